This design comes from an exercise in tuning for small area on the open sky130 flow, not from production work.
RTL that was checked went through simulation tests only; none was proved equivalent to the original.
Runs are listed by start time; runs that overlapped did not see each other's results, and the first one shown may already differ from the original design.
Not every run is shown, and edits may drop behaviour that the tests do not exercise.
No functional check of the RTL was part of runs 1 and 3.
No driver is modelled on the clock port, so clocking that relies on it looks cheaper here than on a real chip.
Power is estimated from default activity; no workload was simulated.

### design/flow/config.mk
export PLATFORM = sky130hd
export DESIGN_NAME = hart
export DESIGN_NICKNAME = hart
export VERILOG_FILES = /design/flow/design.v
export SDC_FILE = /design/flow/constraint.sdc
export NUM_CORES = 4
export LEC_CHECK = 0
export CAP_MARGIN = 20
export CORE_MARGIN = 2
export CORE_UTILIZATION = 40
export SLEW_MARGIN = 20
### design/flow/constraint.sdc
create_clock -name core_clock -period 11.0 [get_ports {i_clk}]
set_input_delay 2.2000 -clock core_clock [delete_from_list [all_inputs] [get_ports {i_clk}]]
set_output_delay 2.2000 -clock core_clock [all_outputs]
set_load 0.01 [all_outputs]
### design/flow/design.v
`default_nettype none
module Control (
    input wire [6:0] i_opcode,
    output wire jal,   
    output wire jalr,   
    output wire branch,   
    output wire MemRead,
    output wire MemWrite,
    output wire ALUsrc2,
    output wire ALUsrc1,
    output wire RegWrite,
    output wire [1:0] Data_sel,
    output wire [2:0] ALUOp
);
  localparam R_type = 7'b0110011;
  localparam I_type = 7'b0010011;
  localparam Load = 7'b0000011;
  localparam S_type = 7'b0100011;
  localparam B_type = 7'b1100011;
  localparam LUI = 7'b0110111;   
  localparam auipc = 7'b0010111;   
  localparam Jump = 7'b1101111;   
  localparam JumpR = 7'b1100111;   
  assign jal = (i_opcode == Jump);   
  assign jalr = (i_opcode == JumpR);   
  assign branch = (i_opcode == B_type);   
  assign MemRead = (i_opcode == Load);   
  assign MemWrite = (i_opcode == S_type);   
  assign ALUsrc1 = (i_opcode == auipc);   
  assign ALUsrc2 = (i_opcode == I_type) || (i_opcode == Load) || (i_opcode == S_type) || (i_opcode==auipc);
  assign RegWrite = (i_opcode == R_type) ||   
      (i_opcode == I_type) ||   
      (i_opcode == Load) ||   
      (i_opcode == Jump) ||   
      (i_opcode == JumpR)  ||   
      (i_opcode == LUI) || (i_opcode == auipc);
  assign ALUOp    =    (i_opcode == R_type) ? 3'b000 : 
                     (i_opcode == I_type) ? 3'b001 : 
                     (i_opcode == Load)   ? 3'b111 :  
      (i_opcode == S_type) ? 3'b010 :
                     (i_opcode == B_type) ? 3'b011 :
                     (i_opcode == LUI)    ? 3'b100 :  
      (i_opcode == auipc) ? 3'b100 :   
      (i_opcode == Jump)   ? 3'b101 : 
                     (i_opcode == JumpR)  ? 3'b001 : 3'b000;   
  assign Data_sel    = (i_opcode == R_type) ? 2'b10 : 
                     (i_opcode == I_type) ? 2'b10 : 
                     (i_opcode == Load)   ? 2'b11 : 
                     (i_opcode == auipc)  ? 2'b10 :
                     (i_opcode == LUI)    ? 2'b01 :
                     (i_opcode == Jump)   ? 2'b00 : 
                     (i_opcode == JumpR)  ? 2'b00 : 2'b10;
endmodule
`default_nettype wire
`default_nettype none
module imm_format(
    input wire [6:0] opcode,
    output wire [5:0] i_format
);
localparam R_type = 7'b0110011;
localparam I_type = 7'b0010011;
localparam Load   = 7'b0000011; 
localparam S_type = 7'b0100011; 
localparam B_type = 7'b1100011; 
localparam LUI    = 7'b0110111;  
localparam auipc  = 7'b0010111;  
localparam Jump   = 7'b1101111;  
localparam JumpR  = 7'b1100111;  
    assign i_format = (opcode == R_type) ? 6'b000001 :  
                      (opcode == Load || opcode == I_type || opcode == JumpR) ? 6'b000010 :  
                      (opcode ==  S_type) ? 6'b000100 :  
                      (opcode ==  B_type) ? 6'b001000 :  
                      (opcode == LUI || opcode == auipc) ? 6'b010000 :  
                      (opcode == Jump) ? 6'b100000 :  
                      6'b000001;  
endmodule
`default_nettype wire
`default_nettype none
module imm (
    input  wire [31:0] i_inst,
    input  wire [ 5:0] i_format,
    output wire [31:0] o_immediate
);
    assign o_immediate = i_format[1] ? {{20{i_inst[31]}}, i_inst[31:20]} :  
                         i_format[2] ? {{20{i_inst[31]}}, i_inst[31:25], i_inst[11:7]} :  
                         i_format[3] ? {{20{i_inst[31]}}, i_inst[7], i_inst[30:25], i_inst[11:8], 1'b0} :  
                         i_format[4] ? {i_inst[31:12], 12'b0} :  
                                       {{12{i_inst[31]}}, i_inst[19:12], i_inst[20], i_inst[30:21], 1'b0};  
endmodule
`default_nettype wire
`default_nettype none
module ID (
    input wire rst,            
    input wire clk,            
    input wire [31:0] i_instruct,  
    input wire [31:0] i_currentPC,  
    input wire [31:0] i_regData1, 
    input wire [31:0] i_regData2, 
    output wire o_jal,
    output wire o_jalr,     
    output wire o_branch,   
    output wire o_MemRead,  
    output wire [1:0] o_Data_sel,  
    output wire o_MemWrite,        
    output wire [31:0] o_op1,        
    output wire [31:0] o_op2,       
    output wire [2:0] o_ALUop,     
    output wire [31:0] o_imm,      
    output wire [31:0] o_Rdata2,  
    output wire o_RegWrite,       
    output wire [3:0] func,
    output wire [2:0] func3
);
    wire ALUmux1; 
    wire ALUmux2;
    wire [5:0] OneHotDecode; 
  Control decoder(
      .i_opcode(i_instruct[6:0]),
      .jal(o_jal),
      .jalr(o_jalr),
      .branch(o_branch),
      .MemRead(o_MemRead),
      .MemWrite(o_MemWrite),
      .ALUsrc1(ALUmux1),
      .ALUsrc2(ALUmux2),
      .RegWrite(o_RegWrite),
      .Data_sel(o_Data_sel),
      .ALUOp(o_ALUop)
  );
 imm_format OneHot(
   .opcode(i_instruct[6:0]),
   .i_format(OneHotDecode)     
);
   imm imm_gen(
      .i_inst(i_instruct),       
      .i_format(OneHotDecode),   
      .o_immediate(o_imm)        
  ); 
  assign func3 = {i_instruct[14:12]}; 
  assign func = {i_instruct[30], i_instruct[14:12] }; 
  assign o_Rdata2 = i_regData2; 
  assign o_op1 = (ALUmux1)? i_currentPC : i_regData1;  
  assign o_op2 = (ALUmux2)? o_imm : i_regData2;
endmodule
`default_nettype wire
`default_nettype none
module IF(
  input wire IF_EN,
  input wire i_clk,            
  input wire i_rst,            
  input wire [31:0] i_NextPC,       
  output reg [31:0] o_PC,           
  output wire [31:0] o_inc_pc   
);
always @(posedge i_clk) begin
    if (i_rst) begin
        o_PC <= 32'h00000000;   
    end else if (IF_EN) begin
        o_PC <= i_NextPC;       
    end else begin
        o_PC <= o_PC;            
    end
end
  assign o_inc_pc = o_PC + 32'd4;
endmodule
`default_nettype wire
`default_nettype none
module rf #(
    parameter BYPASS_EN = 1
) (
    input  wire        i_clk,
    input  wire        i_rst,
    input  wire [ 4:0] i_rs1_raddr,
    output wire [31:0] o_rs1_rdata,
    input  wire [ 4:0] i_rs2_raddr,
    output wire [31:0] o_rs2_rdata,
    input  wire        i_rd_wen,
    input  wire [ 4:0] i_rd_waddr,
    input  wire [31:0] i_rd_wdata
);
  reg [31:0] mem[31:0];   
  integer i;   
  always @(posedge i_clk) begin
    if (i_rst) begin   
      for (i = 0; i < 32; i = i + 1) begin
        mem[i] <= 32'd0;
      end
    end else if (i_rd_wen && (i_rd_waddr != 5'd0)) begin   
      mem[i_rd_waddr] <= i_rd_wdata;
    end
  end
  assign o_rs1_rdata = (BYPASS_EN && i_rd_wen && (i_rd_waddr == i_rs1_raddr) && (i_rd_waddr != 5'd0)) ? i_rd_wdata : mem[i_rs1_raddr];  
  assign o_rs2_rdata = (BYPASS_EN && i_rd_wen && (i_rd_waddr == i_rs2_raddr) && (i_rd_waddr != 5'd0)) ? i_rd_wdata : mem[i_rs2_raddr];  
endmodule
`default_nettype wire
module hazard (
    input wire [4:0] IF_ID_RS1,
    input wire [4:0] IF_ID_RS2,
    input wire valid_inst, 
    input wire [4:0] ID_EX_WriteReg,
    input wire ID_EX_RegWrite,
    input wire [4:0] EX_MEM_WriteReg,
    input wire EX_MEM_RegWrite,
    output wire PC_En,
    output wire IF_ID_En,
    output wire Mux_sel
);
 wire hazard;
assign hazard = valid_inst && (
                   (ID_EX_RegWrite && (ID_EX_WriteReg != 5'd0) &&
                        ((ID_EX_WriteReg == IF_ID_RS1) || (ID_EX_WriteReg == IF_ID_RS2))) ||
                   (EX_MEM_RegWrite && (EX_MEM_WriteReg != 5'd0) &&
                        ((EX_MEM_WriteReg == IF_ID_RS1) || (EX_MEM_WriteReg == IF_ID_RS2)))
                 );
  assign PC_En = (~hazard);
  assign IF_ID_En = (~hazard);
  assign Mux_sel = (hazard);
endmodule
`default_nettype none
module alu_control (
    input wire [3:0] instruction_bits,
    input wire [2:0] alu_op,
    output wire o_unsigned,
    output wire o_sub,
    output wire o_arith,
    output wire [2:0] o_opsel
);
  wire [2:0] sbuj_type;   
  wire [2:0] func3;
  assign func3 = instruction_bits[2:0];   
  assign o_arith = instruction_bits[3] && (alu_op == 3'b000 || alu_op == 3'b001);
  assign o_unsigned = (alu_op == 3'b000 && func3 == 3'b011) || 
                      (alu_op == 3'b001 && func3 == 3'b011) ||
                      (alu_op == 3'b011 && func3 == 3'b110) ||
                      (alu_op == 3'b011 && func3 == 3'b111);
  assign o_sub = instruction_bits[3] && (alu_op == 3'b000);
  assign sbuj_type = 3'b000;
  assign o_opsel =(alu_op==3'b111)?3'b000:((alu_op == 3'b000 || alu_op == 3'b001) ? func3 : sbuj_type);
endmodule
`default_nettype wire
`default_nettype none
module alu (
    input  wire [ 2:0] i_opsel,
    input  wire        i_sub,
    input  wire        i_unsigned,
    input  wire        i_arith,
    input  wire [31:0] i_op1,
    input  wire [31:0] i_op2,
    output wire [31:0] o_result,
    output wire        o_eq,
    output wire        o_slt
);
  assign o_eq = (i_op1 == i_op2);
  wire signed [31:0] signed_op1 = i_op1;
  wire signed [31:0] signed_op2 = i_op2;
  wire slt_signed = (signed_op1 < signed_op2);
  wire slt_unsigned = (i_op1 < i_op2);
  assign o_slt = i_unsigned ? slt_unsigned : slt_signed;
  wire [31:0] op2_mux = i_sub ? ~i_op2 + 1 : i_op2;
  wire [31:0] add_sub_result = i_op1 + op2_mux;
  wire [31:0] and_result = i_op1 & i_op2;
  wire [31:0] or_result = i_op1 | i_op2;
  wire [31:0] xor_result = i_op1 ^ i_op2;
  wire [31:0] shift_result;
  wire shift_left;
  assign shift_left = (i_opsel == 3'b001) ? 1'b1 : 1'b0;
  barrel_shifter shifter (
      .i_value(i_op1),
      .i_shift_amt(i_op2[4:0]),
      .i_left(shift_left),
      .i_arith(i_arith),
      .o_result(shift_result)
  );
  wire is_shift;
  assign is_shift = (i_opsel == 3'b001) | (i_opsel == 3'b101);
  assign o_result = (i_opsel == 3'b000) ? add_sub_result :   
      (i_opsel == 3'b111) ? and_result :   
      (i_opsel == 3'b110) ? or_result :   
      (i_opsel == 3'b100) ? xor_result :   
      (is_shift) ? shift_result :   
      {{31'b0}, o_slt};   
endmodule
module barrel_shifter (
    input wire [31:0] i_value,
    input wire [4:0] i_shift_amt,
    input wire i_left,
    input wire i_arith,
    output wire [31:0] o_result
);
  wire [31:0] stage[4:0];
  assign stage[0] = i_shift_amt[0] ? (i_left ? {i_value[30:0], 1'b0} :   
      (i_arith ? {i_value[31], i_value[31:1]} :   
      {1'b0, i_value[31:1]}))   
      : i_value;
  assign stage[1] = i_shift_amt[1] ? (i_left ? {stage[0][29:0], 2'b0} :   
      (i_arith) ? {{2{stage[0][31]}}, stage[0][31:2]} :   
      {2'b0, stage[0][31:2]}) :   
      stage[0];
  assign stage[2] = i_shift_amt[2] ? (i_left ? {stage[1][27:0], 4'b0} :   
      (i_arith ? {{4{stage[1][31]}}, stage[1][31:4]} :   
      {4'b0, stage[1][31:4]})) :   
      stage[1];
  assign stage[3] = i_shift_amt[3] ? (i_left ? {stage[2][23:0], 8'b0} :   
      (i_arith ? {{8{stage[2][31]}}, stage[2][31:8]} :   
      {8'b0, stage[2][31:8]})) :   
      stage[2];
  assign stage[4] = i_shift_amt[4] ? (i_left ? {stage[3][15:0], 16'b0} :   
      (i_arith ? {{16{stage[3][31]}}, stage[3][31:16]} :   
      {16'b0, stage[3][31:16]})) :   
      stage[3];
  assign o_result = stage[4];
endmodule
`default_nettype wire
`default_nettype none
module branch (
    input wire [2:0] func3,
    input wire jal,
    input wire jalr,
    input wire branch,
    input wire eq,
    input wire slt,
    output wire [1:0] out
);
  assign out=
    (jal)?(2'b11):
    (jalr)?(2'b01):  
    (branch & func3==3'b000)? (eq?  2'b11: 2'b00):
    (branch & func3==3'b001)? (~eq ? 2'b11: 2'b00):
    (branch & func3==3'b100)? (slt ? 2'b11: 2'b00):
    (branch & func3==3'b101)? ((~slt || eq) ? 2'b11:2'b00):
    (branch & func3==3'b110)? (slt ? 2'b11 : 2'b00) :
    (branch & func3==3'b111)? ((~slt||eq) ? 2'b11:2'b00):
    2'b00;
endmodule
`default_nettype wire
`default_nettype none
module EX (
    input wire[31:0] i_pc,     
    input wire [2:0] func3,   
    input wire i_jal,   
    input wire i_jalr,   
    input wire i_branch,   
    input wire [2:0] i_ALUOp,   
    input wire [31:0] i_op1,   
    input wire [31:0] i_op2,   
    input wire[31:0] i_imm, 
    input wire [3:0] func,   
    output wire [31:0] o_result,   
    output wire [1:0] o_PC_Select,   
    output wire [31:0] o_inc_pc   
);
  wire o_sub;
  wire o_unsigned;
  wire o_arith;
  wire [2:0] o_opsel;
  wire o_eq;   
  wire o_slt;   
  alu_control ALU_cntrl (
      .instruction_bits(func),
      .alu_op(i_ALUOp),
      .o_sub(o_sub),
      .o_unsigned(o_unsigned),
      .o_arith(o_arith),
      .o_opsel(o_opsel)
  );
  alu ALU (
      .i_opsel(o_opsel),
      .i_sub(o_sub),
      .i_unsigned(o_unsigned),
      .i_arith(o_arith),
      .i_op1(i_op1),
      .i_op2(i_op2),
      .o_result(o_result),
      .o_eq(o_eq),
      .o_slt(o_slt)
  );
  branch BRANCH (
      .func3(func3),
      .jal(i_jal),
      .jalr(i_jalr),
      .branch(i_branch),
      .eq(o_eq),
      .slt(o_slt),
      .out(o_PC_Select)
  );
  assign o_inc_pc = i_pc + i_imm; 
endmodule
`default_nettype wire
`default_nettype none
module S_extend(
  input wire [3:0] i_mask,         
  input wire i_unsign,
  input wire [3:0] i_old_mask,
  input wire i_old_unsign,
  input wire [31:0] i_Rs2Data,    
  output wire[31:0] o_Memdata,    
  input wire [31:0] i_WB,
  output wire [31:0] o_regData
);
assign o_Memdata = (i_mask == 4'b1111)?  i_Rs2Data :
                   (i_mask == 4'b1100)? { i_Rs2Data[15:0] , 16'h0}:
                   (i_mask == 4'b0011)? { {16{i_Rs2Data[15]}} ,i_Rs2Data[15:0] }:
                   (i_mask == 4'b0001)? { {24{i_Rs2Data[7]}} ,i_Rs2Data[7:0]  }:
                   (i_mask == 4'b0010)? { {16{i_Rs2Data[7]}} ,i_Rs2Data[7:0] , 8'h0 }:
                   (i_mask == 4'b0100)? { {8{i_Rs2Data[7]}} ,i_Rs2Data[7:0] , 16'h0 }:
                   (i_mask == 4'b1000)? { i_Rs2Data[7:0], 24'h0 }:
                   i_Rs2Data; 
assign o_regData = (i_old_mask ==  4'b1111) ? i_WB : 
                   ((i_old_mask == 4'b0011)  &  i_old_unsign)  ? { 16'h0 ,i_WB[15:0] }:
                   ((i_old_mask == 4'b0011)  & ~i_old_unsign)  ? { {16{i_WB[15]}} , i_WB[15:0] } :
                   (i_old_mask  == 4'b1100   & i_old_unsign)   ? {  16'h0,i_WB[31:16] }:
                   (i_old_mask  == 4'b1100   & ~i_old_unsign)  ? {  {16{i_WB[15]}},i_WB[31:16] }:
                   ((i_old_mask == 4'b0001)  & ~i_old_unsign ) ? { {24{i_WB[7]}} ,i_WB[7:0]} : 
                   ((i_old_mask == 4'b0001)  & i_old_unsign)   ? { 24'h0, i_WB[7:0]} :
                   ((i_old_mask == 4'b0010)  & ~i_old_unsign)  ? { {16{i_WB[7]}} ,i_WB[7:0], 8'h0 }: 
                   ((i_old_mask == 4'b0010)  & i_old_unsign)   ? { 16'h0 ,i_WB[7:0], 8'h0 }:
                   ((i_old_mask == 4'b0100)  & ~i_old_unsign)  ? { {8{i_WB[7]}} ,i_WB[7:0], 16'h0 }:
                   ((i_old_mask == 4'b0100)  & i_old_unsign)   ? { 8'h0 ,i_WB[7:0], 16'h0 }:
                   (i_old_mask ==  4'b1000)                ? {i_WB[7:0], 24'h0} 
                    :i_WB; 
endmodule
`default_nettype wire
module mask_gen (
    input wire [31:0] address,
    input wire [2:0] func3,
    input wire [6:0] opcode,
    output wire [31:0] aligned_address,
    output wire o_unsigned,
    output wire [3:0] mask
);
  wire[1:0] lsb;
  assign lsb = address[1:0];
  assign aligned_address = {address[31:2], 2'b0};
  assign mask = (opcode==7'b0000011 || opcode==7'b0100011)?((func3 == 3'b000 || func3 == 3'b100) ?   
      (lsb == 2'b00 ? 4'b0001 :
         lsb == 2'b01 ? 4'b0010 :
         lsb == 2'b10 ? 4'b0100 :
                        4'b1000 ) :
    (func3 == 3'b001 || func3 == 3'b101) ?   
      (lsb[1] == 1'b1 ? 4'b1100 : 4'b0011) : 4'b1111) : 4'b1111;   
  assign o_unsigned = (func3 == 3'b100 || func3 == 3'b101);
endmodule
`default_nettype none
module WB(
  input wire[31:0] i_MemData,   
  input wire[31:0] i_AluRslt,    
  input wire[31:0] i_imm,         
  input wire[31:0] i_PC4,        
  input wire [1:0] i_MUXsel,     
  output wire [31:0] o_dataSel  
  );
  assign o_dataSel = 
   (i_MUXsel == 2'b00) ? i_PC4 
  :(i_MUXsel == 2'b01) ? i_imm
  :(i_MUXsel == 2'b10) ? i_AluRslt : i_MemData;
endmodule
`default_nettype wire
`default_nettype none
module hart #(
    parameter RESET_ADDR = 32'h00000000
) (
    input  wire        i_clk,
    input  wire        i_rst,
    output wire [31:0] o_imem_raddr,
    input  wire [31:0] i_imem_rdata,
    output wire [31:0] o_dmem_addr,
    output wire        o_dmem_ren,
    output wire        o_dmem_wen,
    output wire [31:0] o_dmem_wdata,
    output wire [ 3:0] o_dmem_mask,
    input  wire [31:0] i_dmem_rdata,
    output wire        o_retire_valid,
    output wire [31:0] o_retire_inst,
    output wire        o_retire_trap,
    output wire        o_retire_halt,
    output wire [ 4:0] o_retire_rs1_raddr,
    output wire [ 4:0] o_retire_rs2_raddr,
    output wire [31:0] o_retire_rs1_rdata,
    output wire [31:0] o_retire_rs2_rdata,
    output wire [ 4:0] o_retire_rd_waddr,
    output wire [31:0] o_retire_rd_wdata,
    output wire [31:0] o_retire_dmem_addr,
    output wire [ 3:0] o_retire_dmem_mask,
    output wire        o_retire_dmem_ren,
    output wire        o_retire_dmem_wen,
    output wire [31:0] o_retire_dmem_rdata,
    output wire [31:0] o_retire_dmem_wdata,
    output wire [31:0] o_retire_pc,
    output wire [31:0] o_retire_next_pc
);
  wire [31:0] JB_PC;
  wire [31:0] current_PC;   
  wire [31:0] next_PC;   
  wire [31:0] PC_plus4;   
  wire        jal_C;   
  wire        jalr_C;   
  wire        branch_C;   
  wire        MemRead_C;   
  wire        MemWrite_C;   
  wire [ 1:0] Data_sel_C;   
  wire [ 2:0] ALUop_C;   
  wire [31:0] ALU_operand1;   
  wire [31:0] ALU_operand2;   
  wire [31:0] immediate_val;   
  wire [31:0] Mem_WD;   
  wire [ 2:0] func3_val;   
  wire [ 3:0] func_val;   
  wire [31:0] ALU_result;   
  wire [ 1:0] PC_MUX_SEL;   
  wire [31:0] PC_offset;   
  wire [31:0] MEM_DATA;   
  wire [31:0] WB_DATA;   
  wire IF_ID_En;  
  reg reg2_regWrite;
  reg [31:0] reg3_curr_instruct;
  assign next_PC = (PC_MUX_SEL[0]) ? JB_PC : PC_plus4;
  wire[31:0] current_PC_w;
  IF fetch_inst (
      .IF_EN(IF_ID_En),
      .i_clk   (i_clk),    
      .i_rst   (i_rst),    
      .i_NextPC(next_PC),  
      .o_PC(current_PC_w),             
      .o_inc_pc(PC_plus4)   
  );
  assign current_PC=(IF_ID_En)?(current_PC_w):(current_PC_w-32'd4);
  assign o_imem_raddr = current_PC;   
  reg[31:0] PC_plus4_flop;
  reg rst_reg;
  always@(posedge i_clk)begin
    if(i_rst)
      rst_reg<=1'b1;
    else
      rst_reg<=1'b0;
  end
reg [31:0] flopped_current_PC;
  always @(posedge i_clk) begin
    if (i_rst || rst_reg)begin
      flopped_current_PC      <= 32'd0;
    PC_plus4_flop<=32'd0;
  end
  else if (IF_ID_En)begin
      flopped_current_PC      <= current_PC;
    PC_plus4_flop<=PC_plus4;
  end
  else begin
      flopped_current_PC      <= flopped_current_PC; 
      PC_plus4_flop<=PC_plus4_flop;
    end
  end
  reg [31:0] reg0_PC_plus4;
  reg [31:0] reg0_current_PC;
  reg [31:0] reg0_curr_instruct;
  reg reg0_retire_valid; 
  always @(posedge i_clk) begin
    if (i_rst || rst_reg) begin
      reg0_PC_plus4      <= 32'd0;
      reg0_current_PC    <= 32'd0;
      reg0_curr_instruct <= 32'd0;
      reg0_retire_valid  <= 1'd0; 
    end else if (IF_ID_En) begin
      reg0_PC_plus4      <= PC_plus4_flop;
      reg0_current_PC    <= flopped_current_PC;
      reg0_curr_instruct <= i_imem_rdata;
      reg0_retire_valid  <= 1'd1;
    end else begin 
      reg0_PC_plus4      <= reg0_PC_plus4;
      reg0_current_PC    <= reg0_current_PC;
      reg0_curr_instruct <= reg0_curr_instruct;
      reg0_retire_valid  <= reg0_retire_valid; 
    end
  end
  wire [4:0] IF_ID_RS1;
  wire [4:0] IF_ID_RS2;
  wire [4:0] ID_EX_WriteReg;
  wire ID_EX_RegWrite;
  wire [4:0] EX_MEM_WriteReg;
  wire EX_MEM_RegWrite;
  reg reg0_regWrite;
  reg [31:0] reg1_curr_instruct;
  reg [31:0] reg2_curr_instruct;
  reg reg1_regWrite; 
  wire PC_En;
  wire Mux_sel;
  hazard haz (
      .IF_ID_RS1(reg0_curr_instruct[19:15]),
      .IF_ID_RS2(reg0_curr_instruct[24:20]),
      .ID_EX_RegWrite(reg0_regWrite),
      .EX_MEM_RegWrite(reg1_regWrite), 
      .ID_EX_WriteReg(reg1_curr_instruct[11:7]),
      .EX_MEM_WriteReg(reg2_curr_instruct[11:7]),
      .valid_inst(reg0_retire_valid),
      .PC_En(PC_En),
      .IF_ID_En(IF_ID_En),
      .Mux_sel(Mux_sel)
  );
  wire [31:0] regData1;
  wire [31:0] regData2;
  wire regWrite;
  ID decode_I (
      .rst        (i_rst),                
      .clk        (i_clk),                
      .i_instruct (reg0_curr_instruct),   
      .i_currentPC(reg0_current_PC),      
      .o_RegWrite (regWrite),
      .i_regData1 (regData1),
      .i_regData2 (regData2),
      .o_jal     (jal_C),           
      .o_jalr    (jalr_C),          
      .o_branch  (branch_C),        
      .o_MemRead (MemRead_C),       
      .o_Data_sel(Data_sel_C),      
      .o_MemWrite(MemWrite_C),      
      .o_op1     (ALU_operand1),    
      .o_op2     (ALU_operand2),    
      .o_ALUop   (ALUop_C),         
      .o_imm     (immediate_val),   
      .o_Rdata2  (Mem_WD),          
      .func      (func_val),        
      .func3     (func3_val)        
  );
  wire [4:0] rf_writeAddress;
  assign rf_writeAddress = (reg2_regWrite) ? reg3_curr_instruct[11:7] : 5'b00000;
  wire [31:0] WriteDataReg;
  rf rf (
      .i_clk(i_clk),
      .i_rst(i_rst),
      .i_rs1_raddr(reg0_curr_instruct[19:15]),
      .i_rs2_raddr(reg0_curr_instruct[24:20]),
      .o_rs1_rdata(regData1),
      .o_rs2_rdata(regData2),
      .i_rd_waddr(rf_writeAddress),
      .i_rd_wen  (reg2_regWrite),
      .i_rd_wdata(WriteDataReg)
  );
  reg [31:0] reg1_PC_plus4;
  reg [31:0] reg1_current_PC;
  reg [31:0] reg0_immediate_val;
  reg [2:0] reg0_func3_val;
  reg reg0_jal_C;
  reg reg0_jalr_C;
  reg reg0_branch_C;
  reg reg0_MemRead_C;
  reg [1:0] reg0_Data_sel_C;
  reg reg0_MemWrite_C;
  reg [31:0] reg0_ALU_operand1;
  reg [31:0] reg0_ALU_operand2;
  reg [31:0] reg0_Mem_WD;
  reg [2:0] reg0_ALUop_C;
  reg [3:0] reg0_func_val;
  reg [6:0] reg0_OP;
  reg reg1_retire_valid; 
reg [31:0] reg0_regData1;
reg [31:0] reg0_regData2;
  always @(posedge i_clk) begin
    if (i_rst || Mux_sel) begin
      reg1_current_PC    <= 32'd0;
      reg1_PC_plus4      <= 32'd0;
      reg0_immediate_val <= 32'd0;
      reg0_func3_val     <= 3'd0;
      reg0_jal_C         <= 1'd0;
      reg0_jalr_C        <= 1'd0;
      reg0_branch_C      <= 1'd0;
      reg0_regWrite      <= 1'd0;
      reg0_MemRead_C     <= 1'd0; 
      reg0_Data_sel_C    <= 2'd0; 
      reg0_MemWrite_C    <= 1'd0;
      reg0_ALU_operand1  <= 32'd0;
      reg0_ALU_operand2  <= 32'd0;
      reg0_Mem_WD        <= 32'd0;
      reg0_ALUop_C       <= 3'd0;
      reg0_func_val      <= 4'd0;
      reg0_OP            <= 7'd0;
      reg1_curr_instruct <= 32'd0;
      reg1_retire_valid  <= 1'd0;
      reg0_regData1      <= 32'd0;
      reg0_regData2      <=32'd0;
    end else begin
      reg1_current_PC    <= reg0_current_PC;
      reg1_PC_plus4      <= reg0_PC_plus4;
      reg0_immediate_val <= immediate_val;
      reg0_func3_val     <= func3_val;
      reg0_jal_C         <= jal_C;
      reg0_jalr_C        <= jalr_C;
      reg0_branch_C      <= branch_C;
      reg0_regWrite      <= regWrite;
      reg0_MemRead_C     <= MemRead_C;
      reg0_Data_sel_C    <= Data_sel_C;
      reg0_MemWrite_C    <= MemWrite_C;
      reg0_ALU_operand1  <= ALU_operand1;
      reg0_ALU_operand2  <= ALU_operand2;
      reg0_Mem_WD        <= Mem_WD;
      reg0_ALUop_C       <= ALUop_C;
      reg0_func_val      <= func_val;
      reg0_OP            <= reg0_curr_instruct[6:0];
      reg1_curr_instruct <= reg0_curr_instruct; 
      reg1_retire_valid  <= reg0_retire_valid;
      reg0_regData1      <= regData1;
      reg0_regData2      <= regData2;      
    end 
 end
  EX execute_I (
      .i_pc(reg1_current_PC),       
      .func3(reg0_func3_val),   
      .i_jal(reg0_jal_C),   
      .i_jalr(reg0_jalr_C),   
      .i_branch(reg0_branch_C),   
      .i_ALUOp(reg0_ALUop_C),   
      .i_op1(reg0_ALU_operand1),   
      .i_op2(reg0_ALU_operand2),   
      .i_imm(reg0_immediate_val),         
      .func(reg0_func_val),   
      .o_result(ALU_result),   
      .o_PC_Select(PC_MUX_SEL),      
      .o_inc_pc(PC_offset)           
  );
assign JB_PC = (PC_MUX_SEL[1]) ? PC_offset :  ALU_result;
wire byte_hw_unsigned;
wire [3:0] mask;
wire [31:0] WriteDataMem;
reg [3:0]  reg1_mask;
reg reg1_byte_hw_unsigned;
S_extend dataEXT(
  .i_mask(mask),         
  .i_unsign(byte_hw_unsigned),
  .i_old_mask(reg1_mask),
  .i_old_unsign(reg1_byte_hw_unsigned), 
  .i_Rs2Data(Mem_WD),                  
  .o_Memdata(WriteDataMem),            
  .i_WB(WB_DATA),
  .o_regData(WriteDataReg)
);
wire [31:0] aligned_address;
  mask_gen mask_gen (
      .address(ALU_result),
      .func3(reg0_func3_val),
      .aligned_address(aligned_address),
      .o_unsigned(byte_hw_unsigned),
      .mask(mask),
      .opcode(reg0_OP)
  );
  reg [31:0] reg2_PC_plus4;
  reg [31:0] reg0_alu_result;
  reg [31:0] reg0_aligned_address; 
  reg [3:0] reg0_mask;
  reg reg0_byte_hw_unsigned;
  reg [31:0] reg0_ALU_result;
  reg [31:0] reg1_immediate_val; 
  reg reg1_MemRead_C;
  reg [1:0] reg1_Data_sel_C; 
  reg reg1_MemWrite_C; 
  reg [31:0] reg0_WriteDataMem; 
  reg reg2_retire_valid;
  reg [31:0] reg2_current_PC;
  reg [31:0] reg1_regData1;
  reg [31:0] reg1_regData2;
  always @(posedge i_clk) begin
    if (i_rst) begin
      reg2_PC_plus4 <= 32'b0;
      reg0_aligned_address <= 32'b0;
      reg0_mask <= 4'b0;
      reg0_byte_hw_unsigned <= 1'b0;
      reg0_ALU_result <= 32'b0;
      reg1_immediate_val <= 32'd0;
      reg1_regWrite <= 1'd0;
      reg1_MemRead_C <= 1'd0;
      reg1_Data_sel_C <= 2'd0;
      reg1_MemWrite_C <= 1'd0;
      reg0_WriteDataMem <= 32'd0;
      reg2_curr_instruct <= 32'd0;
      reg2_retire_valid  <= 1'd0;
      reg2_current_PC    <= 32'd0;
      reg1_regData2     <= 32'd0;
      reg1_regData1     <= 32'd0;   
    end else begin
      reg2_PC_plus4 <= reg1_PC_plus4;
      reg0_aligned_address <= aligned_address;
      reg0_mask <= mask;
      reg0_byte_hw_unsigned <= byte_hw_unsigned;
      reg0_ALU_result <= ALU_result;
      reg1_immediate_val <= reg0_immediate_val;
      reg1_regWrite <= reg0_regWrite;
      reg1_MemRead_C <= reg0_MemRead_C;
      reg1_Data_sel_C <= reg0_Data_sel_C;
      reg1_MemWrite_C <= reg0_MemWrite_C;
      reg0_WriteDataMem <= WriteDataMem;
      reg2_curr_instruct <= reg1_curr_instruct;
      reg2_retire_valid  <= reg1_retire_valid;
      reg2_current_PC    <= reg1_current_PC;
      reg1_regData2     <= reg0_regData2;
      reg1_regData1     <= reg0_regData1;       
    end
  end
  assign o_dmem_addr = reg0_aligned_address;   
  assign o_dmem_ren  = reg1_MemRead_C;    
  assign o_dmem_wen  = reg1_MemWrite_C;   
  assign o_dmem_wdata = reg0_WriteDataMem;      
  assign MEM_DATA = i_dmem_rdata;     
reg [1:0]  reg2_Data_sel_C;
reg [31:0] reg0_MEM_DATA;
reg [31:0] reg1_ALU_result;
reg [31:0] reg2_immediate_val;
reg [31:0] reg3_PC_plus4; 
reg reg3_retire_valid;
reg [31:0] reg3_current_PC;
reg [31:0] reg1_aligned_address;
reg reg2_MemRead_C;
reg reg2_MemWrite_C;
reg [31:0] reg1_WriteDataMem;
reg [31:0] reg2_regData1;
reg [31:0] reg2_regData2;
always @(posedge i_clk) begin
    if (i_rst)begin
      reg2_regWrite         <= 1'd0;
      reg2_Data_sel_C       <= 2'd0;
      reg0_MEM_DATA         <= 32'd0; 
      reg1_ALU_result       <= 32'd0;
      reg2_immediate_val    <= 32'd0;
      reg3_PC_plus4         <= 32'd0;
      reg1_mask             <= 4'd0;
      reg1_byte_hw_unsigned <= 1'd0;
      reg3_curr_instruct    <= 32'd0; 
      reg3_retire_valid     <= 1'd0;
      reg3_current_PC       <= 32'd0;  
      reg1_aligned_address  <= 32'd0;
      reg2_MemRead_C        <= 1'd0; 
      reg2_MemWrite_C       <= 1'd0;
      reg1_WriteDataMem     <= 32'd0;
      reg2_regData1         <= 32'd0;
      reg2_regData2         <= 32'd0;   
    end else begin
      reg2_regWrite         <= reg1_regWrite;
      reg2_Data_sel_C       <= reg1_Data_sel_C; 
      reg0_MEM_DATA         <= MEM_DATA;
      reg1_ALU_result       <= reg0_ALU_result;
      reg2_immediate_val    <= reg1_immediate_val; 
      reg3_PC_plus4         <= reg2_PC_plus4;
      reg1_mask             <= reg0_mask;
      reg1_byte_hw_unsigned <= reg0_byte_hw_unsigned;
      reg3_curr_instruct    <= reg2_curr_instruct; 
      reg3_retire_valid     <= reg2_retire_valid;
      reg3_current_PC       <= reg2_current_PC;
      reg1_aligned_address  <= reg0_aligned_address;
      reg2_MemRead_C        <= reg1_MemRead_C;
      reg2_MemWrite_C       <= reg1_MemWrite_C;
      reg1_WriteDataMem     <= reg0_WriteDataMem; 
      reg2_regData1         <= reg1_regData1;
      reg2_regData2         <= reg1_regData2;
    end 
 end
  WB writeback (
      .i_MemData(MEM_DATA),   
      .i_AluRslt(reg1_ALU_result),   
      .i_imm(reg2_immediate_val),   
      .i_PC4(reg3_PC_plus4),   
      .i_MUXsel(reg2_Data_sel_C),   
      .o_dataSel(WB_DATA)         
  );
  assign o_dmem_mask = reg0_mask;  
  assign o_retire_valid = reg3_retire_valid &  ~i_rst;  
  assign o_retire_inst = reg3_curr_instruct;
  assign o_retire_trap = 1'b0;   
  assign o_retire_halt = (reg3_curr_instruct == 32'h00100073);   
  assign o_retire_rs1_raddr = reg3_curr_instruct[19:15];
  assign o_retire_rs2_raddr = reg3_curr_instruct[24:20];
  assign o_retire_rd_waddr = rf_writeAddress;
  assign o_retire_rs1_rdata = reg2_regData1;
  assign o_retire_rs2_rdata = reg2_regData2;
  assign o_retire_rd_wdata = WriteDataReg;
  assign o_retire_pc = reg3_current_PC;
  assign o_retire_next_pc = next_PC;
  assign o_retire_dmem_addr = reg1_aligned_address; 
  assign o_retire_dmem_ren = reg2_MemRead_C;
  assign o_retire_dmem_wen = reg2_MemWrite_C;
  assign o_retire_dmem_mask = reg1_mask; 
  assign o_retire_dmem_wdata = reg1_WriteDataMem; 
  assign o_retire_dmem_rdata = MEM_DATA; 
endmodule
`default_nettype wire
### design/flow/run.sh
#!/bin/bash
# synth_recipe.tcl (not shown) runs the flow's synth.tcl, then flattens the netlist and writes it again
# the make line also repeats each setting of config.mk as NAME=value (left out here)
make -C /OpenROAD-flow-scripts/flow DESIGN_CONFIG=/design/flow/config.mk WORK_HOME=/design/flow/orfs CLKGATE_MAP_FILE= SYNTH_SCRIPT=/design/flow/synth_recipe.tcl finish
==> impl_metrics.json, run 1 <==
{
  "combined_area_of_the_multi_input_logic_cells_um2": 43340,
  "power_leakage_nw": 40.08,
  "synth-main-ff-cell": "sky130_fd_sc_hd__edfxtp_1",
  "finalHoldViolCount": 0,
  "crit_type": "reg -> out",
  "grt_antenna_before_repair": 42,
  "timing.slew.headroom_pct": 12.28,
  "fin_crit_ns": 10.10,
  "nets_finish": 8925,
  "detailed_route_via_count": 76170,
  "die_h_um": 498.0,
  "largest_register": "rf.mem",
  "timing.setup.tns_ns": 0,
  "design.core.area_um2": 243000,
  "track_usage_pct": 33.29,
  "syn_inst": 8571,
  "async_reset_ff_share_pct": 0,
  "hpwl_mm": 280.4,
  "cp-start-kind": "flip-flop",
  "cts-htree-levels": 4,
  "worst-r2r-setup-slack_ns": 4.73,
  "hold-path-endpoint": "reg2_Data_sel_C[0]$_SDFF_PP0_",
  "clk_latency_ns": 0.95,
  "first_pass_iters": 9,
  "synth-warning-count": 4,
  "routability_driven_placement_congestion_ratio": 1.035,
  "r2r.worst_path.cells": 20,
  "postRouteAntennaNets": 0,
  "post_cts_resized": 0,
  "filler_cell_count": 22070,
  "buffer_ports.inserted": 474,
  "setup_ws_ns": 0.9042,
  "detail_route.iter0.violations": 10730,
  "grt_pass1_vias": 72720,
  "floorplan.initialDensity_pct": 40.16,
  "hold_path_class": "reg -> reg",
  "clk_root_buffer_cell": "sky130_fd_sc_hd__clkbuf_16",
  "tightest_slew_ns": 1.316,
  "route.final.wire_length_mm": 423.6,
  "cts.repair_timing.setup_buffer_count": 0,
  "synth_cell_type_count": 104,
  "drt-wirelength-per-cell_um": 34.95,
  "stdcell_area_um2": 112700,
  "cts.hold.buffers_added": 0,
  "post-route-period-util_pct": 91.78,
  "worstReg2RegEnd": "fetch_inst.o_PC[30]$_SDFFE_PP0N_",
  "synth.largest_area_cell": "sky130_fd_sc_hd__edfxtp_1",
  "ys_top_cells_by_area": "sky130_fd_sc_hd__edfxtp_1 (32%), sky130_fd_sc_hd__dfxtp_1 (20%), sky130_fd_sc_hd__mux4_2 (16%)",
  "final_layout_size_suffix_gt1_share_pct": 16.22,
  "largest_net_degree_at_the_start_of_global_routing": 166,
  "wire_length_of_the_first_global_routing_pass_mm": 580.8,
  "clock_path_buffers": 3,
  "avgSynthCellArea_um2": 11.39,
  "io-pin-count": 480,
  "placed_area_um2": 105300,
  "final-max-slew-violation-count": 0,
  "synth.yosys.seq_area_share_pct": 51.87,
  "pre_cts_ws_ns": 2.129,
  "finalSetupViolations": 0,
  "syn2layout_area_growth_pct": 15.44,
  "clkSinkCount": 2017,
  "flip_flop_count_of_the_largest_register_all_copies_and_words_added": 1024,
  "peakVddDrop_uv": 166.1,
  "clock.fmax_ghz": 0.09905,
  "fin_skew_ns": 0.1155,
  "cts_tree": "built",
  "grt_overflow_total": 0,
  "fin_hold_ws_ns": 0.3806,
  "synth_enable_flop_cells": 1024,
  "min_path_cells": 1,
  "synth_top_area_share_pct": 31.51,
  "via_per_inst": 6.284,
  "final_routed_drc_violation_total": 0,
  "regArea_um2": 50670,
  "regToRegStartpoint": "reg0_ALU_operand2[4]$_SDFF_PP0_",
  "netlist_area_um2": 97600,
  "total_power_divided_by_cell_area_nw_per_um2": 164.8,
  "fp.dieArea_um2": 248000,
  "die_x_um": 498.0,
  "critical_path_required_ns": 8.80,
  "unrepaired_setup_endpoints_after_global_routing": "no",
  "crit_path_max_fanout": 12,
  "status": "finished clean",
  "clk_pin_slew_ns": 0.06,
  "ys_ff_latch": 2017,
  "cts_buffers": 212,
  "row_cnt": 181,
  "finish.utilization_pct": 46.37,
  "maxCapViolCount": 0,
  "worst_hold_startpoint": "reg1_Data_sel_C[0]$_SDFF_PP0_",
  "arrival_ns": 7.90,
  "critPathCaptureType": "primary output"
}
==> power by group <==
part / switching (W) / leakage [nW] / internal (W)
combinational: 0.00176 / 17.9 / 0.000918
clock: 0.00324 / 3.52 / 0.00427
sequential: 0.000224 / 18.7 / 0.00816
total: 0.00522 / 40.1 / 0.0133
==> metrics by stage <==
stage,instances,power (W)
2_1_floorplan,8607,0.009880
3_3_place_gp,11680,0.01110
3_5_place_dp,11680,0.01111
4_1_cts,12080,0.01852
5_1_grt,12100,0.01901
6_report,12120,0.01857
==> layout by cell type, fill, tap and decap left out, types with 69 or more instances in the layout <==
cell	count
sky130_fd_sc_hd__nor2_1	1454
sky130_fd_sc_hd__edfxtp_1	1024
sky130_fd_sc_hd__dfxtp_1	978
sky130_fd_sc_hd__mux4_2	679
sky130_fd_sc_hd__nand2_1	564
sky130_fd_sc_hd__nor2b_1	499
sky130_fd_sc_hd__clkdlybuf4s50_1	473
sky130_fd_sc_hd__a21oi_1	433
sky130_fd_sc_hd__buf_4	246
sky130_fd_sc_hd__clkbuf_16	213
sky130_fd_sc_hd__o21ai_0	203
sky130_fd_sc_hd__ha_1	160
sky130_fd_sc_hd__inv_1	153
sky130_fd_sc_hd__and3_1	134
sky130_fd_sc_hd__nand3_1	128
sky130_fd_sc_hd__nor3_1	89
sky130_fd_sc_hd__xnor2_1	88
sky130_fd_sc_hd__xor2_1	71
sky130_fd_sc_hd__mux2i_1	69
==> synth_stat cells (all sizes together), types with 38 or more instances <==
| library cell | number |
|---|---|
| mux2i | 71 |
| nand3 | 129 |
| inv | 156 |
| xor2 | 71 |
| o21ai | 237 |
| nor2 | 1460 |
| xnor2 | 88 |
| a21oi | 451 |
| buf | 290 |
| and3 | 134 |
| dfxtp | 993 |
| a211oi | 70 |
| nor2b | 500 |
| nor4 | 47 |
| a31oi | 59 |
| and2 | 55 |
| nor3 | 93 |
| nand2 | 597 |
| a22oi | 38 |
| ha | 160 |
| o31ai | 39 |
| edfxtp | 1024 |
| mux4 | 679 |
| clkbuf | 559 |
==> cells by family after synthesis <==
family | count (synthesis) | share of synthesized area, %
other | 1 | 0.003842
adder cells (fa/ha/maj) | 162 | 2.092
multiplexers | 771 | 16.64
buffers and inverters | 1006 | 4.472
flip-flops | 2017 | 51.87
AO/OA/AOI/OAI | 1294 | 8.632
AND/OR/NAND/NOR | 3161 | 14.86
XOR/XNOR | 159 | 1.427
==> routing by layer <==
metal  GRT usage [%]  wire length (um)
met3           8.831             45640
met5               0               212
met1           40.79            152600
met4           22.91             34990
met2           51.37            190200
==> worst max path at each step <==
stage | from | end | depth (start not counted)
global placement | reg0_ALU_operand2[4]$_SDFF_PP0_ | o_retire_next_pc[28] | 20
global route | reg0_ALU_operand2[4]$_SDFF_PP0_ | o_retire_next_pc[28] | 20
detailed placement | reg0_ALU_operand2[4]$_SDFF_PP0_ | o_retire_next_pc[28] | 20
CTS | reg0_ALU_operand2[4]$_SDFF_PP0_ | o_retire_next_pc[28] | 20
finish | reg0_ALU_operand2[4]$_SDFF_PP0_ | o_retire_next_pc[28] | 20
floorplan | reg0_ALU_operand2[1]$_SDFF_PP0_ | o_retire_next_pc[28] | 22
==> cell type report <==
cell class                      count  share of cell area (%)
Sequential cell                  2017                   44.97
Multi-Input combinational cell   5584                   38.46
Timing Repair Buffer              725                   5.950
Clock buffer                      278                   5.160
Tap cell                         3202                   3.556
Clock inverter                    122                   1.294
Inverter                          157                  0.5275
Antenna cell                       35                 0.07773
==> critical path: stages, from the launching register on <==
cell and delay, ns:
sky130_fd_sc_hd__dfxtp_1 0.30, sky130_fd_sc_hd__buf_4 0.18, sky130_fd_sc_hd__nor4_1 0.47, sky130_fd_sc_hd__nand2_1 0.22, sky130_fd_sc_hd__nor3_1 0.21, sky130_fd_sc_hd__nor3b_1 0.60, sky130_fd_sc_hd__nand2_1 0.38, sky130_fd_sc_hd__o31ai_1 0.33
sky130_fd_sc_hd__xnor2_1 0.18, sky130_fd_sc_hd__ha_1 0.33, sky130_fd_sc_hd__and3_1 0.21, sky130_fd_sc_hd__a221oi_1 0.38, sky130_fd_sc_hd__a21oi_1 0.20, sky130_fd_sc_hd__o311a_1 0.36, sky130_fd_sc_hd__o31a_1 0.15, sky130_fd_sc_hd__o21ai_0 0.37
sky130_fd_sc_hd__xor2_1 0.13, sky130_fd_sc_hd__o21ai_0 0.44, sky130_fd_sc_hd__o31ai_1 0.21, sky130_fd_sc_hd__o21ai_0 0.59, sky130_fd_sc_hd__clkdlybuf4s50_1 0.68
==> run 2, diff against run 1 <==
==> design/flow/design.v (replaced) <==
`default_nettype none
module hart #(
    parameter RESET_ADDR = 32'h00000000
) (
    input  wire        i_clk,
    input  wire        i_rst,
    output wire [31:0] o_imem_raddr,
    input  wire [31:0] i_imem_rdata,
    output wire [31:0] o_dmem_addr,
    output wire        o_dmem_ren,
    output wire        o_dmem_wen,
    output wire [31:0] o_dmem_wdata,
    output wire [ 3:0] o_dmem_mask,
    input  wire [31:0] i_dmem_rdata,
    output wire        o_retire_valid,
    output wire [31:0] o_retire_inst,
    output wire        o_retire_trap,
    output wire        o_retire_halt,
    output wire [ 4:0] o_retire_rs1_raddr,
    output wire [ 4:0] o_retire_rs2_raddr,
    output wire [31:0] o_retire_rs1_rdata,
    output wire [31:0] o_retire_rs2_rdata,
    output wire [ 4:0] o_retire_rd_waddr,
    output wire [31:0] o_retire_rd_wdata,
    output wire [31:0] o_retire_dmem_addr,
    output wire [ 3:0] o_retire_dmem_mask,
    output wire        o_retire_dmem_ren,
    output wire        o_retire_dmem_wen,
    output wire [31:0] o_retire_dmem_rdata,
    output wire [31:0] o_retire_dmem_wdata,
    output wire [31:0] o_retire_pc,
    output wire [31:0] o_retire_next_pc
);
  reg [31:0] pc;           
  reg        rst_reg;      
  reg [31:0] f_pc;         
  reg [31:0] d_pc, d_ir;   
  reg        d_v, d_z;     
  reg [31:0] e_pc, e_ir, e_rs1, e_rs2;   
  reg        e_v, e_z;
  reg [31:0] m_pc, m_ir, m_rs1, m_rs2, m_res;   
  reg        m_v, m_rw;
  reg [31:0] w_pc, w_ir, w_rs1, w_rs2, w_res;   
  reg        w_v, w_rw;
  wire [6:0] w_op = w_ir[6:0];
  wire       w_ld = w_v & (w_op == 7'b0000011);
  wire       w_st = w_v & (w_op == 7'b0100011);
  wire [1:0] w_sz = w_ir[13:12];
  wire       w_byte = (w_sz == 2'b00);
  wire       w_half = (w_sz == 2'b01);
  wire       w_uns = w_ir[14];
  wire [1:0] w_a = w_res[1:0];
  wire [31:0] ld = i_dmem_rdata;
  wire       sgn = ~w_uns & (w_byte ? ld[7] : ld[15]);
  reg  [31:0] ld_ext;
  always @(*) begin
    if (w_byte) begin
      case (w_a)
        2'b00: ld_ext = {{24{sgn}}, ld[7:0]};
        2'b01: ld_ext = {{16{sgn}}, ld[7:0], 8'h00};
        2'b10: ld_ext = {{8{sgn}}, ld[7:0], 16'h0000};
        default: ld_ext = {ld[7:0], 24'h000000};
      endcase
    end else if (w_half) begin
      ld_ext = w_a[1] ? {{16{sgn}}, ld[31:16]} : {{16{sgn}}, ld[15:0]};
    end else begin
      ld_ext = ld;
    end
  end
  wire [31:0] wb_data = w_ld ? ld_ext : w_res;
  wire [4:0]  w_rd = w_ir[11:7];
  reg [31:0] rf[1:31];
  wire [31:0] rf_wd = i_rst ? 32'd0 : wb_data;
  integer k;
  always @(posedge i_clk) begin
    for (k = 1; k < 32; k = k + 1)
      if (i_rst | (w_rw & (w_rd == k))) rf[k] <= rf_wd;
  end
  wire [4:0] d_rs1 = d_ir[19:15];
  wire [4:0] d_rs2 = d_ir[24:20];
  wire [31:0] rf1 = (d_rs1 == 5'd0) ? 32'd0 : rf[d_rs1];
  wire [31:0] rf2 = (d_rs2 == 5'd0) ? 32'd0 : rf[d_rs2];
  wire [31:0] rd1 = (w_rw & (w_rd == d_rs1)) ? wb_data : rf1;
  wire [31:0] rd2 = (w_rw & (w_rd == d_rs2)) ? wb_data : rf2;
  wire [6:0] op = e_ir[6:0];
  wire [2:0] f3 = e_ir[14:12];
  wire is_jal  = (op == 7'b1101111);
  wire is_jalr = (op == 7'b1100111);
  wire is_br   = (op == 7'b1100011);
  wire is_ld   = (op == 7'b0000011);
  wire is_st   = (op == 7'b0100011);
  wire writer  = (op == 7'b0110011) | (op == 7'b0010011) | is_ld | is_jal | is_jalr |
                 (op == 7'b0110111) | (op == 7'b0010111);
  wire e_rw = e_v & writer & (e_ir[11:7] != 5'd0);
  wire [31:0] imm_i = {{20{e_ir[31]}}, e_ir[31:20]};
  wire [31:0] imm_s = {{20{e_ir[31]}}, e_ir[31:25], e_ir[11:7]};
  wire [31:0] imm_u = {e_ir[31:12], 12'b0};
  wire [31:0] imm_j = {{12{e_ir[31]}}, e_ir[19:12], e_ir[20], e_ir[30:21], 1'b0};
  wire [31:0] imm_b = {{20{e_ir[31]}}, e_ir[7], e_ir[30:25], e_ir[11:8], 1'b0};
  wire [31:0] imm = op[2] ? (op[3] ? imm_j : imm_u) : (op[5] ? imm_s : imm_i);
  wire a_pc   = op[2] & (op[3] | ~op[5]);
  wire a_zero = op[2] & ~op[3] & op[5] & ~op[6];
  wire b_imm  = op[6] ? op[3] : ~(op[5] & op[4] & ~op[2]);
  wire [31:0] a = a_pc ? e_pc : (a_zero ? 32'd0 : e_rs1);
  wire [31:0] b = b_imm ? imm : e_rs2;
  wire use_f3 = (op[4] & ~op[2]) | (op[6] & ~op[3]);
  wire [2:0] fs = use_f3 ? f3 : 3'b000;
  wire sub = use_f3 & ((op[6] & ~op[2]) | (~f3[2] & f3[1]) |
                       (f3 == 3'b000 & e_ir[30] & op[5] & ~op[6]));
  wire [31:0] bx = b ^ {32{sub}};
  wire [33:0] sum_w = {1'b0, a, 1'b1} + {1'b0, bx, sub};
  wire [31:0] sum = sum_w[32:1];
  wire        cout = sum_w[33];
  wire [31:0] x_ab = a ^ b;
  wire        eq = (x_ab == 32'd0);
  wire        ult = ~cout;
  wire        slt = (a[31] ^ b[31]) ? a[31] : sum[31];
  wire        uns = (op[6] & ~op[2]) ? f3[1] : f3[0];
  wire        lt = uns ? ult : slt;
  wire        sh_left = ~fs[2];
  reg  [31:0] a_rev;
  integer j;
  always @(*) for (j = 0; j < 32; j = j + 1) a_rev[j] = a[31-j];
  wire [31:0] sh_in = sh_left ? a_rev : a;
  wire        sh_fill = e_ir[30] & a[31] & ~sh_left;
  wire signed [32:0] sh_ext = {sh_fill, sh_in};
  wire signed [32:0] sh_out = sh_ext >>> b[4:0];
  reg  [31:0] sh_rev;
  always @(*) for (j = 0; j < 32; j = j + 1) sh_rev[j] = sh_out[31-j];
  wire [31:0] shr = sh_left ? sh_rev : sh_out[31:0];
  reg [31:0] alu;
  always @(*) begin
    case (fs)
      3'b000: alu = sum;
      3'b001: alu = shr;
      3'b010, 3'b011: alu = {31'b0, lt};
      3'b100: alu = x_ab;
      3'b101: alu = shr;
      3'b110: alu = a | b;
      default: alu = a & b;
    endcase
  end
  wire [31:0] off = e_pc + (op[2] ? 32'd4 : imm_b);
  wire [31:0] link = e_z ? 32'd0 : off;
  wire taken = e_v & is_br & ~(~f3[2] & f3[1]) & (f3[0] ^ (f3[2] ? lt : eq));
  wire jb = (e_v & (is_jal | is_jalr)) | taken;
  wire [31:0] target = op[2] ? alu : off;
  wire [31:0] e_res = op[6] ? link : alu;
  wire hazard = d_v & ((e_rw & ((e_ir[11:7] == d_rs1) | (e_ir[11:7] == d_rs2))) |
                       (m_rw & ((m_ir[11:7] == d_rs1) | (m_ir[11:7] == d_rs2))));
  wire en = ~hazard;
  wire [31:0] pc4 = pc + 32'd4;
  wire [31:0] next_pc = jb ? target : pc4;
  assign o_imem_raddr = en ? pc : pc - 32'd4;
  always @(posedge i_clk) begin
    rst_reg <= i_rst;
    if (i_rst) pc <= 32'd0;
    else if (en) pc <= next_pc;
    if (en) f_pc <= pc;
  end
  always @(posedge i_clk) begin
    if (en) begin
      d_ir <= i_imem_rdata;
      d_pc <= f_pc;
      d_z  <= ~d_v;
    end
    if (i_rst | rst_reg) d_v <= 1'b0;
    else if (en) d_v <= 1'b1;
  end
  always @(posedge i_clk) begin
    e_ir  <= d_ir;
    e_pc  <= d_pc;
    e_rs1 <= rd1;
    e_rs2 <= rd2;
    e_z   <= d_z;
    e_v   <= ~i_rst & ~hazard & d_v;
  end
  always @(posedge i_clk) begin
    m_ir  <= e_ir;
    m_pc  <= e_pc;
    m_rs1 <= e_rs1;
    m_rs2 <= e_rs2;
    m_res <= e_res;
    m_v   <= ~i_rst & e_v;
    m_rw  <= ~i_rst & e_rw;
  end
  always @(posedge i_clk) begin
    w_ir  <= m_ir;
    w_pc  <= m_pc;
    w_rs1 <= m_rs1;
    w_rs2 <= m_rs2;
    w_res <= m_res;
    w_v   <= ~i_rst & m_v;
    w_rw  <= ~i_rst & m_rw;
  end
  wire [6:0] m_op = m_ir[6:0];
  wire [1:0] m_sz = m_ir[13:12];
  function [3:0] lane_mask(input [1:0] sz, input [1:0] ad);
    lane_mask = (sz == 2'b00) ? (4'b0001 << ad) :
                (sz == 2'b01) ? (ad[1] ? 4'b1100 : 4'b0011) : 4'b1111;
  endfunction
  function [31:0] st_lanes(input [1:0] sz, input [31:0] r);
    st_lanes = {(sz == 2'b00) ? r[7:0] : (sz == 2'b01) ? r[15:8] : r[31:24],
                sz[1] ? r[23:16] : r[7:0],
                (sz == 2'b00) ? r[7:0] : r[15:8],
                r[7:0]};
  endfunction
  assign o_dmem_addr  = {m_res[31:2], 2'b00};
  assign o_dmem_ren   = m_v & (m_op == 7'b0000011);
  assign o_dmem_wen   = m_v & (m_op == 7'b0100011);
  assign o_dmem_mask  = lane_mask(m_sz, m_res[1:0]);
  assign o_dmem_wdata = st_lanes(m_sz, e_rs2);
  assign o_retire_valid      = w_v & ~i_rst;
  assign o_retire_inst       = w_ir;
  assign o_retire_trap       = 1'b0;
  assign o_retire_halt       = (w_ir == 32'h00100073);
  assign o_retire_rs1_raddr  = w_ir[19:15];
  assign o_retire_rs2_raddr  = w_ir[24:20];
  assign o_retire_rs1_rdata  = w_rs1;
  assign o_retire_rs2_rdata  = w_rs2;
  assign o_retire_rd_waddr   = w_rw ? w_rd : 5'd0;
  assign o_retire_rd_wdata   = wb_data;
  assign o_retire_dmem_addr  = {w_res[31:2], 2'b00};
  assign o_retire_dmem_mask  = lane_mask(w_sz, w_a);
  assign o_retire_dmem_ren   = w_ld;
  assign o_retire_dmem_wen   = w_st;
  assign o_retire_dmem_rdata = i_dmem_rdata;
  assign o_retire_dmem_wdata = st_lanes(w_sz, m_rs2);
  assign o_retire_pc         = w_pc;
  assign o_retire_next_pc    = next_pc;
endmodule
`default_nettype wire
==> run 2 against run 1 <==
  * Clock skew down 0.057 ns
  * Sequential cell count down 440
  * Routed wire length down 3.5%
  * Core utilization up 2.0 points
  * Maximum frequency down 1.9%
  * Non-clock buffer count up 8
  * Register-to-register slack worse by 0.91 ns
  * Via count down 16%
==> impl_metrics.json, run 2 <==
{
  "grt_pass1_vias": 58660,
  "clk_root_buffer_cell": "sky130_fd_sc_hd__clkbuf_16",
  "cts-htree-levels": 4,
  "synth.largest_area_cell": "sky130_fd_sc_hd__edfxtp_1",
  "layout_commonest_cell": "sky130_fd_sc_hd__edfxtp_1",
  "detailroute.wirelength.met3_mm": 57.85,
  "track_usage_pct": 43.57,
  "fin_skew_ns": 0.05896,
  "worst-r2r-setup-slack_ns": 3.82,
  "largest_net_degree_at_the_start_of_global_routing": 72,
  "synth.yosys.seq_area_share_pct": 59.74,
  "row_cnt": 154,
  "clock.fmax_ghz": 0.09718,
  "io-pin-count": 480,
  "drt-wirelength-per-cell_um": 46.01,
  "timing.slew.headroom_pct": 14.19,
  "async_reset_ff_share_pct": 0,
  "final-max-slew-violation-count": 0,
  "synth_most_common_cell": "sky130_fd_sc_hd__edfxtp_1",
  "regToRegStartpoint": "e_ir[4]$_DFF_P_",
  "synth-main-ff-cell": "sky130_fd_sc_hd__edfxtp_1",
  "cts.repair_timing.setup_buffer_count": 0,
  "met2RoutedLength_mm": 173.0,
  "r2r.worst_path.cells": 17,
  "drt-met1-wl_mm": 139.6,
  "syn_inst": 5977,
  "finalHoldViolCount": 0,
  "cts_tree": "built",
  "ys_ff_latch": 1577,
  "synth_top_area_share_pct": 46.00,
  "synth-warning-count": 34,
  "detail_route.iter0.violations": 13480,
  "cp-start-kind": "flip-flop",
  "fin_crit_ns": 10.29,
  "worst_hold_startpoint": "m_ir[14]$_DFF_P_",
  "die_h_um": 425.6,
  "total_power_divided_by_cell_area_nw_per_um2": 200.8,
  "filler_cell_count": 15630,
  "grt_antenna_before_repair": 50,
  "cts_buffers": 165,
  "via_per_inst": 7.211,
  "post_cts_resized": 0,
  "stdcell_area_um2": 85320,
  "clk_pin_slew_ns": 0.06,
  "post_synth_most_frequent_cells": "sky130_fd_sc_hd__edfxtp_1 (1089), sky130_fd_sc_hd__a22oi_1 (540), sky130_fd_sc_hd__dfxtp_1 (488)",
  "hold_path_class": "reg -> reg",
  "fp.dieArea_um2": 181100,
  "ys_top_cells_by_area": "sky130_fd_sc_hd__edfxtp_1 (46%), sky130_fd_sc_hd__dfxtp_1 (14%), sky130_fd_sc_hd__a22oi_1 (5.7%)",
  "nets_finish": 6564,
  "design.core.area_um2": 176300,
  "hpwl_mm": 269.0,
  "buffer_ports.inserted": 474,
  "netlist_area_um2": 71100,
  "critical_path_required_ns": 8.80,
  "synth_cell_type_count": 102,
  "crit_path_max_fanout": 38,
  "status": "finished clean",
  "peakVddDrop_uv": 146.2,
  "die_x_um": 425.6,
  "worstReg2RegEnd": "pc[3]$_SDFFE_PP0N_",
  "arrival_ns": 8.09,
  "hold-path-endpoint": "w_ir[14]$_DFF_P_",
  "highest_layer": "met5",
  "routability_driven_placement_congestion_ratio": 1.030,
  "largest_register": "rf",
  "detailed_route_via_count": 64070,
  "synth_enable_flop_cells": 1089,
  "crit_type": "reg -> out",
  "avgSynthCellArea_um2": 11.90,
  "min_path_cells": 0,
  "power_leakage_nw": 31.14,
  "timing.setup.tns_ns": 0,
  "clkSinkCount": 1577,
  "maxCapViolCount": 0,
  "flip_flop_count_of_the_largest_register_all_copies_and_words_added": 992,
  "wire_length_of_the_first_global_routing_pass_mm": 532.5,
  "cts.hold.buffers_added": 0,
  "route.final.wire_length_mm": 408.8,
  "syn2layout_area_growth_pct": 20.00,
  "tightest_slew_ns": 1.287,
  "clock_path_buffers": 3,
  "placed_area_um2": 79280,
  "layout_common_cells": "sky130_fd_sc_hd__edfxtp_1 (1089), sky130_fd_sc_hd__a22oi_1 (540), sky130_fd_sc_hd__dfxtp_1 (485)",
  "floorplan.initialDensity_pct": 40.33,
  "first_pass_iters": 10,
  "critPathCaptureType": "primary output",
  "final_routed_drc_violation_total": 0,
  "final_layout_size_suffix_gt1_share_pct": 12.13,
  "unrepaired_setup_endpoints_after_global_routing": "no",
  "clk_latency_ns": 0.87,
  "post-route-period-util_pct": 93.55,
  "finalSetupViolations": 0,
  "grt_overflow_total": 0,
  "postRouteAntennaNets": 0
}
[run 2: cell types whose count changed after synthesis, sizes merged, moves of 222 or more]
cell | previous run | this run
nand2 | 597 | 375
nor2b | 500 | 41
dfxtp | 993 | 488
mux4 | 679 | 7
a22oi | 38 | 540
clkbuf | 559 | 335
nor2 | 1460 | 297
[run 2: area by class of cell]
type	count	area (um2)	share of cell area (%)
Tap cell	2340	2928	3.432
Antenna cell	34	85.08	0.09973
Sequential cell	1577	42480	49.79
Clock buffer	207	4533	5.313
Inverter	141	533.0	0.6248
Clock inverter	102	1404	1.645
Multi-Input combinational cell	3751	26610	31.20
Timing Repair Buffer	733	6741	7.902
[run 2: how the worst max path moves through the flow]
stage / from / end / slack (ns) / cells past startpoint
2_1_floorplan: e_ir[2]$_DFF_P_ / o_retire_next_pc[17] / 3.59 / 20
3_3_place_gp: e_ir[2]$_DFF_P_ / o_retire_next_pc[23] / 1.70 / 18
3_5_place_dp: e_ir[4]$_DFF_P_ / o_retire_next_pc[19] / 1.68 / 19
4_1_cts: e_ir[4]$_DFF_P_ / o_retire_next_pc[19] / 0.76 / 19
5_1_grt: e_ir[4]$_DFF_P_ / o_retire_next_pc[19] / 0.42 / 19
6_report: e_ir[4]$_DFF_P_ / o_retire_next_pc[19] / 0.71 / 17
[run 2: through the flow]
stage | util [%] | setup WS (ns) | hold WS [ns] | power [W] | instances
floorplan | - | 3.586 | 0.3096 | 0.008861 | 5981
global placement | 44.92 | 1.704 | 0.3101 | 0.01097 | 8540
detailed placement | 44.97 | 1.682 | 0.3121 | 0.01095 | 8542
CTS | 48.33 | 0.7612 | 0.3174 | 0.01695 | 8851
global route | 48.36 | 0.4244 | 0.3174 | 0.01739 | 8861
finish | 48.39 | 0.7099 | 0.3225 | 0.01713 | 8885
[run 2: logic make-up (layout without fill, tap and decap cells)]
| group | Yosys count | after routing | synth area share [%] |
|---|---|---|---|
| AOI/OAI and AO/OA | 1896 | 1896 | 19.43 |
| DFF | 1577 | 1577 | 59.74 |
| xor gates and xnor gates | 166 | 166 | 2.045 |
| and+or+nand+nor | 1363 | 1363 | 9.442 |
| other | 1 | 39 | 0.005274 |
| muxes | 192 | 192 | 2.942 |
| buffers and inverters | 653 | 1183 | 4.118 |
| adders and majority gates | 129 | 129 | 2.281 |
[run 2: where the power goes]
part | internal [W] | switching [W]
sequential | 0.00705 | 0.000609
clock | 0.00353 | 0.00257
combinational | 0.00105 | 0.00233
[run 2: worst max-delay path: stages, from the launching register on]
cell,delay [ns]
sky130_fd_sc_hd__dfxtp_1,0.47
sky130_fd_sc_hd__nor2b_1,0.63
sky130_fd_sc_hd__a221oi_2,0.32
sky130_fd_sc_hd__nor2_4,0.87
sky130_fd_sc_hd__buf_4,0.36
sky130_fd_sc_hd__xnor2_1,0.16
sky130_fd_sc_hd__ha_1,0.49
sky130_fd_sc_hd__nand2_1,0.17
sky130_fd_sc_hd__nor3_1,0.35
sky130_fd_sc_hd__a31oi_1,0.23
sky130_fd_sc_hd__a2111oi_0,0.79
sky130_fd_sc_hd__nor2_1,0.24
sky130_fd_sc_hd__a211o_1,0.44
sky130_fd_sc_hd__a31oi_4,0.21
sky130_fd_sc_hd__buf_4,0.45
sky130_fd_sc_hd__nor2_1,0.11
sky130_fd_sc_hd__a21oi_1,0.30
sky130_fd_sc_hd__clkdlybuf4s50_1,0.61
[run 2: layer usage]
layer / vias to the layer above / track usage [%]
met4: 34 / 31.81
met2: 6672 / 64.56
met5: - / 0.1852
met3: 1942 / 16.22
met1: 31150 / 51.78
li1: 24270 / -
==> run 3, diff against run 2 <==
--- a/design/flow/design.v
+++ b/design/flow/design.v
@@ -78,8 +78,15 @@
   end
   wire [4:0] d_rs1 = d_ir[19:15];
   wire [4:0] d_rs2 = d_ir[24:20];
-  wire [31:0] rf1 = (d_rs1 == 5'd0) ? 32'd0 : rf[d_rs1];
-  wire [31:0] rf2 = (d_rs2 == 5'd0) ? 32'd0 : rf[d_rs2];
+  reg [31:0] rf1, rf2;
+  always @(*) begin
+    rf1 = 32'd0;
+    rf2 = 32'd0;
+    for (k = 1; k < 32; k = k + 1) begin
+      rf1 = rf1 | ({32{d_rs1 == k}} & rf[k]);
+      rf2 = rf2 | ({32{d_rs2 == k}} & rf[k]);
+    end
+  end
   wire [31:0] rd1 = (w_rw & (w_rd == d_rs1)) ? wb_data : rf1;
   wire [31:0] rd2 = (w_rw & (w_rd == d_rs2)) ? wb_data : rf2;
   wire [6:0] op = e_ir[6:0];
@@ -108,9 +115,9 @@
   wire sub = use_f3 & ((op[6] & ~op[2]) | (~f3[2] & f3[1]) |
                        (f3 == 3'b000 & e_ir[30] & op[5] & ~op[6]));
   wire [31:0] bx = b ^ {32{sub}};
-  wire [33:0] sum_w = {1'b0, a, 1'b1} + {1'b0, bx, sub};
-  wire [31:0] sum = sum_w[32:1];
-  wire        cout = sum_w[33];
+  wire [31:0] sum;
+  wire        cout;
+  add_bk #(.W(32)) alu_add (.a(a), .b(bx), .ci(sub), .s(sum), .co(cout));
   wire [31:0] x_ab = a ^ b;
   wire        eq = (x_ab == 32'd0);
   wire        ult = ~cout;
@@ -140,7 +147,9 @@
       default: alu = a & b;
     endcase
   end
-  wire [31:0] off = e_pc + (op[2] ? 32'd4 : imm_b);
+  wire [31:0] off;
+  wire        off_co;
+  add_bk #(.W(32)) off_add (.a(e_pc), .b(op[2] ? 32'd4 : imm_b), .ci(1'b0), .s(off), .co(off_co));
   wire [31:0] link = e_z ? 32'd0 : off;
   wire taken = e_v & is_br & ~(~f3[2] & f3[1]) & (f3[0] ^ (f3[2] ? lt : eq));
   wire jb = (e_v & (is_jal | is_jalr)) | taken;
@@ -149,9 +158,13 @@
   wire hazard = d_v & ((e_rw & ((e_ir[11:7] == d_rs1) | (e_ir[11:7] == d_rs2))) |
                        (m_rw & ((m_ir[11:7] == d_rs1) | (m_ir[11:7] == d_rs2))));
   wire en = ~hazard;
-  wire [31:0] pc4 = pc + 32'd4;
+  wire [29:0] pc4_hi, pcm_hi;
+  wire        pc4_co, pcm_co;
+  add_bk #(.W(30)) inc_add (.a(pc[31:2]), .b(30'd0), .ci(1'b1), .s(pc4_hi), .co(pc4_co));
+  add_bk #(.W(30)) dec_add (.a(pc[31:2]), .b({30{hazard}}), .ci(1'b0), .s(pcm_hi), .co(pcm_co));
+  wire [31:0] pc4 = {pc4_hi, pc[1:0]};
   wire [31:0] next_pc = jb ? target : pc4;
-  assign o_imem_raddr = en ? pc : pc - 32'd4;
+  assign o_imem_raddr = {pcm_hi, pc[1:0]};
   always @(posedge i_clk) begin
     rst_reg <= i_rst;
     if (i_rst) pc <= 32'd0;
@@ -229,4 +242,33 @@
   assign o_retire_pc         = w_pc;
   assign o_retire_next_pc    = next_pc;
 endmodule
+module add_bk #(
+    parameter W = 32
+) (
+    input  wire [W-1:0] a,
+    input  wire [W-1:0] b,
+    input  wire         ci,
+    output wire [W-1:0] s,
+    output wire         co
+);
+  reg [W-1:0] p, g;
+  integer i, j;
+  always @(*) begin
+    p = a ^ b;
+    g = a & b;
+    g[0] = g[0] | (p[0] & ci);
+    for (i = 1; (1 << i) <= W; i = i + 1)
+      for (j = (1 << i) - 1; j < W; j = j + (1 << i)) begin
+        g[j] = g[j] | (p[j] & g[j - (1 << (i-1))]);
+        p[j] = p[j] & p[j - (1 << (i-1))];
+      end
+    for (i = 5; i > 0; i = i - 1)
+      for (j = (1 << i) + (1 << (i-1)) - 1; j < W; j = j + (1 << i)) begin
+        g[j] = g[j] | (p[j] & g[j - (1 << (i-1))]);
+        p[j] = p[j] & p[j - (1 << (i-1))];
+      end
+  end
+  assign s  = (a ^ b) ^ {g[W-2:0], ci};
+  assign co = g[W-1];
+endmodule
 `default_nettype wire
--- a/design/flow/config.mk
+++ b/design/flow/config.mk
@@ -7,5 +7,7 @@
 export LEC_CHECK = 0
 export CAP_MARGIN = 20
 export CORE_MARGIN = 2
-export CORE_UTILIZATION = 40
+export CORE_UTILIZATION = 70
+export CTS_BUF_LIST = sky130_fd_sc_hd__clkbuf_4
+export PLACE_DENSITY = 0.8
 export SLEW_MARGIN = 20
==> run 3 against run 2 <==
  * The flow now stops in global routing (5_1_grt)
  * Synthesized cell count decreased by 7.5%
  * Area after synthesis decreased by 1.6%
==> impl_metrics.json, run 3 <==
{
  "xor_and_xnor_area_share_after_synthesis_pct": 1.540,
  "synth_adder_area_share_pct": 4.269,
  "toolErrorMsg": "[ERROR GRT-0116] Global routing finished with congestion. Check the congestion regions in the DRC Viewer.",
  "netlist_area_um2": 69930,
  "synth.largest_area_cell": "sky130_fd_sc_hd__edfxtp_1",
  "synth_enable_flop_cells": 1089,
  "cts_buffers": 382,
  "row_cnt": 115,
  "clock_path_buffers": 4,
  "synthMuxAreaShare_pct": 2.353,
  "wire_length_of_the_first_global_routing_pass_mm": 592.9,
  "clk_root_buffer_cell": "sky130_fd_sc_hd__clkbuf_4",
  "ys_top_cells_by_area": "sky130_fd_sc_hd__edfxtp_1 (47%), sky130_fd_sc_hd__dfxtp_1 (14%), sky130_fd_sc_hd__a221oi_1 (5.4%)",
  "async_reset_ff_share_pct": 0,
  "synth.yosys.seq_area_share_pct": 60.73,
  "clkSinkCount": 1577,
  "routability_driven_placement_congestion_ratio": 1.153,
  "die_x_um": 320.1,
  "syn_inst": 5528,
  "synth_most_common_cell": "sky130_fd_sc_hd__edfxtp_1",
  "cts.hold.buffers_added": 0,
  "hpwl_mm": 219.4,
  "track_usage_pct": 83.04,
  "grt_overflow_total": 13,
  "lastStage": "global routing (5_1_grt)",
  "number_of_placed_cells_counting_well_taps": 7043,
  "largest_net_degree_at_the_start_of_global_routing": 76,
  "avgSynthCellArea_um2": 12.65,
  "synth_cell_type_count": 88,
  "cts-htree-levels": 5,
  "synth-warning-count": 4,
  "synth_top_family_by_area": "compound AO/OA/AOI/OAI gates",
  "floorplan.initialDensity_pct": 70.85,
  "io-pin-count": 480,
  "yosys.area_share.simple_pct": 7.871,
  "post_synth_most_frequent_cells": "sky130_fd_sc_hd__edfxtp_1 (1089), sky130_fd_sc_hd__dfxtp_1 (488), sky130_fd_sc_hd__a221oi_1 (431)",
  "ys_ff_latch": 1577,
  "buffer_ports.inserted": 474,
  "synth-main-ff-cell": "sky130_fd_sc_hd__edfxtp_1",
  "synth_compound_area_share_pct": 19.21,
  "grt_pass1_vias": 75200,
  "die_h_um": 320.1,
  "status": "did not finish",
  "synth_top_area_share_pct": 46.76
}
-- run 3: changes by cell type after synthesis, moves of 45 or more --
cell                       before  now
sky130_fd_sc_hd__nand3_1      136   84
sky130_fd_sc_hd__a22oi_1      540  135
sky130_fd_sc_hd__xnor2_1      110   58
sky130_fd_sc_hd__a22o_1       182  398
sky130_fd_sc_hd__a21oi_1      346  212
sky130_fd_sc_hd__nand2_1      374  237
sky130_fd_sc_hd__fa_1           1   46
sky130_fd_sc_hd__a221oi_1     178  431
-- run 3: how the worst min path moves through the flow --
stage,start,to,cells after the start
after floorplan,m_ir[14]$_DFF_P_,w_ir[14]$_DFF_P_,0
after global placement,m_ir[26]$_DFF_P_,w_ir[26]$_DFF_P_,0
after detailed placement,m_rs1[7]$_DFF_P_,w_rs1[7]$_DFF_P_,0
after CTS,m_rs2[21]$_DFF_P_,w_rs2[21]$_DFF_P_,0
-- run 3: per-stage QoR --
stage	area [um2]	hold slack, ns	setup WS [ns]
4_1_cts	81580	0.2622	0.03344
2_1_floorplan	69950	0.3096	0.07809
3_5_place_dp	76620	0.3121	0.7581
3_3_place_gp	76600	0.3098	0.8253
-- run 3: power by group through the flow --
stage	combinational [W]	sequential (W)	clock, W
after floorplan	0.00126	0.00743	0
after detailed placement	0.00261	0.00770	0
after CTS	0.00268	0.00762	0.00503
after global placement	0.00258	0.00764	0
-- run 3: cells by family after synthesis --
family	after synthesis
other	1
AOI/OAI and AO/OA	1737
adders and majority gates	211
xor gates and xnor gates	123
DFF	1577
muxes	157
buffers and inverters	632
and+or+nand+nor	1090
-- run 3: what timing repair did --
action / 4_1_cts
gates resized for setup: 27
pin swaps: 2
buffers inserted: 4
setup endpoints to repair: 40
-- run 3: metal layers --
| layer | overflow | global-route usage [%] |
|---|---|---|
| met1 | 4 | 82.30 |
| met5 | 2 | 58.68 |
| met2 | 4 | 94.13 |
| met3 | 2 | 74.31 |
| met4 | 1 | 80.52 |
==> run 4, diff against run 3 <==
--- a/design/flow/design.v
+++ b/design/flow/design.v
@@ -115,36 +115,36 @@
   wire sub = use_f3 & ((op[6] & ~op[2]) | (~f3[2] & f3[1]) |
                        (f3 == 3'b000 & e_ir[30] & op[5] & ~op[6]));
   wire [31:0] bx = b ^ {32{sub}};
+  wire [31:0] p_ab = a ^ bx;
+  wire [31:0] g_ab = a & bx;
   wire [31:0] sum;
   wire        cout;
   add_bk #(.W(32)) alu_add (.a(a), .b(bx), .ci(sub), .s(sum), .co(cout));
-  wire [31:0] x_ab = a ^ b;
-  wire        eq = (x_ab == 32'd0);
+  wire        eq = &p_ab;
   wire        ult = ~cout;
-  wire        slt = (a[31] ^ b[31]) ? a[31] : sum[31];
+  wire        slt = p_ab[31] ? sum[31] : a[31];
   wire        uns = (op[6] & ~op[2]) ? f3[1] : f3[0];
   wire        lt = uns ? ult : slt;
-  wire        sh_left = ~fs[2];
-  reg  [31:0] a_rev;
+  wire        sh_left = ~f3[2];
+  reg  [31:0] rs1_rev;
   integer j;
-  always @(*) for (j = 0; j < 32; j = j + 1) a_rev[j] = a[31-j];
-  wire [31:0] sh_in = sh_left ? a_rev : a;
-  wire        sh_fill = e_ir[30] & a[31] & ~sh_left;
+  always @(*) for (j = 0; j < 32; j = j + 1) rs1_rev[j] = e_rs1[31-j];
+  wire [31:0] sh_in = sh_left ? rs1_rev : e_rs1;
+  wire        sh_fill = e_ir[30] & e_rs1[31] & f3[2];
   wire signed [32:0] sh_ext = {sh_fill, sh_in};
   wire signed [32:0] sh_out = sh_ext >>> b[4:0];
   reg  [31:0] sh_rev;
   always @(*) for (j = 0; j < 32; j = j + 1) sh_rev[j] = sh_out[31-j];
-  wire [31:0] shr = sh_left ? sh_rev : sh_out[31:0];
   reg [31:0] alu;
   always @(*) begin
     case (fs)
       3'b000: alu = sum;
-      3'b001: alu = shr;
+      3'b001: alu = sh_rev;
       3'b010, 3'b011: alu = {31'b0, lt};
-      3'b100: alu = x_ab;
-      3'b101: alu = shr;
-      3'b110: alu = a | b;
-      default: alu = a & b;
+      3'b100: alu = p_ab;
+      3'b101: alu = sh_out[31:0];
+      3'b110: alu = p_ab | g_ab;
+      default: alu = g_ab;
     endcase
   end
   wire [31:0] off;
==> design/flow/flow/run.sh (new file) <==
#!/bin/bash
# Layout flow: the standard ORFS flow (standard.sh, unchanged synthesis),
# with two knobs the ORFS scripts read from the environment:
#  - port buffers use the smallest buffer cell (every port is still buffered);
#  - clock tree synthesis uses clkbuf_16 with larger sink clusters and without
#    dummy loads.
set -euo pipefail
export BUFFER_PORTS_ARGS="-buffer_cell sky130_fd_sc_hd__buf_1"
export CTS_ARGS="-sink_clustering_enable -repair_clock_nets -dont_use_dummy_load -buf_list sky130_fd_sc_hd__clkbuf_16 -sink_clustering_size 25 -sink_clustering_max_diameter 60"
bash standard.sh > standard.log 2>&1
==> design/flow/standard.sh (new file) <==
#!/bin/bash
# synth_recipe.tcl (not shown) runs the flow's synth.tcl, then flattens the netlist and writes it again
# the make line also repeats each setting of config.mk as NAME=value (left out here)
make -C /OpenROAD-flow-scripts/flow DESIGN_CONFIG=/design/flow/config.mk WORK_HOME=/design/flow/orfs CLKGATE_MAP_FILE= SYNTH_SCRIPT=/design/flow/synth_recipe.tcl "${@:-finish}"
--- a/design/flow/config.mk
+++ b/design/flow/config.mk
@@ -7,7 +7,5 @@
 export LEC_CHECK = 0
 export CAP_MARGIN = 20
 export CORE_MARGIN = 2
-export CORE_UTILIZATION = 70
-export CTS_BUF_LIST = sky130_fd_sc_hd__clkbuf_4
-export PLACE_DENSITY = 0.8
+export CORE_UTILIZATION = 50
 export SLEW_MARGIN = 20
removed: design/flow/run.sh
==> run 4 against run 3 <==
  * Now clean on timing, DRC and antenna
  * Synthesized cell count is 0.25% lower
  * Area after synthesis is 0.89% lower
==> impl_metrics.json, run 4 <==
{
  "design.core.area_um2": 137500,
  "synth_cell_type_count": 101,
  "finalHoldViolCount": 0,
  "switchingPower_w": 0.004342,
  "worst_hold_startpoint": "d_z$_DFFE_PN_",
  "route.final.wire_length_mm": 353.3,
  "fin_crit_ns": 10.52,
  "clock.fmax_ghz": 0.09505,
  "arrival_ns": 8.32,
  "r2r.worst_path.cells": 24,
  "final_layout_size_suffix_gt1_share_pct": 8.845,
  "worstReg2RegEnd": "pc[20]$_SDFFE_PP0N_",
  "clkSinkCount": 1577,
  "syn_inst": 5514,
  "cts_buffers": 111,
  "clock_path_buffers": 3,
  "pre_cts_ws_ns": 1.318,
  "grt_antenna_before_repair": 29,
  "synth_top_area_share_pct": 47.18,
  "internal_power_w": 0.009456,
  "post-route-period-util_pct": 95.64,
  "timing.setup.tns_ns": 0,
  "largest_net_degree_at_the_start_of_global_routing": 60,
  "xor_and_xnor_area_share_after_synthesis_pct": 1.504,
  "critPathCaptureType": "primary output",
  "final-max-slew-violation-count": 0,
  "share_seq_of_total_power_pct": 55.5,
  "crit_type": "reg -> out",
  "routability_driven_placement_congestion_ratio": 1.111,
  "synth-main-ff-cell": "sky130_fd_sc_hd__edfxtp_1",
  "flip_flop_count_of_the_largest_register_all_copies_and_words_added": 992,
  "postRouteAntennaNets": 0,
  "layout_common_cells": "sky130_fd_sc_hd__edfxtp_1 (1089), sky130_fd_sc_hd__dfxtp_1 (485), sky130_fd_sc_hd__buf_1 (473)",
  "hold_path_class": "reg -> reg",
  "synth.largest_area_cell": "sky130_fd_sc_hd__edfxtp_1",
  "synthMuxAreaShare_pct": 1.538,
  "cts.repair_timing.setup_buffer_count": 0,
  "timing.slew.headroom_pct": 7.993,
  "die_x_um": 376.3,
  "synth-warning-count": 4,
  "fp.dieArea_um2": 141600,
  "share_comb_of_total_power_pct": 17.6,
  "synth.yosys.seq_area_share_pct": 61.28,
  "synth_compound_area_share_pct": 20.17,
  "worst-r2r-setup-slack_ns": 3.01,
  "yosys.area_share.simple_pct": 7.708,
  "unrepaired_setup_endpoints_after_global_routing": "no",
  "maxCapViolCount": 0,
  "track_usage_pct": 48.40,
  "peakVddDrop_uv": 163.3,
  "grt_overflow_total": 0,
  "synth_most_common_cell": "sky130_fd_sc_hd__edfxtp_1",
  "placed_area_um2": 73460,
  "ys_ff_latch": 1577,
  "synth_enable_flop_cells": 1089,
  "wire_length_of_the_first_global_routing_pass_mm": 467.1,
  "clk_pin_slew_ns": 0.09,
  "total_power_divided_by_cell_area_nw_per_um2": 180.7,
  "status": "finished clean",
  "floorplan.initialDensity_pct": 50.41,
  "row_cnt": 136,
  "swShare_pct": 31.47,
  "final_routed_drc_violation_total": 0,
  "drt-wirelength-per-cell_um": 46.18,
  "regToRegStartpoint": "e_ir[3]$_DFF_P_",
  "stdcell_area_um2": 76350,
  "cts-htree-levels": 3,
  "crit_path_max_fanout": 53,
  "via_per_inst": 7.844,
  "power_leakage_nw": 27.70,
  "netlist_area_um2": 69310,
  "buffer_ports.inserted": 474,
  "largest_register": "rf",
  "finalSetupViolations": 0,
  "detail_route.iter0.violations": 13640,
  "nets_finish": 6083,
  "layout_commonest_cell": "sky130_fd_sc_hd__edfxtp_1",
  "pwr-share-clk_pct": 26.9,
  "cp-start-kind": "flip-flop",
  "first_pass_iters": 14,
  "cts.hold.buffers_added": 0,
  "setup_ws_ns": 0.4794,
  "io-pin-count": 480,
  "synth_top_family_by_area": "compound AO/OA/AOI/OAI gates",
  "die_h_um": 376.3,
  "async_reset_ff_share_pct": 0,
  "syn2layout_area_growth_pct": 10.15,
  "fin_skew_ns": 0.1243,
  "clk_latency_ns": 0.82,
  "critical_path_required_ns": 8.80,
  "clk_root_buffer_cell": "sky130_fd_sc_hd__clkbuf_16",
  "grt_pass1_vias": 54490,
  "hpwl_mm": 218.6,
  "cts_tree": "built",
  "avgSynthCellArea_um2": 12.57,
  "min_path_cells": 0,
  "tightest_slew_ns": 1.367,
  "fin_hold_ws_ns": 0.3025,
  "ys_top_cells_by_area": "sky130_fd_sc_hd__edfxtp_1 (47%), sky130_fd_sc_hd__dfxtp_1 (14%), sky130_fd_sc_hd__a22o_1 (5.3%)",
  "finish.utilization_pct": 55.53,
  "detailed_route_via_count": 60000,
  "synth_adder_area_share_pct": 3.766,
  "hold-path-endpoint": "e_z$_DFF_P_",
  "post_synth_most_frequent_cells": "sky130_fd_sc_hd__edfxtp_1 (1089), sky130_fd_sc_hd__dfxtp_1 (488), sky130_fd_sc_hd__a22o_1 (418)"
}
[run 4: cell count changes after synthesis, sizes merged, moves of 17 or more]
| cell | before | now |
|---|---|---|
| mux2i | 119 | 57 |
| a21oi | 212 | 267 |
| nand3 | 84 | 124 |
| ha | 165 | 135 |
| a311oi | 31 | 4 |
| and4b | 25 | 0 |
| nand2 | 237 | 213 |
| nor2 | 273 | 297 |
| a221oi | 432 | 410 |
| a22o | 401 | 418 |
[run 4: final cells by class]
cell class                 count  area, um2
fill                       11540      61150
sequential                  1577      42480
multi-input combinational   3317      24910
timing repair buffer         677       3312
clock buffer                 111       2778
tap                         1794       2245
inverter                     152      573.1
antenna                       21      52.55
[run 4: critical path, cell delays in order, from the launching register on]
cell and delay (ns):
sky130_fd_sc_hd__dfxtp_1 0.48, sky130_fd_sc_hd__nor2b_2 0.60, sky130_fd_sc_hd__a21oi_1 0.09, sky130_fd_sc_hd__buf_4 0.22, sky130_fd_sc_hd__a21oi_4 0.70, sky130_fd_sc_hd__xnor2_1 0.29, sky130_fd_sc_hd__ha_1 0.42, sky130_fd_sc_hd__a21oi_1 0.18
sky130_fd_sc_hd__nor2_1 0.08, sky130_fd_sc_hd__a2111oi_0 0.92, sky130_fd_sc_hd__a22oi_1 0.26, sky130_fd_sc_hd__and2_1 0.28, sky130_fd_sc_hd__a21o_1 0.18, sky130_fd_sc_hd__a21oi_1 0.20, sky130_fd_sc_hd__fa_1 0.24, sky130_fd_sc_hd__nand2b_1 0.14
sky130_fd_sc_hd__o311a_1 0.17, sky130_fd_sc_hd__o21ai_1 0.08, sky130_fd_sc_hd__a41o_1 0.26, sky130_fd_sc_hd__and3_1 0.19, sky130_fd_sc_hd__or3_2 0.85, sky130_fd_sc_hd__o221a_2 0.30, sky130_fd_sc_hd__a21oi_1 0.23, sky130_fd_sc_hd__buf_1 0.19
[run 4: worst max-delay path by stage]
stage / from / endpoint / slack (ns) / cells past startpoint
after floorplan: e_ir[2]$_DFF_P_ / o_imem_raddr[31] / 0.99 / 23
after global placement: e_ir[5]$_DFF_P_ / o_retire_next_pc[2] / 1.45 / 23
after detailed placement: e_ir[5]$_DFF_P_ / o_retire_next_pc[2] / 1.32 / 23
after CTS: e_ir[5]$_DFF_P_ / o_retire_next_pc[2] / 0.53 / 23
after global routing: e_ir[5]$_DFF_P_ / o_retire_next_pc[2] / 0.1 / 23
final: e_ir[3]$_DFF_P_ / o_retire_next_pc[2] / 0.48 / 23
[run 4: what timing repair did]
| action | CTS | global route |
|---|---|---|
| resized for setup | 0 | 1 |
| setup endpoints to repair | 0 | 7 |
| hold endpoints to repair | 0 | 0 |
[run 4: stage by stage]
step | instances | total power (W)
6_report | 7649 | 0.01380
5_1_grt | 7633 | 0.01402
4_1_cts | 7627 | 0.01359
3_5_place_dp | 7516 | 0.01001
3_3_place_gp | 7516 | 0.01002
2_1_floorplan | 5518 | 0.008666
[run 4: cell families (layout without fill, tap and decap cells)]
logic type / Yosys count / count (layout)
buf+inv: 624 / 940
compound gates: 1833 / 1833
other cells: 1 / 26
simple gates: 1082 / 1082
fa+ha+maj: 181 / 181
flops: 1577 / 1577
xor+xnor: 119 / 119
mux: 97 / 97
[run 4: power groups by stage]
stage / clock network [W] / registers (W) / logic, W
2_1_floorplan: 0 / 0.00743 / 0.00123
3_3_place_gp: 0 / 0.00773 / 0.00229
3_5_place_dp: 0 / 0.00773 / 0.00228
4_1_cts: 0.00370 / 0.00760 / 0.00229
5_1_grt: 0.00390 / 0.00766 / 0.00246
6_report: 0.00371 / 0.00766 / 0.00243
[run 4: routing by layer]
metal	vias up	GRT usage (%)	wire [um]
li1	22470	-	-
met1	29090	59.04	118100
met2	6541	68.31	143400
met3	1885	19.30	55130
met4	24	37.65	36320
met5	-	0.1029	375
==> run 5, diff against run 4 <==
==> design/flow/run.sh (new file) <==
#!/bin/bash
# synth_recipe.tcl (not shown) runs the flow's synth.tcl, then flattens the netlist and writes it again
# the make line also repeats each setting of config.mk as NAME=value (left out here)
make -C /OpenROAD-flow-scripts/flow DESIGN_CONFIG=/design/flow/config.mk WORK_HOME=/design/flow/orfs CLKGATE_MAP_FILE= SYNTH_SCRIPT=/design/flow/synth_recipe.tcl finish
--- a/design/flow/config.mk
+++ b/design/flow/config.mk
@@ -8,4 +8,7 @@
 export CAP_MARGIN = 20
 export CORE_MARGIN = 2
 export CORE_UTILIZATION = 50
+export CTS_BUF_LIST = sky130_fd_sc_hd__clkbuf_16
+export CTS_CLUSTER_DIAMETER = 60
+export CTS_CLUSTER_SIZE = 25
 export SLEW_MARGIN = 20
removed: design/flow/flow/run.sh
removed: design/flow/standard.sh
==> run 5 against run 4 <==
  * Via count about the same
  * Total power is 10% higher
  * Largest power group unchanged
  * Clock-buffer cell count grew 7
==> impl_metrics.json, run 5 <==
{
  "flip_flop_count_of_the_largest_register_all_copies_and_words_added": 992,
  "die_x_um": 376.3,
  "postRouteAntennaNets": 0,
  "synth_top_area_share_pct": 47.18,
  "design.core.area_um2": 137500,
  "ys_ff_latch": 1577,
  "hold-path-endpoint": "w_pc[6]$_DFF_P_",
  "tightest_slew_ns": 1.366,
  "synth-main-ff-cell": "sky130_fd_sc_hd__edfxtp_1",
  "via_per_inst": 7.765,
  "fin_crit_ns": 10.56,
  "clock_path_buffers": 3,
  "critical_path.startpoint": "e_ir[5]$_DFF_P_",
  "layout_common_cells": "sky130_fd_sc_hd__edfxtp_1 (1089), sky130_fd_sc_hd__dfxtp_1 (485), sky130_fd_sc_hd__clkdlybuf4s50_1 (473)",
  "worstReg2RegEnd": "pc[18]$_SDFFE_PP0N_",
  "drt-wirelength-per-cell_um": 46.15,
  "track_usage_pct": 48.97,
  "share_seq_of_total_power_pct": 50.3,
  "total_power_divided_by_cell_area_nw_per_um2": 187.8,
  "clk_root_buffer_cell": "sky130_fd_sc_hd__clkbuf_16",
  "row_cnt": 136,
  "critical-path-top-cell-by-count": "sky130_fd_sc_hd__nor2_1",
  "die_h_um": 376.3,
  "post_synth_most_frequent_cells": "sky130_fd_sc_hd__edfxtp_1 (1089), sky130_fd_sc_hd__dfxtp_1 (488), sky130_fd_sc_hd__a22o_1 (418)",
  "fp.dieArea_um2": 141600,
  "nets_finish": 6075,
  "synth_cell_type_count": 101,
  "min_path_cells": 0,
  "highest_layer": "met5",
  "cts_buffers": 115,
  "r2r.worst_path.cells": 25,
  "ys_top_cells_by_area": "sky130_fd_sc_hd__edfxtp_1 (47%), sky130_fd_sc_hd__dfxtp_1 (14%), sky130_fd_sc_hd__a22o_1 (5.3%)",
  "clk_pin_slew_ns": 0.10,
  "final_layout_size_suffix_gt1_share_pct": 10.14,
  "crit_type": "reg -> out",
  "io-pin-count": 480,
  "post_cts_resized": 0,
  "power_leakage_nw": 29.57,
  "clock.fmax_ghz": 0.09473,
  "synth.yosys.seq_area_share_pct": 61.28,
  "finalSetupViolations": 0,
  "cts-htree-levels": 3,
  "synth.largest_area_cell": "sky130_fd_sc_hd__edfxtp_1",
  "cp-start-kind": "flip-flop",
  "clk_latency_ns": 0.79,
  "cp_slowest_cell": "sky130_fd_sc_hd__dfxtp_1",
  "final-max-slew-violation-count": 0,
  "arrival_ns": 8.36,
  "netlist_area_um2": 69310,
  "layout_commonest_cell": "sky130_fd_sc_hd__edfxtp_1",
  "critPathCaptureType": "primary output",
  "drt-met1-wl_mm": 118.8,
  "largest_net_degree_at_the_start_of_global_routing": 62,
  "worst_hold_startpoint": "m_pc[6]$_DFF_P_",
  "synth-warning-count": 4,
  "syn_inst": 5514,
  "timing.slew.headroom_pct": 8.257,
  "synth_enable_flop_cells": 1089,
  "status": "finished clean",
  "setup_ws_ns": 0.4438,
  "switchingPower_w": 0.004972,
  "synth_most_common_cell": "sky130_fd_sc_hd__edfxtp_1",
  "filler_cell_count": 11050,
  "hpwl_mm": 222.3,
  "detail_route.iter0.violations": 12930,
  "first_pass_iters": 15,
  "routability_driven_placement_congestion_ratio": 1.045,
  "async_reset_ff_share_pct": 0,
  "met2RoutedLength_mm": 147.1,
  "detailroute.wirelength.met3_mm": 56.18,
  "worst-r2r-setup-slack_ns": 3.63,
  "grt_antenna_before_repair": 29,
  "timing.setup.tns_ns": 0,
  "fin_skew_ns": 0.05566,
  "timing.critical_path.slowest_cell_delay_ns": 0.77,
  "syn2layout_area_growth_pct": 16.61,
  "cts_tree": "built",
  "crit_path_max_fanout": 28,
  "wire_length_of_the_first_global_routing_pass_mm": 471.7,
  "internal_power_w": 0.01021,
  "regToRegStartpoint": "e_ir[5]$_DFF_P_",
  "largest_register": "rf",
  "critical_path_required_ns": 8.80,
  "share_comb_of_total_power_pct": 17.8,
  "peakVddDrop_uv": 183.8,
  "critical_path.cell_chain": "nand4bb_1 > nand2_2 > buf_4 > a21oi_1 > xnor2_1 > ha_1 > a211oi_1 > nor2_1 > nor3_1 > nor2_1 > nor2_1 > nor2_1 > o21ai_0 > nand2b_1 > a21oi_1 > fa_1 > nor2_1 > xor2_1 > a21o_1 > a211oi_1 > nor3_1 > o221ai_1 > a32oi_1 > clkdlybuf4s50_1",
  "post-route-period-util_pct": 95.97,
  "floorplan.initialDensity_pct": 50.41,
  "cts.hold.buffers_added": 0,
  "clkSinkCount": 1577,
  "final_routed_drc_violation_total": 0,
  "unrepaired_setup_endpoints_after_global_routing": "no",
  "detailed_route_via_count": 60040,
  "hold_path_class": "reg -> reg",
  "cts.repair_timing.setup_buffer_count": 0,
  "grt_pass1_vias": 54940,
  "swShare_pct": 32.75,
  "avgSynthCellArea_um2": 12.57,
  "pre_cts_ws_ns": 1.457,
  "pwr-share-clk_pct": 31.9,
  "buffer_ports.inserted": 474,
  "finalHoldViolCount": 0,
  "grt_overflow_total": 0,
  "route.final.wire_length_mm": 356.9,
  "maxCapViolCount": 0
}
==> run 5: cell counts after synthesis <==
Identical to the previous run, type by type.
==> run 5: layer usage <==
layer,track usage (%),vias to the layer above
met4,36.14,32
met2,70.18,6505
met1,59.37,29040
met5,1.269,-
met3,19.68,1903
li1,-,22560
==> run 5: logic make-up (layout without fill, tap and decap cells) <==
kind of cell    after synthesis  count (layout)  synth area share [%]
flops                      1577            1577                 61.28
mux                          97              97                 1.538
fa+ha+maj                   181             181                 3.766
buf+inv                     624            1031                 4.038
other cells                   1              18              0.005410
compound gates             1833            1833                 20.17
xor+xnor                    119             119                 1.504
simple gates               1082            1082                 7.708
==> run 5: critical path, delay by kind of cell (launching register included) <==
family	cells	cell delay, ns
simple gates	10	2.91
compound gates	8	1.94
buf+inv	2	1.00
flops	1	0.77
fa+ha+maj	2	0.60
xor+xnor	2	0.34
==> run 5: final cells by class <==
type	count	area, um2	share of cell area, %
Clock buffer	118	2953	3.653
Inverter	152	573.1	0.7090
Antenna cell	13	32.53	0.04025
Tap cell	1794	2245	2.777
Multi-Input combinational cell	3317	24940	30.86
Sequential cell	1577	42480	52.55
Clock inverter	96	1410	1.745
Timing Repair Buffer	665	6196	7.666
==> run 5: worst max path at each step <==
| stage | end | slack, ns | cells past startpoint |
|---|---|---|---|
| after global placement | o_retire_next_pc[14] | 1.53 | 25 |
| after global routing | o_retire_next_pc[14] | 0.01 | 25 |
| after floorplan | o_imem_raddr[31] | 0.99 | 23 |
| after CTS | o_retire_next_pc[10] | 0.59 | 25 |
| after detailed placement | o_retire_next_pc[10] | 1.46 | 25 |
| final | o_retire_next_pc[19] | 0.44 | 24 |
==> run 5: per-stage QoR <==
step / power, W / instance area [um2] / std cells / hold slack (ns) / util, %
2_1_floorplan: 0.008666 / 69330 / 5518 / 0.3096 / -
3_3_place_gp: 0.01030 / 76390 / 7503 / 0.3099 / 55.56
3_5_place_dp: 0.01029 / 76400 / 7503 / 0.3121 / 55.57
4_1_cts: 0.01499 / 80770 / 7717 / 0.3209 / 58.74
5_1_grt: 0.01542 / 80800 / 7722 / 0.3281 / 58.77
6_report: 0.01518 / 80830 / 7732 / 0.3225 / 58.79
==> run 5: power groups by stage <==
stage	sequential [W]	combinational (W)	clock [W]
final	0.00764	0.00271	0.00484
after detailed placement	0.00772	0.00257	0
after global routing	0.00765	0.00274	0.00503
after floorplan	0.00743	0.00123	0
after CTS	0.00759	0.00258	0.00482
after global placement	0.00772	0.00258	0
==> run 6, diff against run 5 <==
==> design/flow/flow/run.sh (new file) <==
#!/bin/bash
# Layout flow: the standard ORFS flow (standard.sh, unchanged synthesis),
# with two knobs the ORFS scripts read from the environment:
#  - port buffers use the smallest buffer cell (every port is still buffered);
#  - clock tree synthesis uses clkbuf_4 in small sink clusters (about 8
#    flip-flops per leaf buffer) and no dummy loads.
set -euo pipefail
export BUFFER_PORTS_ARGS="-buffer_cell sky130_fd_sc_hd__buf_1"
export CTS_ARGS="-sink_clustering_enable -repair_clock_nets -dont_use_dummy_load -buf_list sky130_fd_sc_hd__clkbuf_4 -sink_clustering_size 8 -sink_clustering_max_diameter 50"
bash standard.sh > standard.log 2>&1
==> design/flow/standard.sh (new file) <==
#!/bin/bash
# synth_recipe.tcl (not shown) runs the flow's synth.tcl, then flattens the netlist and writes it again
# the make line also repeats each setting of config.mk as NAME=value (left out here)
make -C /OpenROAD-flow-scripts/flow DESIGN_CONFIG=/design/flow/config.mk WORK_HOME=/design/flow/orfs CLKGATE_MAP_FILE= SYNTH_SCRIPT=/design/flow/synth_recipe.tcl "${@:-finish}"
--- a/design/flow/config.mk
+++ b/design/flow/config.mk
@@ -8,7 +8,4 @@
 export CAP_MARGIN = 20
 export CORE_MARGIN = 2
 export CORE_UTILIZATION = 50
-export CTS_BUF_LIST = sky130_fd_sc_hd__clkbuf_16
-export CTS_CLUSTER_DIAMETER = 60
-export CTS_CLUSTER_SIZE = 25
 export SLEW_MARGIN = 20
removed: design/flow/run.sh
==> run 6 against run 5 <==
  * Combinational power fell by about 10%
  * Critical path depth fell by 2
  * Register-to-register slack got worse by 0.27 ns
  * Cell count up 0.52%
  * Routed wire length fell by 0.63%
  * First-iteration DRC count grew 2.7%
  * Still clean on timing, DRC and antenna
  * Sequential power barely moved
  * Critical endpoint is now o_retire_next_pc[2]
  * Clock skew grew 0.17 ns
==> impl_metrics.json, run 6 <==
{
  "status": "finished clean",
  "placed_area_um2": 73460,
  "critPathCaptureType": "primary output",
  "grt_antenna_before_repair": 36,
  "grt_pass1_vias": 55300,
  "clock.fmax_ghz": 0.09350,
  "clk_root_buffer_cell": "sky130_fd_sc_hd__clkbuf_4",
  "die_h_um": 376.3,
  "clock_path_buffers": 3,
  "stdcell_area_um2": 75310,
  "first_pass_iters": 17,
  "unrepaired_setup_endpoints_after_global_routing": "no",
  "largest_register": "rf",
  "ys_ff_latch": 1577,
  "critical_path.cell_chain": "nand2b_1 > nand4_2 > nand2_4 > o21ai_0 > fa_1 > nand3b_1 > a21oi_1 > o31ai_1 > nand4_1 > and2_1 > a21o_1 > a21oi_1 > fa_1 > nand2b_1 > o311a_1 > o21ai_1 > a41o_1 > a21oi_1 > or3_2 > o221a_2 > a21oi_1 > buf_1",
  "worst-r2r-setup-slack_ns": 3.36,
  "power_leakage_nw": 27.38,
  "finalSetupViolations": 0,
  "cts_buffers": 223,
  "post-route-period-util_pct": 97.23,
  "filler_cell_count": 11740,
  "clk_pin_slew_ns": 0.08,
  "flip_flop_count_of_the_largest_register_all_copies_and_words_added": 992,
  "number_of_placed_cells_counting_well_taps": 7516,
  "timing.slew.headroom_pct": 6.215,
  "synth.largest_area_cell": "sky130_fd_sc_hd__edfxtp_1",
  "track_usage_pct": 48.74,
  "io-pin-count": 480,
  "layout_commonest_cell": "sky130_fd_sc_hd__edfxtp_1",
  "critical_path_required_ns": 8.80,
  "netlist_area_um2": 69310,
  "total_power_divided_by_cell_area_nw_per_um2": 171.7,
  "cts_tree": "built",
  "buf_inv_on_cp": 1,
  "detail_route.iter0.violations": 13280,
  "floorplan.initialDensity_pct": 50.41,
  "grt_overflow_total": 0,
  "wire_length_of_the_first_global_routing_pass_mm": 470.2,
  "fp.dieArea_um2": 141600,
  "postRouteAntennaNets": 0,
  "route.final.wire_length_mm": 354.6,
  "post_synth_most_frequent_cells": "sky130_fd_sc_hd__edfxtp_1 (1089), sky130_fd_sc_hd__dfxtp_1 (488), sky130_fd_sc_hd__a22o_1 (418)",
  "highest_layer": "met5",
  "syn2layout_area_growth_pct": 8.650,
  "met2RoutedLength_mm": 143.7,
  "arrival_ns": 8.49,
  "fin_crit_ns": 10.69,
  "final-max-slew-violation-count": 0,
  "finalHoldViolCount": 0,
  "routability_driven_placement_congestion_ratio": 1.111,
  "die_x_um": 376.3,
  "final_routed_drc_violation_total": 0,
  "synth_cell_type_count": 101,
  "timing.critical_path.slowest_cell_delay_ns": 0.91,
  "synth_top_area_share_pct": 47.18,
  "cp-start-kind": "flip-flop",
  "drt-met1-wl_mm": 118.5,
  "crit_type": "reg -> out",
  "critical-path-top-delay-family": "simple AND/OR/NAND/NOR gates",
  "crit_path_max_fanout": 53,
  "cts-htree-levels": 4,
  "syn_inst": 5514,
  "hold_path_class": "reg -> reg",
  "clk_latency_ns": 1.32,
  "clkSinkCount": 1577,
  "detailroute.wirelength.met3_mm": 56.09,
  "fin_skew_ns": 0.2218,
  "nets_finish": 6198,
  "critical-path-top-cell-by-count": "sky130_fd_sc_hd__a21oi_1",
  "via_per_inst": 7.779,
  "post_layout_nonfiller_instances": 7772,
  "async_reset_ff_share_pct": 0,
  "timing.setup.tns_ns": 0,
  "synth-main-ff-cell": "sky130_fd_sc_hd__edfxtp_1",
  "cp_slowest_cell": "sky130_fd_sc_hd__or3_2",
  "buffer_ports.inserted": 474,
  "final_layout_size_suffix_gt1_share_pct": 10.61,
  "layout_common_cells": "sky130_fd_sc_hd__edfxtp_1 (1089), sky130_fd_sc_hd__dfxtp_1 (485), sky130_fd_sc_hd__buf_1 (473)",
  "drt-wirelength-per-cell_um": 45.63,
  "synth_enable_flop_cells": 1089,
  "design.core.area_um2": 137500,
  "peakVddDrop_uv": 94.37,
  "largest_net_degree_at_the_start_of_global_routing": 60,
  "tightest_slew_ns": 1.397,
  "synth-warning-count": 4,
  "row_cnt": 136,
  "maxCapViolCount": 0,
  "detailed_route_via_count": 60460,
  "synth_most_common_cell": "sky130_fd_sc_hd__edfxtp_1",
  "hpwl_mm": 218.6,
  "ys_top_cells_by_area": "sky130_fd_sc_hd__edfxtp_1 (47%), sky130_fd_sc_hd__dfxtp_1 (14%), sky130_fd_sc_hd__a22o_1 (5.3%)",
  "avgSynthCellArea_um2": 12.57,
  "synth.yosys.seq_area_share_pct": 61.28
}
-- run 6: worst paths after layout --
| kind | start | endpoint | cells past startpoint |
|---|---|---|---|
| max | e_ir[3]$_DFF_P_ | o_retire_next_pc[2] | 22 |
| min | m_pc[6]$_DFF_P_ | w_pc[6]$_DFF_P_ | 0 |
| max reg2reg | e_ir[3]$_DFF_P_ | pc[20]$_SDFFE_PP0N_ | 23 |
| min reg2reg | m_pc[6]$_DFF_P_ | w_pc[6]$_DFF_P_ | 0 |
-- run 6: cell type report --
type	count	area (um2)	share of cell area (%)
antenna	29	72.57	0.09636
sequential	1577	42480	56.40
inverter	152	574.3	0.7626
multi-input combinational	3317	24920	33.09
clock buffer	223	1674	2.223
tap	1794	2245	2.981
timing repair buffer	680	3347	4.444
-- run 6: per-layer routing --
| layer | vias up | track usage, % |
|---|---|---|
| li1 | 22760 | - |
| met1 | 29200 | 58.93 |
| met2 | 6564 | 68.48 |
| met3 | 1917 | 20.65 |
| met4 | 26 | 37.67 |
| met5 | - | 0.7204 |
-- run 6: through the flow --
| stage | hold WS, ns | total power [W] | util [%] | setup WS, ns |
|---|---|---|---|---|
| after global routing | 0.2866 | 0.01321 | 54.73 | 0.01909 |
| after detailed placement | 0.3121 | 0.01001 | 53.43 | 1.318 |
| final | 0.3018 | 0.01293 | 54.77 | 0.3052 |
| after global placement | 0.3096 | 0.01002 | 53.42 | 1.448 |
| after floorplan | 0.3096 | 0.008666 | - | 0.9860 |
| after CTS | 0.2828 | 0.01273 | 54.65 | 0.03745 |
-- run 6: repair_timing --
| item | in CTS | in global routing |
|---|---|---|
| resized for setup | 0 | 5 |
| endpoints found under the setup margin | 0 | 33 |
| buffers inserted | 0 | 2 |
| hold buffers | 0 | 0 |
-- run 6: cell families (layout without fill, tap and decap cells) --
family / Yosys count / count (layout) / share of synthesized area [%]
flip-flops: 1577 / 1577 / 61.28
AO/OA/AOI/OAI: 1833 / 1833 / 20.17
XOR/XNOR: 119 / 119 / 1.504
adder cells (fa/ha/maj): 181 / 181 / 3.766
AND/OR/NAND/NOR: 1082 / 1082 / 7.708
other: 1 / 34 / 0.005410
buffers and inverters: 624 / 1055 / 4.038
multiplexers: 97 / 97 / 1.538
-- run 6: power breakdown --
part | internal [W] | switching [W]
combinational | 0.000647 | 0.00178
clock | 0.000921 | 0.00193
sequential | 0.00704 | 0.000608
==> run 7, diff against run 6 <==
--- a/design/flow/design.v
+++ b/design/flow/design.v
@@ -67,10 +67,10 @@
       ld_ext = ld;
     end
   end
-  wire [31:0] wb_data = w_ld ? ld_ext : w_res;
+  wire [31:0] wb_data = ({32{w_ld & ~i_rst}} & ld_ext) | ({32{~w_ld & ~i_rst}} & w_res);
   wire [4:0]  w_rd = w_ir[11:7];
   reg [31:0] rf[1:31];
-  wire [31:0] rf_wd = i_rst ? 32'd0 : wb_data;
+  wire [31:0] rf_wd = wb_data;
   integer k;
   always @(posedge i_clk) begin
     for (k = 1; k < 32; k = k + 1)
==> run 7 against run 6 <==
  * Clock-buffer cell count is 2 lower
  * Die area down 0.45%
  * Cell count shrank 0.24%
  * Highest routed layer unchanged
==> impl_metrics.json, run 7 <==
{
  "status": "finished clean",
  "power_leakage_nw": 27.14,
  "track_usage_pct": 47.93,
  "tightest_slew_ns": 1.262,
  "switchingPower_w": 0.004247,
  "post_synth_most_frequent_cells": "sky130_fd_sc_hd__edfxtp_1 (1089), sky130_fd_sc_hd__dfxtp_1 (488), sky130_fd_sc_hd__a22oi_1 (434)",
  "buffer_ports.inserted": 474,
  "postRouteAntennaNets": 0,
  "layout_common_cells": "sky130_fd_sc_hd__edfxtp_1 (1089), sky130_fd_sc_hd__dfxtp_1 (486), sky130_fd_sc_hd__buf_1 (473)",
  "synth_top_area_share_pct": 47.40,
  "cts-htree-levels": 4,
  "final_routed_drc_violation_total": 0,
  "hpwl_mm": 205.4,
  "clock.fmax_ghz": 0.09582,
  "crit_type": "reg -> out",
  "share_seq_of_total_power_pct": 60.0,
  "grt_overflow_total": 0,
  "cts.hold.buffers_added": 0,
  "peakVddDrop_uv": 97.79,
  "cts_tree": "built",
  "timing.setup.tns_ns": 0,
  "detailed_route_via_count": 59760,
  "ys_ff_latch": 1577,
  "critical_path.cell_chain": "nor2b_1 > nor2_2 > mux2i_2 > buf_4 > xnor2_1 > ha_1 > a21oi_1 > nand2_1 > inv_1 > o21ai_1 > a2111oi_4 > a21oi_1 > a21oi_1 > nor2b_1 > nor2_1 > fa_1 > mux2i_1 > a221o_1 > o32ai_2 > or2_4 > o21ai_0 > o22a_1 > buf_1",
  "filler_cell_count": 11720,
  "synth-warning-count": 4,
  "clock_path_buffers": 3,
  "pwr-share-clk_pct": 22.2,
  "nets_finish": 6176,
  "finalHoldViolCount": 0,
  "cts_buffers": 221,
  "largest_register": "rf",
  "fp.dieArea_um2": 141000,
  "ys_top_cells_by_area": "sky130_fd_sc_hd__edfxtp_1 (47%), sky130_fd_sc_hd__dfxtp_1 (14%), sky130_fd_sc_hd__a22oi_1 (4.7%)",
  "largest_net_degree_at_the_start_of_global_routing": 138,
  "syn2layout_area_growth_pct": 8.512,
  "hold_path_class": "reg -> reg",
  "share_comb_of_total_power_pct": 17.8,
  "row_cnt": 136,
  "async_reset_ff_share_pct": 0,
  "fin_crit_ns": 10.44,
  "finalSetupViolations": 0,
  "total_power_divided_by_cell_area_nw_per_um2": 171.2,
  "final-max-slew-violation-count": 0,
  "design.core.area_um2": 137200,
  "critical-path-top-cell-by-count": "sky130_fd_sc_hd__a21oi_1",
  "floorplan.initialDensity_pct": 50.31,
  "cp_slowest_cell": "sky130_fd_sc_hd__dfxtp_1",
  "finish.utilization_pct": 54.59,
  "synth.yosys.seq_area_share_pct": 61.56,
  "netlist_area_um2": 68990,
  "cts.repair_timing.setup_buffer_count": 0,
  "detail_route.iter0.violations": 12940,
  "timing.slew.headroom_pct": 15.59,
  "critical-path-top-delay-family": "compound AO/OA/AOI/OAI gates",
  "synth.largest_area_cell": "sky130_fd_sc_hd__edfxtp_1",
  "synth_cell_type_count": 89,
  "unrepaired_setup_endpoints_after_global_routing": "no",
  "clk_latency_ns": 1.33,
  "clk_pin_slew_ns": 0.08,
  "swShare_pct": 33.15,
  "regArea_um2": 42480,
  "maxCapViolCount": 0,
  "synth-main-ff-cell": "sky130_fd_sc_hd__edfxtp_1",
  "wire_length_of_the_first_global_routing_pass_mm": 460.4,
  "post-route-period-util_pct": 94.87,
  "final_layout_size_suffix_gt1_share_pct": 10.41,
  "grt_pass1_vias": 54680,
  "routability_driven_placement_congestion_ratio": 1.082,
  "cp-start-kind": "flip-flop",
  "flip_flop_count_of_the_largest_register_all_copies_and_words_added": 992,
  "die_x_um": 375.5,
  "die_h_um": 375.5,
  "first_pass_iters": 13,
  "synth_most_common_cell": "sky130_fd_sc_hd__edfxtp_1",
  "route.final.wire_length_mm": 348.3,
  "number_of_placed_cells_counting_well_taps": 7498,
  "critical_path_required_ns": 8.80,
  "post_layout_nonfiller_instances": 7753,
  "critPathCaptureType": "primary output",
  "timing.critical_path.slowest_cell_delay_ns": 0.73,
  "io-pin-count": 480,
  "fin_hold_ws_ns": 0.2949,
  "synth_enable_flop_cells": 1089,
  "layout_commonest_cell": "sky130_fd_sc_hd__edfxtp_1",
  "drt-wirelength-per-cell_um": 44.93,
  "grt_antenna_before_repair": 26,
  "via_per_inst": 7.708,
  "arrival_ns": 8.24,
  "fin_skew_ns": 0.2165,
  "buf_inv_on_cp": 3,
  "clkSinkCount": 1577,
  "internal_power_w": 0.008567,
  "clk_root_buffer_cell": "sky130_fd_sc_hd__clkbuf_4",
  "avgSynthCellArea_um2": 12.48,
  "crit_path_max_fanout": 44,
  "design_power_total_w": 0.01281,
  "syn_inst": 5527,
  "combined_area_of_the_multi_input_logic_cells_um2": 24820
}
==> run 7: repair_timing <==
| action | CTS | global route |
|---|---|---|
| endpoints found under the hold margin | 0 | 0 |
| cloned | 0 | 1 |
| pin swaps | 0 | 1 |
| setup endpoints to repair | 16 | 32 |
| resized for setup | 2 | 4 |
==> run 7: worst paths after layout <==
check | cells after the start | startpoint | endpoint | slack [ns]
worst min register to register | 0 | m_rs1[22]$_DFF_P_ | w_rs1[22]$_DFF_P_ | 0.29
worst max register to register | 22 | e_ir[6]$_DFF_P_ | pc[27]$_SDFFE_PP0N_ | 3.28
worst min-delay path | 0 | m_rs1[22]$_DFF_P_ | w_rs1[22]$_DFF_P_ | 0.29
worst max-delay path | 23 | e_ir[6]$_DFF_P_ | o_retire_next_pc[18] | 0.56
==> run 7: logic make-up (layout without fill, tap and decap cells) <==
| kind of cell | after synthesis | count (layout) | share of synthesized area (%) |
|---|---|---|---|
| buffers and inverters | 604 | 999 | 3.888 |
| flip-flops | 1577 | 1577 | 61.56 |
| AND/OR/NAND/NOR | 1128 | 1129 | 8.066 |
| AO/OA/AOI/OAI | 1802 | 1802 | 19.40 |
| multiplexers | 113 | 113 | 1.763 |
| other | 1 | 37 | 0.005435 |
| adder cells (fa/ha/maj) | 181 | 181 | 3.783 |
| XOR/XNOR | 121 | 121 | 1.536 |
==> run 7: stage by stage <==
step | cell area (um2) | setup WS [ns]
after floorplan | 69010 | 1.113
after global placement | 73070 | 1.086
after detailed placement | 73070 | 0.9017
after CTS | 74740 | 0.1507
after global routing | 74810 | 0.01860
final | 74870 | 0.5642
==> run 7: cell type report <==
type	instances	area share, %
sequential	1577	56.73
multi-input combinational	3351	33.16
timing repair buffer	647	4.130
tap	1794	2.998
clock buffer	221	2.216
inverter	131	0.6601
antenna	32	0.1070
==> run 7: layer usage <==
metal | track usage [%] | share of wire [%]
met1 | 57.84 | 33
met3 | 19.20 | 15
met2 | 68.57 | 41
met4 | 36.64 | 9.9
met5 | 0.5146 | 0.056
==> run 7: power by group through the flow <==
stage / logic [W] / clock network, W / registers, W
floorplan: 0.00120 / 0 / 0.00744
global placement: 0.00217 / 0 / 0.00776
detailed placement: 0.00216 / 0 / 0.00776
CTS: 0.00217 / 0.00284 / 0.00763
global route: 0.00233 / 0.00306 / 0.00769
finish: 0.00228 / 0.00285 / 0.00768
==> run 8, diff against run 7 <==
==> design/flow/flow/run.sh (replaced) <==
#!/bin/bash
# Layout flow: the standard ORFS flow (standard.sh, unchanged synthesis),
# with knobs the ORFS scripts read from the environment:
#  - port buffers use the smallest buffer cell (every port is still buffered);
#  - clock tree synthesis uses clkbuf_4 in small sink clusters (about 8
#    flip-flops per leaf buffer) and no dummy loads;
#  - the placement and routing repair steps do not use buf_4, so they insert
#    the smaller buf_2 where it suffices.
set -euo pipefail
export BUFFER_PORTS_ARGS="-buffer_cell sky130_fd_sc_hd__buf_1"
export CTS_ARGS="-sink_clustering_enable -repair_clock_nets -dont_use_dummy_load -buf_list sky130_fd_sc_hd__clkbuf_4 -sink_clustering_size 8 -sink_clustering_max_diameter 50"
HOOK="$PWD/flow/no_buf4.tcl"
export PRE_GLOBAL_PLACE_TCL="$HOOK" PRE_RESIZE_TCL="$HOOK" PRE_CTS_TCL="$HOOK" PRE_GLOBAL_ROUTE_TCL="$HOOK" PRE_DETAIL_ROUTE_TCL="$HOOK"
bash standard.sh > standard.log 2>&1
==> design/flow/flow/no_buf4.tcl (new file) <==
set_dont_use {sky130_fd_sc_hd__buf_4}
==> run 8 against run 7 <==
  * Critical path depth rose by 2
  * Die area did not move
  * Clock-buffer cell count increased by 5
  * Routed wire length increased by 2.0%
  * Combinational power increased by 2%
  * Critical path type unchanged
  * Critical endpoint is now o_retire_next_pc[30]
  * Largest power group unchanged
==> impl_metrics.json, run 8 <==
{
  "status": "finished clean",
  "cts_tree": "built",
  "timing.slew.headroom_pct": 7.351,
  "netlist_area_um2": 68990,
  "r2r.worst_path.cells": 25,
  "final_layout_size_suffix_gt1_share_pct": 11.50,
  "postRouteAntennaNets": 0,
  "share_comb_of_total_power_pct": 18.1,
  "row_cnt": 136,
  "io-pin-count": 480,
  "worst-r2r-setup-slack_ns": 3.23,
  "avgSynthCellArea_um2": 12.48,
  "switchingPower_w": 0.004296,
  "detailroute.wirelength.met3_mm": 57.45,
  "nets_finish": 6250,
  "arrival_ns": 8.41,
  "drt-wirelength-per-cell_um": 45.33,
  "largest_register": "rf",
  "swShare_pct": 33.36,
  "unrepaired_setup_endpoints_after_global_routing": "no",
  "finalHoldViolCount": 0,
  "synth-main-ff-cell": "sky130_fd_sc_hd__edfxtp_1",
  "worstReg2RegEnd": "pc[27]$_SDFFE_PP0N_",
  "largest_net_degree_at_the_start_of_global_routing": 113,
  "pre_cts_ws_ns": 1.216,
  "design.core.area_um2": 137200,
  "peakVddDrop_uv": 90.11,
  "fin_crit_ns": 10.61,
  "cp_slowest_cell": "sky130_fd_sc_hd__dfxtp_1",
  "layout_common_cells": "sky130_fd_sc_hd__edfxtp_1 (1089), sky130_fd_sc_hd__dfxtp_1 (486), sky130_fd_sc_hd__buf_1 (473)",
  "ys_ff_latch": 1577,
  "share_seq_of_total_power_pct": 59.6,
  "internal_power_w": 0.008580,
  "highest_layer": "met5",
  "tightest_slew_ns": 1.379,
  "finalSetupViolations": 0,
  "synth.yosys.seq_area_share_pct": 61.56,
  "die_x_um": 375.5,
  "setup_ws_ns": 0.3876,
  "layout_commonest_cell": "sky130_fd_sc_hd__edfxtp_1",
  "clkSinkCount": 1577,
  "flip_flop_count_of_the_largest_register_all_copies_and_words_added": 992,
  "regToRegStartpoint": "e_ir[3]$_DFF_P_",
  "total_power_divided_by_cell_area_nw_per_um2": 171.8,
  "crit_path_max_fanout": 29,
  "synth-warning-count": 4,
  "async_reset_ff_share_pct": 0,
  "number_of_placed_cells_counting_well_taps": 7559,
  "timing.critical_path.slowest_cell_delay_ns": 0.79,
  "synth_enable_flop_cells": 1089,
  "crit_type": "reg -> out",
  "cts_buffers": 226,
  "met2RoutedLength_mm": 145.2,
  "cp-endpoint": "o_retire_next_pc[30]",
  "ys_top_cells_by_area": "sky130_fd_sc_hd__edfxtp_1 (47%), sky130_fd_sc_hd__dfxtp_1 (14%), sky130_fd_sc_hd__a22oi_1 (4.7%)",
  "floorplan.initialDensity_pct": 50.31,
  "post_synth_most_frequent_cells": "sky130_fd_sc_hd__edfxtp_1 (1089), sky130_fd_sc_hd__dfxtp_1 (488), sky130_fd_sc_hd__a22oi_1 (434)",
  "detail_route.iter0.violations": 12830,
  "drt-met1-wl_mm": 116.5,
  "clk_latency_ns": 1.34,
  "post-route-period-util_pct": 96.48,
  "timing.setup.tns_ns": 0,
  "synth.largest_area_cell": "sky130_fd_sc_hd__edfxtp_1",
  "fin_skew_ns": 0.2541,
  "critical_path.startpoint": "e_ir[3]$_DFF_P_",
  "cp-start-kind": "flip-flop",
  "die_h_um": 375.5,
  "grt_pass1_vias": 55670,
  "via_per_inst": 7.771,
  "critPathCaptureType": "primary output",
  "detailed_route_via_count": 60900,
  "fp.dieArea_um2": 141000,
  "synth_top_area_share_pct": 47.40,
  "power_leakage_nw": 27.47,
  "synth_most_common_cell": "sky130_fd_sc_hd__edfxtp_1",
  "fin_hold_ws_ns": 0.2854,
  "final_routed_drc_violation_total": 0,
  "synth_cell_type_count": 89,
  "syn_inst": 5527,
  "critical_path_required_ns": 8.80,
  "route.final.wire_length_mm": 355.2,
  "buffer_ports.inserted": 474,
  "syn2layout_area_growth_pct": 8.652,
  "wire_length_of_the_first_global_routing_pass_mm": 468.6,
  "critical-path-top-cell-by-count": "sky130_fd_sc_hd__buf_2",
  "hold_path_class": "reg -> reg",
  "pwr-share-clk_pct": 22.3,
  "track_usage_pct": 48.96,
  "maxCapViolCount": 0,
  "routability_driven_placement_congestion_ratio": 1.054,
  "clock.fmax_ghz": 0.09423,
  "hpwl_mm": 229.6,
  "grt_overflow_total": 0,
  "grt_antenna_before_repair": 43,
  "clk_pin_slew_ns": 0.10,
  "final-max-slew-violation-count": 0,
  "post_layout_nonfiller_instances": 7836,
  "design_power_total_w": 0.01288,
  "first_pass_iters": 11
}
-- run 8: cell count changes in the layout (fill, tap and decap cells not counted), moves of 2 or more --
cell                       change
sky130_fd_sc_hd__buf_12        +5
sky130_fd_sc_hd__buf_16        +2
sky130_fd_sc_hd__buf_2       +233
sky130_fd_sc_hd__buf_4       -171
sky130_fd_sc_hd__clkbuf_4      +4
sky130_fd_sc_hd__diode_2       +9
-- run 8: layout make-up --
class | count | area (um2)
Antenna cell | 41 | 102.6
Clock buffer | 226 | 1697
Fill cell | 11710 | 62190
Inverter | 131 | 494.2
Multi-Input combinational cell | 3352 | 24830
Sequential cell | 1577 | 42480
Tap cell | 1794 | 2245
Timing Repair Buffer | 715 | 3122
-- run 8: logic make-up (layout without fill, tap and decap cells) --
logic type | after synthesis | after routing | share of synthesized area (%)
fa+ha+maj | 181 | 181 | 3.783
simple gates | 1128 | 1130 | 8.066
compound gates | 1802 | 1802 | 19.40
xor+xnor | 121 | 121 | 1.536
other cells | 1 | 46 | 0.005435
buf+inv | 604 | 1072 | 3.888
mux | 113 | 113 | 1.763
flops | 1577 | 1577 | 61.56
-- run 8: stage by stage --
stage	util, %	area (um2)
6_report	54.66	74960
2_1_floorplan	-	69010
4_1_cts	54.47	74700
3_5_place_dp	53.22	72990
5_1_grt	54.61	74890
3_3_place_gp	53.19	72950
-- run 8: power groups by stage --
stage / clock network [W] / registers, W / logic (W)
detailed placement: 0 / 0.00775 / 0.00219
CTS: 0.00286 / 0.00762 / 0.00220
global route: 0.00310 / 0.00768 / 0.00236
finish: 0.00287 / 0.00767 / 0.00233
floorplan: 0 / 0.00744 / 0.00120
global placement: 0 / 0.00775 / 0.00220
-- run 8: critical path, delay by kind of cell (launching register included) --
family | cells | cell delay, ns
AO/OA/AOI/OAI | 6 | 1.67
adder cells (fa/ha/maj) | 2 | 0.98
buffers and inverters | 6 | 1.37
flip-flops | 1 | 0.79
multiplexers | 3 | 0.68
AND/OR/NAND/NOR | 8 | 1.66
-- run 8: repair_timing --
action                                  4_1_cts  5_1_grt
setup buffers                                 0        3
cloned                                        1        1
endpoints found under the setup margin       13       25
pin swaps                                     1        1
hold buffers                                  0        0
resized for setup                             1        3
-- run 8: per-layer routing --
metal	vias up	global-route usage, %
met3	1999	21.68
met5	-	1.029
met2	6654	69.19
met1	29380	58.27
met4	44	37.70
li1	22820	-
-- run 8: worst min-delay path by stage --
stage                                  from                end  slack (ns)  depth (start not counted)
after floorplan            m_ir[14]$_DFF_P_   w_ir[14]$_DFF_P_        0.31                          0
after global placement     m_ir[14]$_DFF_P_   w_ir[14]$_DFF_P_        0.31                          0
after detailed placement   m_rs1[7]$_DFF_P_   w_rs1[7]$_DFF_P_        0.31                          0
after CTS                 m_rs1[23]$_DFF_P_  w_rs1[23]$_DFF_P_        0.28                          0
after global routing      m_rs1[23]$_DFF_P_  w_rs1[23]$_DFF_P_        0.28                          0
final                      m_ir[11]$_DFF_P_   w_ir[11]$_DFF_P_        0.29                          0

-- static timing again, ports no longer ideal --
The flow's constraints put no driver on any port. The routed layouts listed below were extracted and timed again, unchanged, in two steps.
Step 1 sets driving cells, clkbuf_16 on the clock port and buf_2 on the other inputs (assumed; they add their load-dependent delay and slew).
Step 2 also shifts input and output timing later by t, the mid clock arrival at the registers, as if the neighbouring blocks saw the same clock.
Three values: ideal, step 1, step 2; two values: the first two.
run	shift t [ns]	setup WS [ns]	hold WS [ns]	clock arrival spread, ns	pins driven straight from the clock port
run 1	0.983	0.904 / 0.813 / 1.796	0.381 / 0.381 / 0.381	0.118 / 0.118	1
run 2	0.928	0.710 / 0.618 / 1.547	0.323 / 0.323 / 0.323	0.063 / 0.063	1
run 4	0.834	0.479 / 0.399 / 1.233	0.303 / 0.303 / 0.303	0.143 / 0.143	1
run 5	0.849	0.444 / 0.361 / 1.210	0.323 / 0.323 / 0.323	0.062 / 0.062	1
run 6	1.273	0.305 / 0.228 / 1.501	0.302 / 0.302 / 0.302	0.265 / 0.264	1
run 7	1.300	0.564 / 0.473 / 1.772	0.295 / 0.295 / 0.295	0.238 / 0.237	1
run 8	1.294	0.388 / 0.300 / 1.594	0.285 / 0.285 / 0.285	0.259 / 0.259	1
After both steps setup and hold are still met in every run listed.
